What follows belongs to an exercise in optimizing a design on an open flow for small area; a production flow would make more cautious choices.
Function was checked by simulation only, so behaviour that the tests miss may differ from the original.
Order is by start time. A run may have started before the one above it ended, and the first run may already hold edits.
The series may have gaps, and a smaller design here may also do less where the tests do not look.
The flow treats the clock pin as an ideal source, which a real chip does not have.
No activity file was given, so power comes from the tool's default toggle rates.

`design.v`:
```
module clk_div (
	CLK, RST, CLK_DIV, cntr
	);
	input CLK;
	input RST;
	output CLK_DIV;
	output [31:0] cntr;
	reg [31:0] cntr;
	reg CLK_DIV;
	parameter divider = 32'd6_000_000;
	always@(posedge CLK)
	begin
		if (!RST || !cntr) cntr <= divider;
		else cntr <= cntr - 1;
	end
	always@(posedge CLK)
	begin
		if (cntr == 1) CLK_DIV <= 1;
		else CLK_DIV <= 0;
	end
endmodule
module pb170proj (
		CLK, KEY, SW, LEDG, LEDR, HEX4, HEX5, HEX6, HEX7
	);
	clk_div #(.divider(250)) divider1 (
		.cntr(cntr), .CLK(CLK), .RST(RST), .CLK_DIV(clk_div)
	);
	input CLK;
	input [1:0] KEY;
	input [15:0] SW;
	output [4:0] LEDG;
	output [15:0] LEDR;
	output [6:0] HEX4;
	output [6:0] HEX5;
	output [6:0] HEX6;
	output [6:0] HEX7;
	wire clk_div;
	wire RST;
	wire [31:0] cntr;
	reg [19:0] rnd_cnt;
	reg [15:0] LEDS;
	reg [4:0] LEDZ;
	reg [19:0] rnd;
	reg [6:0] HX4;
	reg [6:0] HX6;
	wire [6:0] HX5;
	wire [6:0] HX7;
	assign HEX4 = HX4;
	assign HEX6 = HX6;
	assign HEX5 = HX5;
	assign HEX7 = HX7;
	reg [15:0] ledscfg;
	reg [2:0] mode;
	reg [15:0] cntdwn;
	wire [15:0] cnt_m1;
	wire [15:0] cnt_m2;
	wire [15:0] cnt_m4a;
	wire [15:0] cnt_m4b;
	reg [3:0] rounds_ok;
	reg [3:0] rounds;
	wire [3:0] max_rounds;
	reg old_key1;
	assign LEDR = LEDS;
	assign LEDG = LEDZ;
	assign RST = KEY[0];
	task showhex;
	input pos;
	input [3:0] num;
	reg [6:0] hex;
	begin
		case (num)
		0: hex = 7'b1000000;
		1: hex = 7'b1111001;
		2: hex = 7'b0100100;
		3: hex = 7'b0110000;
		4: hex = 7'b0011001;
		5: hex = 7'b0010010;
		6: hex = 7'b0000010;
		7: hex = 7'b1111000;
		8: hex = 7'b0000000;
		9: hex = 7'b0010000;
		default: hex = 7'b1111111;
		endcase
		if (pos == 0)
			HX6 <= hex;
		else
			HX4 <= hex;
	end
	endtask
	assign HX7 = 7'b1111111;
	assign HX5 = 7'b1111111;
	assign max_rounds = 4'd8;
	assign cnt_m1 = 16'd5;
	assign cnt_m2 = 16'd500;
	assign cnt_m4a = 16'd96;
	assign cnt_m4b = 16'd48;
	always @(posedge CLK)
	begin
		if (KEY[0] == 0)
			rnd_cnt <= 20'd0;
		else
			rnd_cnt <= rnd_cnt + 20'd1;
	end
	always @(posedge CLK)
	begin
		if (KEY[0] == 0)
		begin
			mode = 0;
			rounds = 0;
			rounds_ok = 0;
			old_key1 = 0;
		end
		if (KEY[1] == 0 && old_key1 == 1)
		begin
			case (mode)
			0:
			begin
				rnd = rnd_cnt;
				cntdwn = cnt_m1;
				mode = 1;
			end
			2:
			begin
				mode = 3;
			end
			endcase
		end
		old_key1 = KEY[1];
		if (clk_div)
		begin
			case (mode)
			0:
			begin
				cntdwn = cnt_m1;
			end
			1:
			begin
				case (cntdwn)
				0:
				begin
					LEDS <= 0;
					cntdwn = cnt_m2;
					mode = 2;
				end
				cnt_m1:
				begin
					ledscfg = (16'b1 << rnd[3:0]) | (16'b1 << rnd[7:4]) | (16'b1 << rnd[11:8]) | (16'b1 << rnd[15:12]) | (16'b1 << rnd[19:16]);
					LEDS <= ledscfg;
					cntdwn = cntdwn - 16'b1;
				end
				default:
				begin
					cntdwn = cntdwn - 16'b1;
				end
				endcase
			end
			2:
			begin
				if (cntdwn == 0)
				begin
					mode = 3;
				end
				else
				begin
					cntdwn = cntdwn - 16'b1;
				end
			end
			3:
			begin
				cntdwn = cnt_m4a;
				if (SW[15:0] == ledscfg)
				begin
					rounds_ok = rounds_ok + 4'b1;
					cntdwn = cnt_m4b;
				end
				rounds = rounds + 4'b1;
				showhex(0, rounds_ok);
				showhex(1, rounds);
				mode = 4;
			end
			4:
			begin
				LEDS <= cntdwn[2] ? ledscfg : 16'b0;
				if (cntdwn == 0)
				begin
					if (rounds == max_rounds)
					begin
						LEDS <= 16'b1;
						mode = 5;
					end
					else
					begin
						mode = 0;
					end
				end
				cntdwn = cntdwn - 16'b1;
			end
			5:
			begin
				LEDS <= (LEDS[14:0] << 1) | LEDS[15];
			end
			endcase
			LEDZ <= (5'b1 << mode);
		end
	end
endmodule
```
`run.sh`:
```
#!/bin/bash
# synth_recipe.tcl (not shown) runs the flow's synth.tcl, then flattens the netlist and writes it again
# the make line also repeats each setting of config.mk as NAME=value (left out here)
make -C /OpenROAD-flow-scripts/flow DESIGN_CONFIG=/design/flow/config.mk WORK_HOME=/design/flow/orfs CLKGATE_MAP_FILE= SYNTH_SCRIPT=/design/flow/synth_recipe.tcl finish
```
`config.mk`:
```
export PLATFORM = sky130hd
export DESIGN_NAME = pb170proj
export DESIGN_NICKNAME = pb170proj
export VERILOG_FILES = /design/flow/design.v
export SDC_FILE = /design/flow/constraint.sdc
export NUM_CORES = 4
export LEC_CHECK = 0
export CAP_MARGIN = 20
export CORE_MARGIN = 2
export CORE_UTILIZATION = 40
export SLEW_MARGIN = 20
```
`constraint.sdc`:
```
create_clock -name core_clock -period 10.0 [get_ports {CLK}]
set_input_delay 2.0000 -clock core_clock [delete_from_list [all_inputs] [get_ports {CLK}]]
set_output_delay 2.0000 -clock core_clock [all_outputs]
set_load 0.01 [all_outputs]
```
==> results of run 1 <==
[worst max path at each step]
| stage | from | to | depth (start not counted) |
|---|---|---|---|
| finish | KEY[0] | ledscfg[12] | 7 |
| floorplan | KEY[0] | HX6[4] | 12 |
| global placement | KEY[0] | ledscfg[2] | 7 |
| global route | KEY[0] | ledscfg[8] | 7 |
| CTS | KEY[0] | ledscfg[12] | 7 |
| detailed placement | KEY[0] | ledscfg[1] | 7 |
[worst max-delay path: stages]
cell and delay [ps]:
clkdlybuf4s50_1 450, buf_4 340, clkinv_1 740, nor4_1 910, nand2_1 230, inv_1 150
and3_1 640
[report_power, final]
group	switching (µW)	leakage [µW]	internal [µW]	total, µW
sequential	9.53	0.00127	642	652
clock	282	0.000276	330	613
combinational	41.5	0.00202	26.5	68.1
total	334	0.00357	999	1330
[layout by cell type, fill, tap and decap left out, types with 7 or more instances in the layout]
cell type / netlist / routed
clkdlybuf4s50_1: 0 / 53
inv_1: 24 / 24
dfxtp_1: 101 / 101
xnor2_1: 31 / 31
a21oi_1: 35 / 34
or3_1: 19 / 19
a31oi_1: 15 / 15
edfxtp_1: 51 / 51
nor3_1: 49 / 48
ha_1: 15 / 15
nor2b_1: 11 / 11
conb_1: 1 / 14
xor2_1: 39 / 39
nand2b_1: 43 / 43
a22o_1: 8 / 8
a22oi_1: 11 / 11
nor2_1: 117 / 117
clkbuf_16: 0 / 17
nand2_1: 137 / 137
a31o_2: 11 / 11
nor4_1: 25 / 24
and2_1: 8 / 7
o22ai_1: 31 / 31
o21ai_0: 45 / 45
nand3_1: 39 / 39
o31ai_1: 10 / 10
[registers in the layout (all words and copies together), names as in the netlist, 5 cells and up]
signal and cells:
HX4 7, HX6 7, LEDS 16, LEDZ 5, cntdwn 16, divider1.cntr 32, ledscfg 16, rnd 20
rnd_cnt 20
[cells by family after synthesis]
kind of cell / after synthesis / synth area share [%]
DFF: 152 / 40.6
and+or+nand+nor: 492 / 27.9
buffers and inverters: 94 / 4.99
adders and majority gates: 15 / 2.15
other: 1 / 0.0429
AOI/OAI and AO/OA: 216 / 16.5
muxes: 6 / 0.758
xor gates and xnor gates: 70 / 7.01
[layout make-up]
cell class | instances | area [µm²]
clock inverters | 13 | 109
clock buffers | 18 | 439
fillers | 2163 | 11700
flip-flops and latches | 152 | 3550
well taps | 280 | 350
multi-input cells | 813 | 4820
repair buffers | 58 | 568
inverters | 26 | 97.6
[routing by layer]
layer  routed length (µm)  vias up
met5                    0        -
met3                 1720       65
met1                10700     3632
met4                  693        0
met2                10300      349
li1                     -     3767
[through the flow]
stage               instances  total power [µW]  setup WS, ps  hold WS (ps)
floorplan                1059               713          5570           436
global placement         1329               733          4230           456
detailed placement       1329               732          4110           465
CTS                      1360              1350          4570           474
global route             1360              1380          4260           490
finish                   1360              1330          4580           468
==> results_dict.tcl, run 1 <==
set metrics [dict create \
    period_needed_ps 5420 \
    p_leak_uw 0.00357 \
    final_area_um2 9940 \
    cp.arrival_ps 5480 \
    synth_top_area_share_pct 23.1 \
    port_buffers 53 \
    die_height_um 152 \
    fin_util_pct 46.0 \
    dp.final_hpwl_mm 16.9 \
    clock_path_buffers 2 \
    synth_edf_count 51 \
    crit_fanout 34 \
    crit_required_ps 10060 \
    hold_class "flop to flop" \
    diodes 0 \
    placementRows 54 \
    grt_pass1_vias 7211 \
    drt_first_pass_iters 7 \
    yosysSeqAreaShare_pct 40.6 \
    p_per_area_nw_per_um2 134 \
    worstMarginPinSlew_ps 1050 \
    path_class "input pin to flop" \
    min_to "divider1.cntr[15]" \
    relSlewSlack_pct 29.4 \
    holdPathStages 2 \
    reg2reg_slack_ps 6740 \
    start_util_pct 40.5 \
    hold_viol_final 0 \
    area_growth_pct 13.6 \
    vdd_drop_max_v 0.000103 \
    synth_cells 1046 \
    yosys-top-cells-area "dfxtp_1 (23%), edfxtp_1 (18%), nand2_1 (5.9%)" \
    h-tree-depth 4 \
    cts.sinks 152 \
    grt_usage_pct 20.2 \
    routed_via_density 5.74 \
    grt_use_met1_pct 27.9 \
    clk_pin_slew_ps 70 \
    place_congestion 0.945 \
    grt_pass1_wl_mm 38.4 \
    overflow 0 \
    worstSkewPairLatency_ps 430 \
    fin_nets 1102 \
    ys_ff_latch 152 \
    drt_iter0_markers 863 \
    grt_max_degree 55 \
    cts_setup_buffers 0 \
    synth_cell_types 74 \
    post_drt_wl_per_cell_um 17.2 \
    setup_viol 0 \
    period_share_pct 54.2 \
    start_kind "input pin" \
    worst_clock_skew_ps 9.99 \
    netlist_area_um2 8750 \
    core_region_area_um2 21600 \
    critical_path.endpoint_type "flop" \
    use_met3_pct 4.34 \
    r2r_end "LEDS[12]" \
    dr_total_vias 7813 \
    cts_hold_buf 0 \
    netlist_top_cells_count "nand2_1 (137), nor2_1 (117), dfxtp_1 (101)" \
    rsz0062_at_grt "false" \
    cts_root_buf "clkbuf_16" \
    ant_nets 0 \
    final.setup.tns_ps 0 \
    ctsResizeCount 0 \
    r2r-start "mode[1]" \
    yosysMostFrequentCell "nand2_1" \
    finalMaxSlewViolations 0 \
    maxCapViolCount 0 \
    dieArea_um2 23100 \
    yosysWarnings 2 \
    top_level_ports 68 \
    synth_top_cell_by_area "dfxtp_1" \
    ff2ff_path_depth 5 \
    place_area_um2 9390 \
    max_freq_mhz 184 \
    drive_above_1_share_pct 7.22 \
    numCtsBuffers 17 \
    status "complete, no violations" \
    busiest_layer "met2" \
    min_from "divider1.cntr[15]" \
    synth_flop_cell "dfxtp_1" \
    cts_tree "done" \
    grt_use_met2_pct 31.3 \
    drc 0 \
    routed_wl_mm 23.3 \
    synth.avg_cell_area_um2 8.36 \
    postSynth.asyncResetShare_pct 0 \
    antenna_found_initial 0 \
    dieWidth_um 152 \
]
==> run 2, diff against run 1 <==
==> design.v (replaced) <==
module clk_div (
	CLK, RST, CLK_DIV
	);
	parameter divider = 250;
	localparam W = 8;
	input CLK;
	input RST;
	output CLK_DIV;
	reg [W-1:0] cntr;
	reg CLK_DIV;
	always @(posedge CLK)
	begin
		if (!RST || cntr == 0) cntr <= divider;
		else cntr <= cntr - 1'b1;
	end
	always @(posedge CLK)
		CLK_DIV <= (cntr == 1);
endmodule
module pb170proj (
		CLK, KEY, SW, LEDG, LEDR, HEX4, HEX5, HEX6, HEX7
	);
	input CLK;
	input [1:0] KEY;
	input [15:0] SW;
	output [4:0] LEDG;
	output [15:0] LEDR;
	output [6:0] HEX4;
	output [6:0] HEX5;
	output [6:0] HEX6;
	output [6:0] HEX7;
	wire rst_n = KEY[0];
	wire tick;
	clk_div #(.divider(250)) divider1 (.CLK(CLK), .RST(rst_n), .CLK_DIV(tick));
	reg [19:0] rnd_cnt;
	reg [15:0] ledscfg;
	reg [15:0] LEDS;
	reg [8:0] cntdwn;
	reg [2:0] disp;       
	reg rflag;            
	reg pflag;            
	reg zflag;            
	reg [2:0] rnds;       
	reg [3:0] oks;        
	reg old_key1;
	wire [3:0] n = oks;          
	assign HEX6 = {
		(~n[3] & ~n[2] & ~n[1]) | (n[2] & n[1] & n[0]),
		(~n[2] & (n[1] | n[0])) | (n[1] & n[0]),
		n[0] | (n[2] & ~n[1]),
		(~n[1] & (n[2] ^ n[0])) | (n[2] & n[1] & n[0]),
		~n[2] & n[1] & ~n[0],
		n[2] & (n[1] ^ n[0]),
		~n[1] & (n[2] ^ n[0])};
	wire [3:0] m = {1'b0, rnds} + 4'd1;    
	assign HEX4 = {
		(~m[3] & ~m[2] & ~m[1]) | (m[2] & m[1] & m[0]),
		(~m[2] & (m[1] | m[0])) | (m[1] & m[0]),
		m[0] | (m[2] & ~m[1]),
		(~m[1] & (m[2] ^ m[0])) | (m[2] & m[1] & m[0]),
		~m[2] & m[1] & ~m[0],
		m[2] & (m[1] ^ m[0]),
		~m[1] & (m[2] ^ m[0])};
	assign HEX5 = 7'b1111111;
	assign HEX7 = 7'b1111111;
	assign LEDR = LEDS;
	assign LEDG = {disp == 3'd4, disp == 3'd3, disp == 3'd2, disp == 3'd1, disp == 3'd0};
	wire [19:0] rnd_next = rst_n ? rnd_cnt + 20'd1 : 20'd0;
	always @(posedge CLK)
		rnd_cnt <= rnd_next;
	wire [15:0] pattern = (16'b1 << rnd_next[3:0]) | (16'b1 << rnd_next[7:4]) |
		(16'b1 << rnd_next[11:8]) | (16'b1 << rnd_next[15:12]) | (16'b1 << rnd_next[19:16]);
	wire [2:0] mode = rflag ? {2'b00, pflag} : {disp[2:1], disp[0] | pflag};
	wire press = !KEY[1] && old_key1;
	wire advance = press && (mode == 3'd0 || mode == 3'd2);
	wire [2:0] mode1 = !rst_n ? 3'd0 : advance ? mode + 3'd1 : mode;
	wire cnt0 = cntdwn == 9'd0;
	wire match = SW == ledscfg;
	reg [2:0] mode2;
	always @(*)
	begin
		mode2 = mode1;
		if (tick)
			case (mode1)
			1: if (cnt0) mode2 = 3'd2;
			2: if (cnt0) mode2 = 3'd3;
			3: mode2 = 3'd4;
			4: if (cnt0) mode2 = (rnds == 3'd7) ? 3'd5 : 3'd0;
			default: ;
			endcase
	end
	wire idle = mode2 == 3'd0;
	always @(posedge CLK)
	begin
		old_key1 <= KEY[1];
		if (idle)
			ledscfg <= pattern;
		if (!rst_n) begin
			rflag <= 1'b1;
			pflag <= 1'b0;
			zflag <= 1'b1;
		end else if (advance)
			pflag <= 1'b1;
		if (tick) begin
			case (mode1)
			1: begin
				if (cnt0) begin
					LEDS <= 16'd0;
					cntdwn <= 9'd500;
				end else begin
					if (cntdwn == 9'd5)
						LEDS <= ledscfg;
					cntdwn <= cntdwn - 9'd1;
				end
			end
			2: begin
				if (!cnt0)
					cntdwn <= cntdwn - 9'd1;
			end
			3: begin
				cntdwn <= match ? 9'd48 : 9'd96;
				oks <= (zflag ? 4'd0 : oks) + match;
				rnds <= zflag ? 3'd0 : rnds + 3'd1;
				zflag <= 1'b0;
			end
			4: begin
				LEDS <= cntdwn[2] ? ledscfg : 16'd0;
				if (cnt0 && rnds == 3'd7)
					LEDS <= 16'd1;
				cntdwn <= cntdwn - 9'd1;
			end
			5: begin
				LEDS <= {LEDS[14:0], LEDS[15]};
			end
			default: ;
			endcase
			disp <= mode2;
			rflag <= 1'b0;
			pflag <= 1'b0;
		end
		if (idle)
			cntdwn <= 9'd5;
	end
endmodule
--- a/config.mk
+++ b/config.mk
@@ -5,6 +5,7 @@
 export SDC_FILE = /design/flow/constraint.sdc
 export NUM_CORES = 4
 export LEC_CHECK = 0
+export ABC_AREA = 1
 export CAP_MARGIN = 20
 export CORE_MARGIN = 2
 export CORE_UTILIZATION = 40
==> results_dict.tcl, run 2 <==
set metrics [dict create \
    cp.arrival_ps 4510 \
    overflow 0 \
    max_freq_mhz 221 \
    dieWidth_um 119 \
    cts_setup_buffers 0 \
    dp_slack_ps 5160 \
    hold_slack_ps 450 \
    relSlewSlack_pct 25.5 \
    yosysMostFrequentCell "nand2_1" \
    dr_total_vias 5066 \
    routed_via_density 4.94 \
    maxCapViolCount 0 \
    finalMaxSlewViolations 0 \
    placementRows 42 \
    dp.final_hpwl_mm 10.8 \
    netlist_area_um2 5330 \
    clk_pin_slew_ps 60 \
    drive_above_1_share_pct 5.29 \
    period_needed_ps 4530 \
    p_per_area_nw_per_um2 116 \
    path_class "input pin to flop" \
    synth_cell_types 37 \
    yosysWarnings 2 \
    clock_path_buffers 2 \
    area_growth_pct 17.7 \
    power.total_uw 729 \
    hold_class "flop to flop" \
    place_congestion 0.945 \
    rsz0062_at_grt "false" \
    drt_iter0_markers 299 \
    die_height_um 119 \
    drt_first_pass_iters 5 \
    largest_register_ffs 20 \
    holdPathStages 1 \
    worst_clock_skew_ps 8.84 \
    ant_nets 0 \
    vdd_drop_max_v 0.0000606 \
    final_cell_mix "nand2_1 (229), nor2_1 (122), inv_1 (106)" \
    synth_flop_cell "edfxtp_1" \
    status "complete, no violations" \
    grt_use_met2_pct 31.5 \
    fin_ws_ps 5470 \
    grt_max_degree 25 \
    hold_viol_final 0 \
    yosys-top-cells-area "edfxtp_1 (24%), nand2_1 (16%), dfxtp_1 (16%)" \
    netlist_top_cells_count "nand2_1 (229), nor2_1 (122), inv_1 (106)" \
    routed_wl_mm 13.7 \
    antenna_found_initial 0 \
    grt_pass1_vias 4565 \
    ys_ff_latch 84 \
    yosysSeqAreaShare_pct 39.5 \
    cp_common_cell "nand2_2" \
    cts.sinks 84 \
    critical_path.endpoint_type "flop" \
    min_from "divider1.cntr[0]" \
    setup_viol 0 \
    drc 0 \
    grt_usage_pct 19.6 \
    core_region_area_um2 13100 \
    ff2ff_path_depth 10 \
    final_common_cell "nand2_1" \
    h-tree-depth 3 \
    dieArea_um2 14300 \
    start_util_pct 40.5 \
    crit_fanout 24 \
    path_cells "clkdlybuf4s50_1 > buf_4 > nand3_1 > nor2_2 > nand3_1 > nand2_1 > nand2_2 > nand2_2 > nand4_1 > nand2_2 > nand2_2 > inv_1" \
    reg2reg_slack_ps 7340 \
    worstSkewPairLatency_ps 340 \
    use_met3_pct 3.45 \
    grt_use_met1_pct 26.4 \
    r2r_end "ledscfg[6]" \
    top_level_ports 68 \
    slowest_delay_ps 450 \
    worstMarginPinSlew_ps 1110 \
    port_buffers 53 \
    p_leak_uw 0.00288 \
    busiest_layer "met2" \
    grt_pass1_wl_mm 22.3 \
    min_to "divider1.cntr[0]" \
    ctsResizeCount 0 \
    regMostFlops "rnd_cnt" \
    cts_root_buf "clkbuf_16" \
    synth_top_cell_by_area "edfxtp_1" \
    diodes 0 \
    critical-path-slowest-cell "clkdlybuf4s50_1" \
    synth_edf_count 42 \
    final.setup.tns_ps 0 \
    synth_top_area_share_pct 23.7 \
    post_drt_wl_per_cell_um 13.3 \
    synth_cells 787 \
    numCtsBuffers 9 \
    synth.avg_cell_area_um2 6.77 \
    fin_util_pct 47.7 \
    start_kind "input pin" \
    postSynth.asyncResetShare_pct 0 \
    cts_tree "done" \
    fin_nets 875 \
    crit_required_ps 9970 \
    cts_hold_buf 0 \
    r2r-start "disp[2]" \
    period_share_pct 45.3 \
]
[run 2: cell types whose count changed after synthesis, moves of 31 or more]
cell | previous run | this run
clkbuf_1 | 41 | 2
nand2b_1 | 43 | 0
inv_1 | 24 | 106
nor3_1 | 49 | 18
nand3_1 | 39 | 81
nand2_1 | 137 | 229
dfxtp_1 | 101 | 42
[run 2: kinds of logic (layout without fill, tap and decap cells)]
logic type                 Yosys count  after routing  synth area share [%]
and+or+nand+nor                    483            483                  38.5
adders and majority gates           11             11                  2.58
DFF                                 84             84                  39.5
other                                1             14                0.0704
xor gates and xnor gates            14             14                  2.30
AOI/OAI and AO/OA                   58             58                  6.32
buffers and inverters              136            186                  10.7
[run 2: worst max-delay path by stage]
stage                     slack, ps   start          end
final                          5470  KEY[0]   ledscfg[6]
after global routing           5270  KEY[0]   ledscfg[6]
after CTS                      5520  KEY[0]   ledscfg[6]
after detailed placement       5160  KEY[0]  ledscfg[12]
after global placement         5260  KEY[0]  ledscfg[15]
after floorplan                6270  KEY[1]   ledscfg[0]
[run 2: worst max-delay path: cells and delay by family]
kind                   cells  cell delay [ps]
buffers and inverters      3             1160
AND/OR/NAND/NOR            9             1350
[run 2: cell type report]
type / instances / area, µm²
inverter: 115 / 432
timing repair buffer: 55 / 546
multi-input combinational: 580 / 2700
fill: 1373 / 6870
clock buffer: 10 / 229
clock inverter: 6 / 41.3
tap: 176 / 220
sequential: 84 / 2100
[run 2: power by group]
part	switching, µW	internal, µW
clock	137	168
sequential	5.46	369
combinational	30.0	19.3
total	172	557
[run 2: metal layers]
| layer | wire length [µm] | share of wire [%] | up-vias |
|---|---|---|---|
| met1 | 6420 | 47 | 2287 |
| met2 | 6150 | 45 | 156 |
| met3 | 756 | 5.5 | 29 |
| met5 | 0 | 0 | - |
| met4 | 357 | 2.6 | 0 |
| li1 | - | - | 2594 |
[run 2: metrics by stage]
| step | std cells | cell area [µm²] |
|---|---|---|
| floorplan | 800 | 5380 |
| global placement | 1010 | 6000 |
| detailed placement | 1010 | 6000 |
| CTS | 1026 | 6270 |
| global route | 1026 | 6270 |
| finish | 1026 | 6270 |
==> run 3, diff against run 2 <==
==> flow/run.sh (new file) <==
#!/bin/bash
set -euo pipefail
export BUFFER_PORTS_ARGS="-buffer_cell sky130_fd_sc_hd__buf_1"
export CTS_ARGS="-sink_clustering_enable -repair_clock_nets -dont_use_dummy_load -buf_list sky130_fd_sc_hd__clkbuf_8 -sink_clustering_size 30 -sink_clustering_max_diameter 200"
bash standard.sh > standard.log 2>&1
==> standard.sh (new file) <==
#!/bin/bash
# synth_recipe.tcl (not shown) runs the flow's synth.tcl, then flattens the netlist and writes it again
# the make line also repeats each setting of config.mk as NAME=value (left out here)
make -C /OpenROAD-flow-scripts/flow DESIGN_CONFIG=/design/flow/config.mk WORK_HOME=/design/flow/orfs CLKGATE_MAP_FILE= SYNTH_SCRIPT=/design/flow/synth_recipe.tcl "${@:-finish}"
--- a/config.mk
+++ b/config.mk
@@ -8,5 +8,6 @@
 export ABC_AREA = 1
 export CAP_MARGIN = 20
 export CORE_MARGIN = 2
-export CORE_UTILIZATION = 40
+export CORE_UTILIZATION = 70
+export PLACE_DENSITY = 0.8
 export SLEW_MARGIN = 20
removed: run.sh
==> results_dict.tcl, run 3 <==
set metrics [dict create \
    status "complete, no violations" \
    numCtsBuffers 9 \
    path_buf_inv 3 \
    fin_util_pct 78.1 \
    antenna_found_initial 0 \
    drt_first_pass_iters 6 \
    synth_cell_types 37 \
    die_height_um 91.2 \
    yosysMostFrequentCell "nand2_1" \
    grt_max_degree 25 \
    min_from "divider1.cntr[0]" \
    hold_viol_final 0 \
    area_growth_pct 6.91 \
    synth_edf_count 42 \
    critical-path-slowest-cell "inv_1" \
    routed_wl_mm 12.0 \
    crit_start "KEY[0]" \
    start_kind "input pin" \
    worstMarginPinSlew_ps 800 \
    worstSkewPairLatency_ps 360 \
    overflow 0 \
    path_cells "buf_1 > buf_4 > nand3_1 > nor2_2 > nand3_1 > nand2_1 > nand2_2 > nand2_2 > nand4_1 > nand2_2 > nand2_2 > inv_1" \
    crit_required_ps 9960 \
    clock_path_buffers 2 \
    p_leak_uw 0.00267 \
    maxCapViolCount 0 \
    cp.arrival_ps 4090 \
    hold_class "flop to flop" \
    relSlewSlack_pct 46.6 \
    synth_cells 787 \
    postSynth.asyncResetShare_pct 0 \
    cts_root_buf "clkbuf_8" \
    grt_pass1_wl_mm 20.2 \
    synth_top_area_share_pct 23.7 \
    largest_register_ffs 20 \
    dieWidth_um 91.2 \
    ctsResizeCount 0 \
    yosysSeqAreaShare_pct 39.5 \
    r2r-start "disp[2]" \
    drive_above_1_share_pct 4.87 \
    post_drt_wl_per_cell_um 12.8 \
    netlist_area_um2 5330 \
    setup_viol 0 \
    ant_nets 0 \
    fin_nets 874 \
    cp_top_family "simple AND/OR/NAND/NOR gates" \
    start_util_pct 73.0 \
    placementRows 31 \
    period_needed_ps 4120 \
    routed_via_density 5.35 \
    cts_setup_buffers 0 \
    yosys-top-cells-area "edfxtp_1 (24%), nand2_1 (16%), dfxtp_1 (16%)" \
    dp.final_hpwl_mm 9.52 \
    dieArea_um2 8320 \
    slowest_delay_ps 420 \
    drc 0 \
    cts_tree "done" \
    synth_top_cell_by_area "edfxtp_1" \
    clk_pin_slew_ps 70 \
    diodes 0 \
    vdd_drop_max_v 0.0000822 \
    regMostFlops "rnd_cnt" \
    rsz0062_at_grt "false" \
    cts.sinks 84 \
    drt_iter0_markers 330 \
    p_per_area_nw_per_um2 106 \
    grt_usage_pct 29.9 \
    cp_common_cell "nand2_2" \
    place_congestion 0.956 \
    final.setup.tns_ps 0 \
    synth_flop_cell "edfxtp_1" \
    port_buffers 53 \
    crit_fanout 24 \
    final_cell_mix "nand2_1 (229), nor2_1 (120), inv_1 (106)" \
    ys_ff_latch 84 \
    h-tree-depth 3 \
    final_common_cell "nand2_1" \
    worst_clock_skew_ps 31.4 \
    netlist_top_cells_count "nand2_1 (229), nor2_1 (122), inv_1 (106)" \
    finalMaxSlewViolations 0 \
    top_level_ports 68 \
    max_freq_mhz 243 \
    critical_path.endpoint_type "flop" \
    period_share_pct 41.2 \
    dr_total_vias 5038 \
    reg2reg_slack_ps 7360 \
    grt_pass1_vias 4582 \
    hold_slack_ps 460 \
    yosysWarnings 2 \
    cts_hold_buf 0 \
    core_region_area_um2 7290 \
    synth.avg_cell_area_um2 6.77 \
    path_class "input pin to flop" \
]
==> run 3: cell counts after synthesis <==
No cell type changed its count.
==> run 3: per-stage QoR <==
step	setup slack (ps)	area, µm²	cells	power [µW]
floorplan	6270	5380	800	417
detailed placement	5570	5570	932	426
finish	5880	5690	941	602
global placement	5600	5570	932	424
global route	5650	5690	941	626
CTS	5920	5690	941	604
==> run 3: worst paths after layout <==
| check | to | depth (start not counted) |
|---|---|---|
| setup / recovery | ledscfg[2] | 12 |
| hold / removal | divider1.cntr[0] | 1 |
| hold reg to reg | divider1.cntr[0] | 1 |
| setup reg to reg | ledscfg[2] | 10 |
==> run 3: where the power goes <==
| group | internal [µW] | leakage, µW | total, µW | switching, µW |
|---|---|---|---|---|
| combinational | 14.8 | 0.00184 | 44.6 | 29.8 |
| sequential | 369 | 0.000758 | 375 | 5.87 |
| clock | 80.6 | 0.0000647 | 182 | 102 |
==> run 3: area by class of cell <==
class                      count  area, µm²
multi-input combinational    580       2710
sequential                    84       2100
fill                         558       1600
inverter                     115        432
timing repair buffer          54        206
clock buffer                   9        124
tap                           99        124
==> run 3: cell families (layout without fill, tap and decap cells) <==
kind of cell | count (synthesis) | count (layout) | share of synthesized area (%)
and+or+nand+nor | 483 | 483 | 38.5
adders and majority gates | 11 | 11 | 2.58
DFF | 84 | 84 | 39.5
xor gates and xnor gates | 14 | 14 | 2.30
buffers and inverters | 136 | 178 | 10.7
AOI/OAI and AO/OA | 58 | 58 | 6.32
other | 1 | 14 | 0.0704
==> run 3: worst register-to-register path: cells and delay by family (launching register included) <==
kind                   cells  cell delay (ps)
and+or+nand+nor            9             1350
DFF                        1              520
buffers and inverters      1              420
==> run 3: routing by layer <==
layer	wire length [µm]	track usage (%)	part of all wire, %
met5	0	0	0
met4	163	9.09	1.4
met3	829	5.81	6.9
met2	5730	50.6	48
met1	5280	38.9	44
==> run 4, diff against run 3 <==
==> flow/run.sh (replaced) <==
#!/bin/bash
set -euo pipefail
export BUFFER_PORTS_ARGS="-buffer_cell sky130_fd_sc_hd__buf_1"
export CTS_ARGS="-sink_clustering_enable -repair_clock_nets -dont_use_dummy_load -buf_list sky130_fd_sc_hd__clkbuf_16 -sink_clustering_size 90 -sink_clustering_max_diameter 500"
export SKIP_REPAIR_TIE_FANOUT=1
bash standard.sh > standard.log 2>&1
--- a/config.mk
+++ b/config.mk
@@ -8,6 +8,6 @@
 export ABC_AREA = 1
 export CAP_MARGIN = 20
 export CORE_MARGIN = 2
-export CORE_UTILIZATION = 70
-export PLACE_DENSITY = 0.8
+export CORE_UTILIZATION = 80
+export PLACE_DENSITY = 0.9
 export SLEW_MARGIN = 20
==> results_dict.tcl, run 4 <==
set metrics [dict create \
    area_growth_pct 7.33 \
    crit_start "KEY[0]" \
    cp.arrival_ps 4220 \
    placementRows 29 \
    cp_top_family "simple AND/OR/NAND/NOR gates" \
    yosysMostFrequentCell "nand2_1" \
    internal_power_uw 542 \
    synth_top_cell_by_area "edfxtp_1" \
    start_util_pct 83.4 \
    ant_nets 0 \
    final.setup.tns_ps 0 \
    netlist_top_cells_count "nand2_1 (229), nor2_1 (122), inv_1 (106)" \
    hold_viol_final 0 \
    p_sw_share_pct 22.7 \
    antenna_found_initial 0 \
    r2r-start "cntdwn[1]" \
    final_area_um2 5720 \
    critical-path-slowest-cell "inv_1" \
    largest_register_ffs 20 \
    ctsResizeCount 0 \
    cts_setup_buffers 0 \
    nFillCells 347 \
    place_area_um2 5490 \
    drive_above_1_share_pct 4.83 \
    clkPwrFrac_pct 39.5 \
    drc 0 \
    routed_via_density 6.34 \
    synth_top_family_by_area "simple AND/OR/NAND/NOR gates" \
    hold_class "flop to flop" \
    h-tree-depth 3 \
    cts.sinks 84 \
    comb_power_share_pct 7.0 \
    cts_root_buf "clkbuf_16" \
    synth_cells 787 \
    netlist_area_um2 5330 \
    multi_input_area_um2 2660 \
    synth_edf_count 42 \
    start_kind "input pin" \
    synth_flop_cell "edfxtp_1" \
    period_share_pct 42.5 \
    synth.mux.area_fraction_pct 0 \
    max_freq_mhz 235 \
    drt_iter0_markers 827 \
    power.total_uw 702 \
    crit_fanout 24 \
    numCtsBuffers 9 \
    place_congestion 1.06 \
    rsz0062_at_grt "false" \
    path_buf_inv 3 \
    slowest_delay_ps 420 \
    synth-xor-area-share_pct 2.30 \
    r2r_end "ledscfg[13]" \
    vdd_drop_max_v 0.000138 \
    routed_wl_mm 15.6 \
    synth-compound-area-share_pct 6.32 \
    cts_tree "done" \
    drt_first_pass_iters 12 \
    core_region_area_um2 6390 \
    setup_viol 0 \
    status "complete, no violations" \
    dp.final_hpwl_mm 9.79 \
    fin_nets 861 \
    path_cells "buf_1 > buf_4 > nand3_1 > nor2_2 > nand3_1 > nand2_1 > nand2_2 > nand2_2 > nand4_1 > nand2_2 > nand2_2 > inv_1" \
    synth_cell_types 37 \
    yosys-top-cells-area "edfxtp_1 (24%), nand2_1 (16%), dfxtp_1 (16%)" \
    finalMaxSlewViolations 0 \
    synth_top_area_share_pct 23.7 \
    port_buffers 53 \
    final_cell_mix "nand2_1 (229), nor2_1 (121), inv_1 (106)" \
    yosys.area_share.simple_pct 38.5 \
    diodes 0 \
    period_needed_ps 4250 \
    critical_path.endpoint_type "flop" \
    relSlewSlack_pct 27.2 \
    top_level_ports 68 \
    clock_path_buffers 2 \
    reg2reg_slack_ps 7210 \
    ff2ff_path_depth 10 \
    dieWidth_um 85.6 \
    dr_total_vias 5746 \
    path_class "input pin to flop" \
    grt_pass1_wl_mm 25.4 \
    dieArea_um2 7330 \
    worst_clock_skew_ps 16.3 \
    yosysWarnings 2 \
    postSynth.asyncResetShare_pct 0 \
    grt_max_degree 25 \
    synth.avg_cell_area_um2 6.77 \
    seq_area_um2 2100 \
    p_switching_uw 159 \
    worstSkewPairLatency_ps 340 \
    crit_required_ps 9970 \
    critical_path_depth 12 \
    cts_hold_buf 0 \
    synth-adder-area-share_pct 2.58 \
    critPathCapture "ledscfg[9]" \
    grt_usage_pct 44.3 \
    regMostFlops "rnd_cnt" \
    yosysSeqAreaShare_pct 39.5 \
    clk_pin_slew_ps 50 \
    grt_pass1_vias 5318 \
    worstMarginPinSlew_ps 1090 \
    fin_util_pct 89.5 \
    cp_common_cell "nand2_2" \
    post_drt_wl_per_cell_um 17.2 \
    ys_ff_latch 84 \
    p_leak_uw 0.00267 \
    overflow 0 \
    holdPathStages 1 \
    die_height_um 85.6 \
    p_per_area_nw_per_um2 123 \
    final_common_cell "nand2_1" \
    maxCapViolCount 0 \
    power_frac_seq_pct 53.6 \
]
## run 4: cell counts after synthesis
Identical to the previous run, type by type.
## run 4: how the worst min path moves through the flow
stage / start / end / slack [ps]
after global placement: divider1.cntr[0] / divider1.cntr[0] / 440
after CTS: divider1.cntr[0] / divider1.cntr[0] / 470
final: divider1.cntr[0] / divider1.cntr[0] / 470
after detailed placement: divider1.cntr[0] / divider1.cntr[0] / 460
after floorplan: divider1.cntr[0] / divider1.cntr[0] / 420
after global routing: divider1.cntr[0] / divider1.cntr[0] / 510
## run 4: metrics by stage
step           hold slack (ps)  setup slack (ps)  cells
2_1_floorplan              417              6270    787
3_3_place_gp               436              5650    897
3_5_place_dp               462              5590    897
4_1_cts                    472              5860    906
5_1_grt                    506              5590    906
6_report                   468              5750    906
## run 4: logic make-up after synthesis
kind of cell | after synthesis
XOR/XNOR | 14
AO/OA/AOI/OAI | 58
buffers and inverters | 136
other | 1
flip-flops | 84
AND/OR/NAND/NOR | 483
adder cells (fa/ha/maj) | 11
## run 4: power groups by stage
stage / combinational [µW] / sequential (µW) / clock [µW]
4_1_cts: 46.7 / 376 / 274
3_5_place_dp: 43.8 / 382 / 0
6_report: 48.9 / 376 / 277
5_1_grt: 53.2 / 376 / 289
2_1_floorplan: 36.5 / 381 / 0
3_3_place_gp: 41.3 / 382 / 0
## run 4: area by class of cell
class	instances	area share, %
clock buffer	9	3.94
inverter	115	7.55
multi-input combinational	567	46.4
sequential	84	36.8
tap	77	1.69
timing repair buffer	54	3.61
## run 4: per-layer routing
layer | track usage, % | share of wire, % | vias to the layer above
met5 | 0 | 0 | -
met3 | 10.9 | 12 | 154
met2 | 72.4 | 45 | 575
li1 | - | - | 2570
met1 | 52.3 | 35 | 2447
met4 | 28.1 | 7.3 | 0
==> run 5, diff against run 4 <==
--- a/design.v
+++ b/design.v
@@ -67,8 +67,6 @@
 	wire [19:0] rnd_next = rst_n ? rnd_cnt + 20'd1 : 20'd0;
 	always @(posedge CLK)
 		rnd_cnt <= rnd_next;
-	wire [15:0] pattern = (16'b1 << rnd_next[3:0]) | (16'b1 << rnd_next[7:4]) |
-		(16'b1 << rnd_next[11:8]) | (16'b1 << rnd_next[15:12]) | (16'b1 << rnd_next[19:16]);
 	wire [2:0] mode = rflag ? {2'b00, pflag} : {disp[2:1], disp[0] | pflag};
 	wire press = !KEY[1] && old_key1;
 	wire advance = press && (mode == 3'd0 || mode == 3'd2);
@@ -88,56 +86,62 @@
 			default: ;
 			endcase
 	end
-	wire idle = mode2 == 3'd0;
+	wire idle = mode2 == 3'd0 || mode2 == 3'd5;
+	wire t1 = tick && mode1 == 3'd1;
+	wire t3 = tick && mode1 == 3'd3;
+	wire t4 = tick && mode1 == 3'd4;
+	wire t5 = tick && mode1 == 3'd5;
+	wire showp = (t1 && cntdwn == 9'd5) || (t4 && cntdwn[2] && !(cnt0 && rnds == 3'd7));
+	wire set1 = t4 && cnt0 && rnds == 3'd7;
+	wire keep = !(t1 && (cnt0 || cntdwn == 9'd5)) && !t4 && !t5;
+	wire [15:0] leds_next = ({16{showp}} & ledscfg) | ({16{t5}} & {LEDS[14:0], LEDS[15]}) |
+		({16{keep}} & LEDS) | {15'd0, set1};
+	wire load500 = t1 && cnt0;
+	wire dec = tick && (mode1 == 3'd1 || mode1 == 3'd2 || mode1 == 3'd4) && !load500;
+	wire [3:0] dlo [0:4];
+	wire [3:0] dhi [0:4];
+	wire [15:0] pattern;
+	genvar k, i;
+	generate
+		for (k = 0; k < 5; k = k + 1) begin : pdec
+			wire [1:0] a = rnd_next[4*k+1:4*k];
+			wire [1:0] b = rnd_next[4*k+3:4*k+2];
+			assign dlo[k] = {a[1] & a[0], a[1] & ~a[0], ~a[1] & a[0], ~a[1] & ~a[0]};
+			assign dhi[k] = {idle & b[1] & b[0], idle & b[1] & ~b[0], idle & ~b[1] & b[0], idle & ~b[1] & ~b[0]};
+		end
+		for (i = 0; i < 16; i = i + 1) begin : pat
+			assign pattern[i] = (dhi[0][i/4] & dlo[0][i%4]) | (dhi[1][i/4] & dlo[1][i%4]) |
+				(dhi[2][i/4] & dlo[2][i%4]) | (dhi[3][i/4] & dlo[3][i%4]) | (dhi[4][i/4] & dlo[4][i%4]);
+		end
+	endgenerate
 	always @(posedge CLK)
 	begin
 		old_key1 <= KEY[1];
-		if (idle)
-			ledscfg <= pattern;
+		LEDS <= leds_next;
+		ledscfg <= pattern | ({16{!idle}} & ledscfg);
 		if (!rst_n) begin
 			rflag <= 1'b1;
 			pflag <= 1'b0;
 			zflag <= 1'b1;
 		end else if (advance)
 			pflag <= 1'b1;
+		if (idle)
+			cntdwn <= 9'd5;
+		else if (load500)
+			cntdwn <= 9'd500;
+		else if (t3)
+			cntdwn <= match ? 9'd48 : 9'd96;
+		else if (dec)
+			cntdwn <= cntdwn - 9'd1;
+		if (t3) begin
+			oks <= (zflag ? 4'd0 : oks) + match;
+			rnds <= zflag ? 3'd0 : rnds + 3'd1;
+			zflag <= 1'b0;
+		end
 		if (tick) begin
-			case (mode1)
-			1: begin
-				if (cnt0) begin
-					LEDS <= 16'd0;
-					cntdwn <= 9'd500;
-				end else begin
-					if (cntdwn == 9'd5)
-						LEDS <= ledscfg;
-					cntdwn <= cntdwn - 9'd1;
-				end
-			end
-			2: begin
-				if (!cnt0)
-					cntdwn <= cntdwn - 9'd1;
-			end
-			3: begin
-				cntdwn <= match ? 9'd48 : 9'd96;
-				oks <= (zflag ? 4'd0 : oks) + match;
-				rnds <= zflag ? 3'd0 : rnds + 3'd1;
-				zflag <= 1'b0;
-			end
-			4: begin
-				LEDS <= cntdwn[2] ? ledscfg : 16'd0;
-				if (cnt0 && rnds == 3'd7)
-					LEDS <= 16'd1;
-				cntdwn <= cntdwn - 9'd1;
-			end
-			5: begin
-				LEDS <= {LEDS[14:0], LEDS[15]};
-			end
-			default: ;
-			endcase
 			disp <= mode2;
 			rflag <= 1'b0;
 			pflag <= 1'b0;
 		end
-		if (idle)
-			cntdwn <= 9'd5;
 	end
 endmodule
==> flow/run.sh (replaced) <==
#!/bin/bash
# The standard layout (standard.sh), with these changes:
#  - synthesis maps the logic with an area-oriented ABC script (flow/synth.tcl
#    wraps synth_recipe.tcl; the registers are the standard synthesis's);
#  - the port buffers are the smallest buffer, buf_1;
#  - CTS uses clkbuf_8 and no dummy loads.
set -euo pipefail
here=$(pwd)
sed -E "s#SYNTH_SCRIPT=[^ ]*synth_recipe\.tcl#SYNTH_SCRIPT=$here/flow/synth.tcl#" standard.sh > own_standard.sh
grep -q "SYNTH_SCRIPT=$here/flow/synth.tcl" own_standard.sh
export BUFFER_PORTS_ARGS="-buffer_cell sky130_fd_sc_hd__buf_1"
export CTS_ARGS="-sink_clustering_enable -repair_clock_nets -dont_use_dummy_load -buf_list sky130_fd_sc_hd__clkbuf_8 -sink_clustering_size 30 -sink_clustering_max_diameter 200"
bash own_standard.sh > standard.log 2>&1
==> flow/abc_area.script (new file) <==
strash
&get -n
&deepsyn -T 30
&put
dch -f
amap
topo
==> flow/synth.tcl (new file) <==
# The standard flow's synthesis (synth_recipe.tcl, in the work folder), with ORFS's
# combinational mapping step run with an area-oriented ABC script
# (flow/abc_area.script). Registers are mapped before ABC runs, so they are
# the standard synthesis's registers.
set own_dir [file dirname [file normalize [info script]]]
proc abc {args} {
  global own_dir
  set i [lsearch -exact $args -script]
  if { $i >= 0 } {
    lset args [expr { $i + 1 }] [file join $own_dir abc_area.script]
  }
  puts "abc (own script): $args"
  yosys abc {*}$args
}
source [file join [file dirname $own_dir] synth_recipe.tcl]
--- a/config.mk
+++ b/config.mk
@@ -8,6 +8,6 @@
 export ABC_AREA = 1
 export CAP_MARGIN = 20
 export CORE_MARGIN = 2
-export CORE_UTILIZATION = 80
-export PLACE_DENSITY = 0.9
+export CORE_UTILIZATION = 70
+export PLACE_DENSITY = 0.8
 export SLEW_MARGIN = 20
==> results_dict.tcl, run 5 <==
set metrics [dict create \
    ctsResizeCount 0 \
    hold_viol_final 0 \
    cts.sinks 84 \
    fin_nets 657 \
    routed_via_density 6.55 \
    largest_register_ffs 20 \
    placementRows 28 \
    dieWidth_um 82.7 \
    drt_iter0_markers 420 \
    overflow 0 \
    diodes 0 \
    h-tree-depth 3 \
    cts_root_buf "clkbuf_8" \
    synth.avg_cell_area_um2 7.71 \
    p_leak_uw 0.00160 \
    crit_fanout 32 \
    synth_cells 562 \
    crit_start "KEY[0]" \
    path_class "input pin to flop" \
    ys_ff_latch 84 \
    nFillCells 419 \
    synth_edf_count 10 \
    final.setup.tns_ps 0 \
    cts_tree "done" \
    post_drt_wl_per_cell_um 17.4 \
    max_freq_mhz 163 \
    path_cells "buf_1 > clkinv_1 > nor2_1 > clkinv_1 > o21ai_0 > or2_0 > o21ai_0 > nor2_1 > a21oi_1 > nor2_1 > buf_4 > clkinv_1 > or4_1 > o22ai_1 > nor3_1 > o221ai_1" \
    path_buf_inv 5 \
    critical_path_depth 16 \
    top_level_ports 68 \
    cts_hold_buf 0 \
    antenna_found_initial 0 \
    postSynth.asyncResetShare_pct 0 \
    hold_class "flop to flop" \
    synth_top_cell_by_area "dfxtp_1" \
    routed_wl_mm 12.2 \
    yosysWarnings 2 \
    cp_top_family "buffers and inverters" \
    clk_pin_slew_ps 80 \
    reg2reg_slack_ps 5720 \
    grt_usage_pct 36.6 \
    crit_required_ps 10250 \
    dr_total_vias 4584 \
    clock_path_buffers 2 \
    multi_input_area_um2 2200 \
    holdPathStages 1 \
    start_kind "input pin" \
    status "complete, no violations" \
    period_needed_ps 6130 \
    start_util_pct 72.7 \
    r2r-start "disp[1]" \
    drive_above_1_share_pct 1.92 \
    worst_clock_skew_ps 19.8 \
    yosysSeqAreaShare_pct 41.1 \
    finalMaxSlewViolations 0 \
    port_buffers 53 \
    place_congestion 1.04 \
    synth_flop_cell "dfxtp_1" \
    netlist_area_um2 4330 \
    period_share_pct 61.3 \
    worstSkewPairLatency_ps 360 \
    min_to "divider1.CLK_DIV" \
    relSlewSlack_pct 34.2 \
    slowest_delay_ps 730 \
    setup_viol 0 \
    grt_max_degree 33 \
    regMostFlops "rnd_cnt" \
    dp.final_hpwl_mm 9.05 \
    r2r_end "ledscfg[12]" \
    cp.arrival_ps 6380 \
    min_from "divider1.cntr[2]" \
    synth_top_area_share_pct 34.2 \
    critical-path-slowest-cell "clkinv_1" \
    synth_cell_types 40 \
    rsz0062_at_grt "false" \
    cts_setup_buffers 0 \
    hold_slack_ps 441 \
    area_growth_pct 8.73 \
    ff2ff_path_depth 17 \
    grt_pass1_wl_mm 18.8 \
    fin_util_pct 79.1 \
    worstMarginPinSlew_ps 983 \
    yosysMostFrequentCell "nor2_1" \
    p_per_area_nw_per_um2 123 \
    ant_nets 0 \
    seq_area_um2 1780 \
    final_cell_mix "nor2_1 (94), clkinv_1 (78), dfxtp_1 (74)" \
    grt_pass1_vias 4018 \
    core_region_area_um2 5960 \
    dieArea_um2 6830 \
    vdd_drop_max_v 0.000118 \
    netlist_top_cells_count "nor2_1 (95), clkinv_1 (78), dfxtp_1 (74)" \
    yosys-top-cells-area "dfxtp_1 (34%), nor2_1 (8.2%), edfxtp_1 (6.9%)" \
    drt_first_pass_iters 6 \
    drc 0 \
    maxCapViolCount 0 \
    die_height_um 82.7 \
    critical_path.endpoint_type "flop" \
    numCtsBuffers 9 \
    final_common_cell "nor2_1" \
]
## run 5: cell count changes in the layout (fill, tap and decap cells not counted), sizes merged, moves of 32 or more
cell    delta
clkinv    +76
dfxtp     +32
edfxtp    -32
inv      -113
nand2    -186
nand3     -69
nor2      -33
## run 5: stage by stage
stage	std cells	power [µW]	instance area, µm²	setup WS [ps]
final	700	577	4710	3870
after global routing	700	594	4710	3370
after CTS	700	575	4710	4050
after detailed placement	691	394	4580	3710
after global placement	691	392	4580	3920
after floorplan	575	385	4380	4030
## run 5: where the power goes
part	total (µW)	leakage [µW]	internal (µW)	switching, µW
registers	349	0.000692	345	3.36
logic	39.8	0.000844	11.6	28.2
clock network	188	0.0000647	80.6	108
## run 5: routing by layer
| metal | vias up | wire (µm) | global-route usage (%) |
|---|---|---|---|
| li1 | 2104 | - | - |
| met1 | 2102 | 4890 | 46.5 |
| met2 | 311 | 5500 | 57.7 |
| met3 | 67 | 1190 | 6.41 |
| met4 | 0 | 586 | 23.1 |
| met5 | - | 0 | 0 |
## run 5: cell type report
type                    count  area share (%)
well taps                  75            1.99
repair buffers             55            4.54
flip-flops and latches     84            37.8
multi-input cells         399            46.8
clock buffers               9            2.63
inverters                  78            6.22
## run 5: how the worst max path moves through the flow
| stage | endpoint | slack (ps) |
|---|---|---|
| after global routing | ledscfg[12] | 3370 |
| after CTS | ledscfg[12] | 4050 |
| after floorplan | ledscfg[12] | 4030 |
| after detailed placement | ledscfg[12] | 3710 |
| after global placement | ledscfg[12] | 3920 |
| final | ledscfg[12] | 3870 |
## run 5: logic make-up after synthesis
| family | after synthesis | share of synthesized area, % |
|---|---|---|
| flip-flops | 84 | 41.1 |
| XOR/XNOR | 1 | 0.202 |
| AND/OR/NAND/NOR | 227 | 23.4 |
| buffers and inverters | 92 | 9.19 |
| other | 1 | 0.0866 |
| adder cells (fa/ha/maj) | 11 | 3.18 |
| AO/OA/AOI/OAI | 146 | 22.8 |
## run 5: worst reg2reg max path: stages, from the launching register on
cell and delay (ps):
edfxtp_1 430, clkinv_1 130, or2_0 260, o21ai_0 430
clkinv_1 250, nand2_1 170, nor3_1 80, nand2_1 100
clkinv_1 100, o221ai_1 270, a21oi_1 110, nor2_1 110
buf_4 310, clkinv_1 400, or4_1 670, o22ai_1 210
nor3_1 80, o221ai_1 90
==> run 6, diff against run 5 <==
--- a/design.v
+++ b/design.v
@@ -2,19 +2,42 @@
 	CLK, RST, CLK_DIV
 	);
 	parameter divider = 250;
-	localparam W = 8;
 	input CLK;
 	input RST;
 	output CLK_DIV;
-	reg [W-1:0] cntr;
+	reg [7:0] state;
 	reg CLK_DIV;
+	function [7:0] step;
+		input [7:0] s;
+		begin
+			step = {s[6:0], s[7] ^ s[5] ^ s[4] ^ s[3]};
+		end
+	endfunction
+	function [7:0] steps;
+		input [7:0] s;
+		input integer n;
+		integer j;
+		begin
+			steps = s;
+			for (j = 0; j < n; j = j + 1)
+				steps = step(steps);
+		end
+	endfunction
+	localparam [7:0] START = 8'h01;                        
+	localparam [7:0] ONE = steps(START, divider - 1);      
+	localparam [7:0] ZERO = steps(START, divider);         
+	localparam integer B = (ZERO[0] != START[0]) ? 0 : (ZERO[1] != START[1]) ? 1 :
+		(ZERO[2] != START[2]) ? 2 : (ZERO[3] != START[3]) ? 3 :
+		(ZERO[4] != START[4]) ? 4 : (ZERO[5] != START[5]) ? 5 :
+		(ZERO[6] != START[6]) ? 6 : 7;
+	wire zero = CLK_DIV && state[B] == ZERO[B];
 	always @(posedge CLK)
 	begin
-		if (!RST || cntr == 0) cntr <= divider;
-		else cntr <= cntr - 1'b1;
+		if (!RST || zero) state <= START;
+		else state <= step(state);
 	end
 	always @(posedge CLK)
-		CLK_DIV <= (cntr == 1);
+		CLK_DIV <= (state == ONE);
 endmodule
 module pb170proj (
 		CLK, KEY, SW, LEDG, LEDR, HEX4, HEX5, HEX6, HEX7
==> flow/run.sh (replaced) <==
#!/bin/bash
# The standard layout (standard.sh), with these changes:
#  - synthesis maps the logic with an area-oriented ABC script
#    (flow/synth.tcl wraps synth_recipe.tcl; registers are mapped before ABC
#    runs, so they are the standard synthesis's), and adders are left to ABC
#    instead of being mapped to half/full adder cells first;
#  - the port buffers are the smallest buffer, buf_1;
#  - the constant outputs share one tie cell;
#  - CTS uses clkbuf_8 and no dummy loads.
# Every tool's log is under orfs/logs/; make's own output is in standard.log.
set -euo pipefail
here=$(pwd)
sed -E "s#SYNTH_SCRIPT=[^ ]*synth_recipe\.tcl#SYNTH_SCRIPT=$here/flow/synth.tcl#" standard.sh > own_standard.sh
grep -q "SYNTH_SCRIPT=$here/flow/synth.tcl" own_standard.sh
export ADDER_MAP_FILE=
export SKIP_REPAIR_TIE_FANOUT=1
export BUFFER_PORTS_ARGS="-buffer_cell sky130_fd_sc_hd__buf_1"
export CTS_ARGS="-sink_clustering_enable -repair_clock_nets -dont_use_dummy_load -buf_list sky130_fd_sc_hd__clkbuf_8 -sink_clustering_size 30 -sink_clustering_max_diameter 200"
bash own_standard.sh > standard.log 2>&1
==> flow/abc_area.script (replaced) <==
strash
dc2
&get -n
&deepsyn -T 60 -I 8
&put
dch -f -r
amap -F 2 -A 4
topo
==> results_dict.tcl, run 6 <==
set metrics [dict create \
    dp_slack_ps 3670 \
    cts_tree "done" \
    postSynth.asyncResetShare_pct 0 \
    synth.avg_cell_area_um2 7.92 \
    cp.arrival_ps 6420 \
    status "complete, no violations" \
    finalMaxSlewViolations 0 \
    use_met3_pct 9.32 \
    yosys-top-cells-area "dfxtp_1 (38%), edfxtp_1 (7.6%), nor2_1 (7.4%)" \
    synth_top_area_share_pct 37.6 \
    antenna_found_initial 0 \
    area_growth_pct 8.79 \
    final.setup.tns_ps 0 \
    hold_viol_final 0 \
    regMostFlops "rnd_cnt" \
    synth.mux.area_fraction_pct 0 \
    path_class "input pin to flop" \
    vdd_drop_max_v 0.000141 \
    yosys.area_share.simple_pct 21.8 \
    relSlewSlack_pct 67.3 \
    routed_wl_mm 10.7 \
    synth_top_family_by_area "compound AO/OA/AOI/OAI gates" \
    synth_flop_cell "dfxtp_1" \
    clk_pin_slew_ps 80 \
    synth_top_cell_by_area "dfxtp_1" \
    crit_fanout 32 \
    grt_use_met2_pct 54.7 \
    place_congestion 1.08 \
    period_share_pct 61.5 \
    grt_use_met1_pct 47.2 \
    instances_no_fill 622 \
    clock_path_buffers 2 \
    grt_pass1_wl_mm 17.2 \
    synth_cell_types 36 \
    drc 0 \
    crit_required_ps 10270 \
    routed_via_density 6.52 \
    overflow 0 \
    dp.final_hpwl_mm 8.03 \
    netlist_area_um2 3940 \
    die_height_um 79.1 \
    yosysSeqAreaShare_pct 45.2 \
    setup_viol 0 \
    cts_setup_buffers 0 \
    largest_register_ffs 20 \
    dieWidth_um 79.1 \
    grt_pass1_vias 3672 \
    cts_hold_buf 0 \
    ant_nets 0 \
    p_per_area_nw_per_um2 132 \
    worstSkewPairLatency_ps 340 \
    grt_usage_pct 35.5 \
    worstMarginPinSlew_ps 486 \
    final_cell_mix "nor2_1 (77), dfxtp_1 (74), clkinv_1 (70)" \
    final_common_cell "nor2_1" \
    ys_ff_latch 84 \
    drt_iter0_markers 546 \
    period_needed_ps 6150 \
    post_drt_wl_per_cell_um 17.3 \
    rsz0062_at_grt "false" \
    busiest_layer "met2" \
    fin_nets 571 \
    p_leak_uw 0.00141 \
    maxCapViolCount 0 \
    ctsResizeCount 0 \
    numCtsBuffers 9 \
    placementRows 27 \
    dp.cells 613 \
    fin_ws_ps 3850 \
    start_kind "input pin" \
    yosysWarnings 2 \
    start_util_pct 72.1 \
    cts.sinks 84 \
    synth_edf_count 10 \
    worst_clock_skew_ps 22.6 \
    synth-adder-area-share_pct 0 \
    nFillCells 399 \
    drt_first_pass_iters 9 \
    max_freq_mhz 163 \
    diodes 0 \
    synth-compound-area-share_pct 23.6 \
    dr_total_vias 4058 \
    port_buffers 53 \
    grt_max_degree 33 \
    h-tree-depth 3 \
    top_level_ports 68 \
    synth-xor-area-share_pct 0 \
    hold_class "flop to flop" \
    cts_root_buf "clkbuf_8" \
    critical_path.endpoint_type "flop" \
    synth_cells 498 \
    drive_above_1_share_pct 2.73 \
    yosysMostFrequentCell "nor2_1" \
    netlist_top_cells_count "nor2_1 (78), dfxtp_1 (74), clkinv_1 (70)" \
    dieArea_um2 6250 \
    core_region_area_um2 5470 \
]
run 6: cell types whose count changed after synthesis, moves of 7 or more:
cell	previous run	this run
a222oi_1	0	16
a22oi_1	11	2
clkinv_1	78	70
ha_1	11	0
nand2_1	51	43
nor2_1	95	78
o2111ai_1	10	0
o221ai_1	10	3
or3_1	21	9
run 6: logic make-up (layout without fill, tap and decap cells):
family / after synthesis / count (layout)
AND/OR/NAND/NOR: 194 / 194
AO/OA/AOI/OAI: 135 / 135
flip-flops: 84 / 84
buffers and inverters: 84 / 136
other: 1 / 1
run 6: cell type report:
type	count	area, µm²	share of cell area, %
multi-input cells	330	1800	42.0
clock buffers	9	124	2.89
inverters	70	263	6.12
repair buffers	57	229	5.34
flip-flops and latches	84	1780	41.5
well taps	72	90.1	2.10
run 6: routing by layer:
metal	up-vias	wire [µm]	share of wire [%]
met5	-	0	0
met4	0	424	3.9
met3	59	1210	11
met2	277	4810	45
met1	1840	4310	40
li1	1882	-	-
run 6: report_power, final:
group	switching, µW	internal, µW	total (µW)
Sequential	3.42	346	349
Combinational	24.0	10.4	34.4
Clock	103	80.5	183
Total	130	437	567
run 6: final timing paths:
check        slack [ps]              start  depth (start not counted)                end
max reg2reg        5520         rnd_cnt[3]                         21         ledscfg[1]
min reg2reg         430  divider1.state[1]                          2  divider1.state[2]
max                3850             KEY[0]                         18        ledscfg[11]
min                 430  divider1.state[1]                          2  divider1.state[2]
run 6: worst max-delay path: stages:
cell and delay, ps:
buf_1 340, clkinv_1 530, nor2_1 330, nand2_1 140
nor3_1 220, nand2_1 220, o21ai_0 190, nor2_1 100
or2_0 230, a31oi_1 250, a22oi_1 120, nor2_2 110
buf_4 320, clkinv_1 430, or3_1 520, o22ai_1 210
nor3_1 80, o21ai_0 70
run 6: metrics by stage:
| stage | hold slack, ps | instance area, µm² | utilization, % | total power (µW) |
|---|---|---|---|---|
| final | 429 | 4290 | 78.4 | 567 |
| after global routing | 450 | 4290 | 78.4 | 585 |
| after CTS | 439 | 4290 | 78.4 | 566 |
| after detailed placement | 423 | 4170 | 76.1 | 390 |
| after global placement | 417 | 4170 | 76.1 | 388 |
| after floorplan | 403 | 3940 | - | 382 |
==> run 7, diff against run 6 <==
--- a/design.v
+++ b/design.v
@@ -65,24 +65,33 @@
 	reg [2:0] rnds;       
 	reg [3:0] oks;        
 	reg old_key1;
-	wire [3:0] n = oks;          
+	wire [2:0] rnds_inc;
+	wire [3:0] oks_inc;
+	assign rnds_inc = {
+		(rnds[2] & rnds[1]) | (rnds[1] & ~rnds[0]) | (~rnds[2] & ~rnds[1] & rnds[0]),
+		(~rnds[0]),
+		(rnds[2])};
+	assign HEX4 = {
+		(~rnds[1] & ~rnds[0]),
+		(~rnds[0]),
+		(rnds[2]) | (~rnds[1] & ~rnds[0]),
+		(~rnds[1] & ~rnds[0]) | (rnds[2] & rnds[1] & rnds[0]),
+		(~rnds[2] & rnds[1] & ~rnds[0]),
+		(~rnds[1] & rnds[0]),
+		(rnds[2] & rnds[1] & rnds[0]) | (~rnds[2] & ~rnds[1] & ~rnds[0])};
+	assign oks_inc = {
+		(~oks[0]) | (oks[2]) | (oks[1]),
+		(~oks[3] & ~oks[2]) | (~oks[2] & oks[1]),
+		(oks[2] & ~oks[0]) | (~oks[3] & ~oks[0]),
+		(oks[3] & ~oks[2]) | (oks[1])};
 	assign HEX6 = {
-		(~n[3] & ~n[2] & ~n[1]) | (n[2] & n[1] & n[0]),
-		(~n[2] & (n[1] | n[0])) | (n[1] & n[0]),
-		n[0] | (n[2] & ~n[1]),
-		(~n[1] & (n[2] ^ n[0])) | (n[2] & n[1] & n[0]),
-		~n[2] & n[1] & ~n[0],
-		n[2] & (n[1] ^ n[0]),
-		~n[1] & (n[2] ^ n[0])};
-	wire [3:0] m = {1'b0, rnds} + 4'd1;    
-	assign HEX4 = {
-		(~m[3] & ~m[2] & ~m[1]) | (m[2] & m[1] & m[0]),
-		(~m[2] & (m[1] | m[0])) | (m[1] & m[0]),
-		m[0] | (m[2] & ~m[1]),
-		(~m[1] & (m[2] ^ m[0])) | (m[2] & m[1] & m[0]),
-		~m[2] & m[1] & ~m[0],
-		m[2] & (m[1] ^ m[0]),
-		~m[1] & (m[2] ^ m[0])};
+		(oks[2] & ~oks[0]) | (~oks[3] & ~oks[0]),
+		(oks[2]) | (oks[1] & oks[0]),
+		(oks[2]) | (oks[3] & ~oks[1]),
+		(oks[2] & ~oks[0]) | (oks[3] & ~oks[1] & ~oks[0]),
+		(oks[1] & oks[0]),
+		(~oks[2] & ~oks[1] & oks[0]),
+		(oks[2] & oks[1]) | (oks[3] & ~oks[1] & ~oks[0])};
 	assign HEX5 = 7'b1111111;
 	assign HEX7 = 7'b1111111;
 	assign LEDR = LEDS;
@@ -105,7 +114,7 @@
 			1: if (cnt0) mode2 = 3'd2;
 			2: if (cnt0) mode2 = 3'd3;
 			3: mode2 = 3'd4;
-			4: if (cnt0) mode2 = (rnds == 3'd7) ? 3'd5 : 3'd0;
+			4: if (cnt0) mode2 = (rnds == 3'd3) ? 3'd5 : 3'd0;
 			default: ;
 			endcase
 	end
@@ -114,8 +123,8 @@
 	wire t3 = tick && mode1 == 3'd3;
 	wire t4 = tick && mode1 == 3'd4;
 	wire t5 = tick && mode1 == 3'd5;
-	wire showp = (t1 && cntdwn == 9'd5) || (t4 && cntdwn[2] && !(cnt0 && rnds == 3'd7));
-	wire set1 = t4 && cnt0 && rnds == 3'd7;
+	wire showp = (t1 && cntdwn == 9'd5) || (t4 && cntdwn[2] && !(cnt0 && rnds == 3'd3));
+	wire set1 = t4 && cnt0 && rnds == 3'd3;
 	wire keep = !(t1 && (cnt0 || cntdwn == 9'd5)) && !t4 && !t5;
 	wire [15:0] leds_next = ({16{showp}} & ledscfg) | ({16{t5}} & {LEDS[14:0], LEDS[15]}) |
 		({16{keep}} & LEDS) | {15'd0, set1};
@@ -157,8 +166,8 @@
 		else if (dec)
 			cntdwn <= cntdwn - 9'd1;
 		if (t3) begin
-			oks <= (zflag ? 4'd0 : oks) + match;
-			rnds <= zflag ? 3'd0 : rnds + 3'd1;
+			oks <= match ? (zflag ? 4'd14 : oks_inc) : (zflag ? 4'd0 : oks);
+			rnds <= zflag ? 3'd0 : rnds_inc;
 			zflag <= 1'b0;
 		end
 		if (tick) begin
==> flow/abc_area.script (replaced) <==
strash
dc2
&get -n
&deepsyn -T 60
&put
dch -f
amap
topo
==> results_dict.tcl, run 7 <==
set metrics [dict create \
    status "complete, no violations" \
    h-tree-depth 3 \
    cp_top_family "simple AND/OR/NAND/NOR gates" \
    maxCapViolCount 0 \
    min_from "divider1.state[6]" \
    die_height_um 80.1 \
    port_buffers 53 \
    place_congestion 1.10 \
    ant_nets 0 \
    synth_top_area_share_pct 36.6 \
    antenna_found_initial 0 \
    cts_setup_buffers 0 \
    netlist_area_um2 4050 \
    max_freq_mhz 151 \
    path_cells "buf_1 > clkinv_1 > nor2_1 > nand3_1 > nor2_1 > clkinv_1 > nor2_1 > clkinv_1 > o311a_1 > or2_0 > nor2_1 > o21ai_0 > clkinv_1 > a22oi_1 > nor2_1 > clkinv_1 > nor3_1 > clkinv_1 > or3_1 > o2111ai_1" \
    routed_via_density 6.57 \
    grt_use_met2_pct 53.8 \
    synth.avg_cell_area_um2 7.94 \
    yosysWarnings 2 \
    hold_slack_ps 436 \
    numCtsBuffers 9 \
    largest_register_ffs 20 \
    worstMarginPinSlew_ps 870 \
    use_met3_pct 7.42 \
    synth_cell_types 36 \
    drt_iter0_markers 444 \
    ctsResizeCount 0 \
    clk_pin_slew_ps 80 \
    critical_path.endpoint_type "flop" \
    grt_pass1_wl_mm 17.7 \
    hold_viol_final 0 \
    slowest_delay_ps 570 \
    period_share_pct 66.2 \
    cts.sinks 84 \
    synth_flop_cell "dfxtp_1" \
    path_class "input pin to flop" \
    final.setup.tns_ps 0 \
    p_per_area_nw_per_um2 130 \
    grt_use_met1_pct 48.8 \
    placementRows 27 \
    yosysMostFrequentCell "nor2_1" \
    yosysSeqAreaShare_pct 44.0 \
    cp.arrival_ps 6870 \
    synth_edf_count 10 \
    crit_fanout 21 \
    postSynth.asyncResetShare_pct 0 \
    critical-path-slowest-cell "clkinv_1" \
    regMostFlops "rnd_cnt" \
    rsz0062_at_grt "false" \
    clock_path_buffers 2 \
    r2r-start "disp[0]" \
    cts_root_buf "clkbuf_8" \
    post_drt_wl_per_cell_um 17.6 \
    drt_first_pass_iters 10 \
    dr_total_vias 4139 \
    setup_viol 0 \
    period_needed_ps 6620 \
    ys_ff_latch 84 \
    busiest_layer "met2" \
    diodes 0 \
    cp_common_cell "clkinv_1" \
    start_util_pct 73.1 \
    worstSkewPairLatency_ps 360 \
    drc 0 \
    netlist_top_cells_count "nor2_1 (86), clkinv_1 (80), dfxtp_1 (74)" \
    grt_max_degree 25 \
    synth_top_cell_by_area "dfxtp_1" \
    p_leak_uw 0.00142 \
    final_common_cell "nor2_1" \
    synth_cells 510 \
    cts_tree "done" \
    final_cell_mix "nor2_1 (85), clkinv_1 (80), dfxtp_1 (74)" \
    core_region_area_um2 5540 \
    top_level_ports 68 \
    cts_hold_buf 0 \
    finalMaxSlewViolations 0 \
    yosys-top-cells-area "dfxtp_1 (37%), nor2_1 (8.0%), clkinv_1 (7.4%)" \
    grt_usage_pct 35.9 \
    overflow 0 \
    worst_clock_skew_ps 36.0 \
    path_buf_inv 7 \
    crit_required_ps 10260 \
    dp.final_hpwl_mm 8.45 \
    fin_nets 579 \
    drive_above_1_share_pct 2.33 \
    grt_pass1_vias 3760 \
    hold_class "flop to flop" \
    fin_util_pct 78.8 \
    dieWidth_um 80.1 \
    dieArea_um2 6410 \
    vdd_drop_max_v 0.000130 \
    area_growth_pct 7.75 \
    routed_wl_mm 11.1 \
    relSlewSlack_pct 41.8 \
    crit_start "KEY[0]" \
    start_kind "input pin" \
]
## run 7: cell count changes in the layout (fill, tap and decap cells not counted), sizes merged, moves of 3 or more
cell / delta
o22a: +7
nor3: -9
nor4: -5
o2111ai: +12
a31oi: +3
clkinv: +10
a211oi: +11
nor2: +8
a2111oi: -4
or3: +7
nand2: -4
a21oi: +11
o22ai: -21
o21ai: -19
## run 7: cell families after synthesis
group | Yosys count | synth area share [%]
other cells | 1 | 0.0926
flops | 84 | 44.0
buf+inv | 96 | 10.4
simple gates | 198 | 22.0
compound gates | 131 | 23.6
## run 7: final cells by class
type                       count  area (µm²)
multi-input combinational    330        1860
sequential                    84        1780
fill                         347        1170
inverter                      80         300
timing repair buffer          55         214
clock buffer                   9         124
tap                           72        90.1
## run 7: worst paths after layout
path	endpoint	slack [ps]	cells after the start
setup reg to reg	ledscfg[8]	5300	17
hold / removal	divider1.state[7]	440	2
setup / recovery	ledscfg[8]	3380	20
hold reg to reg	divider1.state[7]	440	2
## run 7: through the flow
step / std cells / power, µW / worst slack (ps) / cell area (µm²)
2_1_floorplan: 510 / 382 / 3570 / 4050
3_3_place_gp: 621 / 388 / 3640 / 4240
3_5_place_dp: 621 / 390 / 3240 / 4240
4_1_cts: 630 / 565 / 3550 / 4360
5_1_grt: 630 / 582 / 2940 / 4370
6_report: 630 / 569 / 3380 / 4370
## run 7: worst reg2reg max path: cells and delay by family (launching register included)
| kind | cells | cell delay [ps] |
|---|---|---|
| compound gates | 6 | 1260 |
| buf+inv | 5 | 1190 |
| flops | 1 | 460 |
| simple gates | 6 | 1680 |
## run 7: metal layers
layer | vias to the layer above | wire length [µm] | part of all wire (%)
met5 | - | 0 | 0
met4 | 0 | 417 | 3.8
met3 | 60 | 1270 | 11
met2 | 319 | 4880 | 44
met1 | 1850 | 4510 | 41
li1 | 1910 | - | -
## run 7: power breakdown
group          internal, µW  total, µW  switching [µW]
clock network          80.6        185             104
logic                  9.93       34.4            24.4
registers               346        349            3.85
==> run 8, diff against run 7 <==
--- a/flow/run.sh
+++ b/flow/run.sh
@@ -1,9 +1,9 @@
 #!/bin/bash
 # The standard layout (standard.sh), with these changes:
-#  - synthesis maps the logic with an area-oriented ABC script
-#    (flow/synth.tcl wraps synth_recipe.tcl; registers are mapped before ABC
-#    runs, so they are the standard synthesis's), and adders are left to ABC
-#    instead of being mapped to half/full adder cells first;
+#  - synthesis maps the logic with area-oriented ABC scripts and keeps the
+#    smallest result (flow/synth.tcl wraps synth_recipe.tcl; registers are
+#    mapped before ABC runs, so they are the standard synthesis's), and
+#    adders are left to ABC instead of being mapped to adder cells first;
 #  - the port buffers are the smallest buffer, buf_1;
 #  - the constant outputs share one tie cell;
 #  - CTS uses clkbuf_8 and no dummy loads.
==> flow/abc_area1.script (new file) <==
strash
dc2
&get -n
&deepsyn -T 30 -S 1
&put
dch -f
amap
topo
==> flow/abc_area2.script (new file) <==
strash
dc2
&get -n
&deepsyn -T 30 -S 2
&put
dch -f
amap
topo
==> flow/abc_area3.script (new file) <==
strash
dc2
&get -n
&deepsyn -T 30 -S 3
&put
dch -f
amap
topo
==> flow/abc_area4.script (new file) <==
strash
dc2
&get -n
&deepsyn -T 30 -S 4
&put
dch -f
amap
topo
==> flow/synth.tcl (replaced) <==
# The standard flow's synthesis (synth_recipe.tcl, in the work folder), with ORFS's
# combinational mapping step (its one abc call) replaced: ABC runs with each
# of the area-oriented scripts flow/abc_area*.script and the smallest result
# is kept. Registers are mapped before this step, so they are the standard
# synthesis's registers.
set own_dir [file dirname [file normalize [info script]]]
proc abc {args} {
  global own_dir
  set i [lsearch -exact $args -script]
  set libs {}
  foreach {a b} [lrange $args 0 end] { }
  for {set j 0} {$j < [llength $args]} {incr j} {
    if { [lindex $args $j] == "-liberty" } { lappend libs -liberty [lindex $args [expr { $j + 1 }]] }
  }
  yosys design -save own_pre_abc
  set best ""
  set best_area 1e18
  foreach script [lsort [glob [file join $own_dir abc_area*.script]]] {
    yosys design -load own_pre_abc
    set a $args
    lset a [expr { $i + 1 }] $script
    puts "abc (own script [file tail $script])"
    yosys abc {*}$a
    set stat_file [file join $::env(OBJECTS_DIR) own_abc_stat.txt]
    yosys tee -q -o $stat_file stat {*}$libs
    set fh [open $stat_file r]
    set txt [read $fh]
    close $fh
    if { ![regexp {Chip area for module '[^']*': ([0-9.eE+]+)} $txt -> area] } { error "no area" }
    puts "abc (own script [file tail $script]): area $area"
    if { $area < $best_area } {
      set best_area $area
      set best $script
      yosys design -save own_best_abc
    }
  }
  puts "abc: keeping [file tail $best], area $best_area"
  yosys design -load own_best_abc
}
source [file join [file dirname $own_dir] synth_recipe.tcl]
--- a/config.mk
+++ b/config.mk
@@ -9,5 +9,5 @@
 export CAP_MARGIN = 20
 export CORE_MARGIN = 2
 export CORE_UTILIZATION = 70
-export PLACE_DENSITY = 0.8
+export PLACE_DENSITY = 0.72
 export SLEW_MARGIN = 20
removed: flow/abc_area.script
==> results_dict.tcl, run 8 <==
set metrics [dict create \
    fin_nets 587 \
    place_area_um2 4140 \
    period_needed_ps 6110 \
    worst_clock_skew_ps 24.0 \
    hold_viol_final 0 \
    fin_ws_ps 3890 \
    max_freq_mhz 164 \
    critical_path.endpoint_type "flop" \
    netlist_area_um2 3960 \
    reg2reg_slack_ps 5720 \
    synth_top_cell_by_area "dfxtp_1" \
    period_share_pct 61.1 \
    die_height_um 79.2 \
    nFillCells 395 \
    postSynth.asyncResetShare_pct 0 \
    setup_viol 0 \
    synth-xor-area-share_pct 0 \
    worstSkewPairLatency_ps 350 \
    ys_ff_latch 84 \
    drc 0 \
    regMostFlops "rnd_cnt" \
    hold_slack_ps 430 \
    cp_top_family "buffers and inverters" \
    path_class "input pin to flop" \
    largest_register_ffs 20 \
    yosysMostFrequentCell "nor2_1" \
    diodes 0 \
    top_level_ports 68 \
    antenna_found_initial 0 \
    grt_usage_pct 35.1 \
    r2r_end "ledscfg[1]" \
    clk_pin_slew_ps 80 \
    crit_start "KEY[0]" \
    ctsResizeCount 0 \
    critical_path_depth 17 \
    synth.mux.area_fraction_pct 0 \
    critPathCapture "ledscfg[1]" \
    grt_max_degree 35 \
    placementRows 27 \
    yosysSeqAreaShare_pct 45.0 \
    cp.arrival_ps 6380 \
    cts_hold_buf 0 \
    status "complete, no violations" \
    crit_required_ps 10270 \
    port_buffers 53 \
    cts_tree "done" \
    ff2ff_path_depth 21 \
    cp_common_cell "clkinv_1" \
    cts_root_buf "clkbuf_8" \
    hold_class "flop to flop" \
    r2r-start "disp[0]" \
    drt_iter0_markers 445 \
    p_per_area_nw_per_um2 133 \
    synth_cells 519 \
    path_buf_inv 5 \
    vdd_drop_max_v 0.000135 \
    slowest_delay_ps 630 \
    final_common_cell "nor2_1" \
    clock_path_buffers 2 \
    core_region_area_um2 5470 \
    relSlewSlack_pct 23.9 \
    fin_util_pct 78.0 \
    dp_slack_ps 3680 \
    ant_nets 0 \
    yosys-top-cells-area "dfxtp_1 (37%), nor2_1 (8.8%), edfxtp_1 (7.6%)" \
    synth_top_family_by_area "compound AO/OA/AOI/OAI gates" \
    finalMaxSlewViolations 0 \
    dp.final_hpwl_mm 7.98 \
    drive_above_1_share_pct 2.12 \
    synth_flop_cell "dfxtp_1" \
    cts_setup_buffers 0 \
    grt_pass1_vias 3567 \
    dieWidth_um 79.2 \
    dieArea_um2 6270 \
    synth_edf_count 10 \
    cts.sinks 84 \
    synth_top_area_share_pct 37.4 \
    numCtsBuffers 9 \
    synth-adder-area-share_pct 0 \
    h-tree-depth 3 \
    internal_power_uw 437 \
    final_area_um2 4270 \
    start_kind "input pin" \
    worstMarginPinSlew_ps 1130 \
    power_frac_seq_pct 61.4 \
    drt_first_pass_iters 6 \
    p_sw_share_pct 23.0 \
    synth-compound-area-share_pct 23.4 \
    yosysWarnings 2 \
    start_util_pct 72.3 \
    maxCapViolCount 0 \
    area_growth_pct 7.77 \
    comb_power_share_pct 6.5 \
    clkPwrFrac_pct 32.1 \
    final_cell_mix "nor2_1 (92), dfxtp_1 (74), clkinv_1 (64)" \
    path_cells "buf_1 > clkinv_1 > nor2_1 > nand2_1 > o31ai_1 > nand2_1 > nor2_1 > o21ai_0 > clkinv_1 > a22oi_1 > nor2_2 > buf_4 > clkinv_1 > or3_1 > o22ai_1 > nor3_1 > o21ai_0" \
    p_switching_uw 131 \
    routed_via_density 6.35 \
    critical-path-slowest-cell "clkinv_1" \
    post_drt_wl_per_cell_um 16.5 \
    final.setup.tns_ps 0 \
    dr_total_vias 4052 \
    p_leak_uw 0.00137 \
    netlist_top_cells_count "nor2_1 (93), dfxtp_1 (74), clkinv_1 (64)" \
    synth.avg_cell_area_um2 7.63 \
    place_congestion 1.00 \
    overflow 0 \
    grt_pass1_wl_mm 17.1 \
    rsz0062_at_grt "false" \
    yosys.area_share.simple_pct 22.4 \
    routed_wl_mm 10.5 \
    synth_cell_types 34 \
    crit_fanout 34 \
]
## run 8: logic make-up (layout without fill, tap and decap cells)
family          count (synthesis)  after routing
other cells                     1              1
flops                          84             84
compound gates                149            149
simple gates                  205            205
buf+inv                        80            127
## run 8: final cells by class
type	instances	area, µm²	share of cell area [%]
clock buffer	9	124	2.90
tap	72	90.1	2.11
inverter	64	240	5.63
sequential	84	1780	41.8
timing repair buffer	54	206	4.84
multi-input combinational	355	1820	42.8
## run 8: power groups by stage
| stage | logic (µW) | clock network, µW | registers (µW) |
|---|---|---|---|
| 2_1_floorplan | 28.2 | 0 | 356 |
| 3_3_place_gp | 34.6 | 0 | 356 |
| 3_5_place_dp | 35.8 | 0 | 357 |
| 4_1_cts | 35.9 | 184 | 349 |
| 5_1_grt | 41.4 | 197 | 350 |
| 6_report | 36.9 | 182 | 349 |
## run 8: stage by stage
step | std cells | total power [µW]
after detailed placement | 629 | 392
final | 638 | 568
after global routing | 638 | 587
after CTS | 638 | 569
after floorplan | 519 | 384
after global placement | 629 | 391
## run 8: tightest hold or removal path, delay by kind of cell (launching register included)
family | cells | cell delay [ps]
flip-flops | 1 | 310
buffers and inverters | 1 | 50
AND/OR/NAND/NOR | 1 | 40
## run 8: how the worst min path moves through the flow
stage | from | end | slack, ps | cells after the start
after floorplan | divider1.state[1] | divider1.state[2] | 400 | 2
after global placement | divider1.state[1] | divider1.state[2] | 410 | 2
after detailed placement | divider1.state[6] | divider1.state[7] | 420 | 2
after CTS | divider1.state[6] | divider1.state[7] | 440 | 2
after global routing | divider1.state[1] | divider1.state[2] | 450 | 2
final | divider1.state[6] | divider1.state[7] | 430 | 2
## run 8: metal layers
metal / part of all wire (%) / global-route usage, %
met3: 11 / 7.39
met1: 40 / 45.2
met4: 3.5 / 15.2
met2: 46 / 57.3
met5: 0 / 0
==> run 9, diff against run 8 <==
--- a/design.v
+++ b/design.v
@@ -55,8 +55,9 @@
 	wire tick;
 	clk_div #(.divider(250)) divider1 (.CLK(CLK), .RST(rst_n), .CLK_DIV(tick));
 	reg [19:0] rnd_cnt;
-	reg [15:0] ledscfg;
-	reg [15:0] LEDS;
+	reg pending;          
+	reg [15:0] ledscfg;   
+	reg show;             
 	reg [8:0] cntdwn;
 	reg [2:0] disp;       
 	reg rflag;            
@@ -94,27 +95,29 @@
 		(oks[2] & oks[1]) | (oks[3] & ~oks[1] & ~oks[0])};
 	assign HEX5 = 7'b1111111;
 	assign HEX7 = 7'b1111111;
-	assign LEDR = LEDS;
+	assign LEDR = {16{show}} & ledscfg;
 	assign LEDG = {disp == 3'd4, disp == 3'd3, disp == 3'd2, disp == 3'd1, disp == 3'd0};
-	wire [19:0] rnd_next = rst_n ? rnd_cnt + 20'd1 : 20'd0;
-	always @(posedge CLK)
-		rnd_cnt <= rnd_next;
 	wire [2:0] mode = rflag ? {2'b00, pflag} : {disp[2:1], disp[0] | pflag};
 	wire press = !KEY[1] && old_key1;
 	wire advance = press && (mode == 3'd0 || mode == 3'd2);
 	wire [2:0] mode1 = !rst_n ? 3'd0 : advance ? mode + 3'd1 : mode;
+	wire starting = mode1 == 3'd1 && (pflag || advance);
 	wire cnt0 = cntdwn == 9'd0;
 	wire match = SW == ledscfg;
+	wire last = rnds == 3'd3;
+	wire carry8 = &rnd_cnt[7:0];
+	wire up = !starting && (carry8 || pending);
+	wire [19:0] rnd_next = rst_n ? {rnd_cnt[19:8] + {11'd0, up}, rnd_cnt[7:0] + 8'd1} : 20'd0;
 	reg [2:0] mode2;
 	always @(*)
 	begin
 		mode2 = mode1;
 		if (tick)
 			case (mode1)
-			1: if (cnt0) mode2 = 3'd2;
+			1: if (cnt0 && !starting) mode2 = 3'd2;
 			2: if (cnt0) mode2 = 3'd3;
 			3: mode2 = 3'd4;
-			4: if (cnt0) mode2 = (rnds == 3'd3) ? 3'd5 : 3'd0;
+			4: if (cnt0) mode2 = last ? 3'd5 : 3'd0;
 			default: ;
 			endcase
 	end
@@ -123,34 +126,41 @@
 	wire t3 = tick && mode1 == 3'd3;
 	wire t4 = tick && mode1 == 3'd4;
 	wire t5 = tick && mode1 == 3'd5;
-	wire showp = (t1 && cntdwn == 9'd5) || (t4 && cntdwn[2] && !(cnt0 && rnds == 3'd3));
-	wire set1 = t4 && cnt0 && rnds == 3'd3;
-	wire keep = !(t1 && (cnt0 || cntdwn == 9'd5)) && !t4 && !t5;
-	wire [15:0] leds_next = ({16{showp}} & ledscfg) | ({16{t5}} & {LEDS[14:0], LEDS[15]}) |
-		({16{keep}} & LEDS) | {15'd0, set1};
-	wire load500 = t1 && cnt0;
-	wire dec = tick && (mode1 == 3'd1 || mode1 == 3'd2 || mode1 == 3'd4) && !load500;
+	wire first = tick && starting;       
+	wire t1end = t1 && !starting && cnt0;
+	wire set1 = t4 && cnt0 && last;      
+	wire dec = tick && (mode1 == 3'd1 || mode1 == 3'd2 || mode1 == 3'd4);
+	wire [19:0] r = {rnd_cnt[19:8], cntdwn[7:0]};
 	wire [3:0] dlo [0:4];
 	wire [3:0] dhi [0:4];
 	wire [15:0] pattern;
 	genvar k, i;
 	generate
 		for (k = 0; k < 5; k = k + 1) begin : pdec
-			wire [1:0] a = rnd_next[4*k+1:4*k];
-			wire [1:0] b = rnd_next[4*k+3:4*k+2];
+			wire [1:0] a = r[4*k+1:4*k];
+			wire [1:0] b = r[4*k+3:4*k+2];
 			assign dlo[k] = {a[1] & a[0], a[1] & ~a[0], ~a[1] & a[0], ~a[1] & ~a[0]};
-			assign dhi[k] = {idle & b[1] & b[0], idle & b[1] & ~b[0], idle & ~b[1] & b[0], idle & ~b[1] & ~b[0]};
+			assign dhi[k] = {first & b[1] & b[0], first & b[1] & ~b[0], first & ~b[1] & b[0], first & ~b[1] & ~b[0]};
 		end
 		for (i = 0; i < 16; i = i + 1) begin : pat
 			assign pattern[i] = (dhi[0][i/4] & dlo[0][i%4]) | (dhi[1][i/4] & dlo[1][i%4]) |
 				(dhi[2][i/4] & dlo[2][i%4]) | (dhi[3][i/4] & dlo[3][i%4]) | (dhi[4][i/4] & dlo[4][i%4]);
 		end
 	endgenerate
+	wire keep = !first && !set1 && !t5;
 	always @(posedge CLK)
 	begin
 		old_key1 <= KEY[1];
-		LEDS <= leds_next;
-		ledscfg <= pattern | ({16{!idle}} & ledscfg);
+		rnd_cnt <= rnd_next;
+		pending <= rst_n && (starting ? (pending || carry8) : (pending && carry8));
+		ledscfg <= pattern | ({16{t5}} & {ledscfg[14:0], ledscfg[15]}) |
+			({16{keep}} & ledscfg) | {15'd0, set1};
+		if (first)
+			show <= 1'b1;
+		else if (t1end)
+			show <= 1'b0;
+		else if (t4)
+			show <= cntdwn[2] || set1;
 		if (!rst_n) begin
 			rflag <= 1'b1;
 			pflag <= 1'b0;
@@ -158,8 +168,10 @@
 		end else if (advance)
 			pflag <= 1'b1;
 		if (idle)
-			cntdwn <= 9'd5;
-		else if (load500)
+			cntdwn <= {1'b0, rnd_next[7:0]};
+		else if (first)
+			cntdwn <= 9'd4;
+		else if (t1end)
 			cntdwn <= 9'd500;
 		else if (t3)
 			cntdwn <= match ? 9'd48 : 9'd96;
==> results_dict.tcl, run 9 <==
set metrics [dict create \
    place_congestion 1.07 \
    cp_common_cell "nand2_1" \
    crit_required_ps 10180 \
    die_height_um 77.2 \
    grt_pass1_vias 3677 \
    max_freq_mhz 213 \
    nFillCells 357 \
    hold_class "flop to flop" \
    instances_no_fill 618 \
    synth_edf_count 18 \
    cp.arrival_ps 4880 \
    grt_pass1_wl_mm 16.3 \
    dp_slack_ps 4740 \
    grt_max_degree 20 \
    crit_fanout 19 \
    synth_cell_types 33 \
    finalMaxSlewViolations 0 \
    routed_wl_mm 10.3 \
    path_buf_inv 4 \
    cts_setup_buffers 0 \
    regMostFlops "rnd_cnt" \
    synth_top_cell_by_area "dfxtp_1" \
    area_growth_pct 8.60 \
    h-tree-depth 3 \
    hold_viol_final 0 \
    largest_register_ffs 20 \
    worst_clock_skew_ps 19.0 \
    crit_start "KEY[1]" \
    maxCapViolCount 0 \
    cts_root_buf "clkbuf_8" \
    fin_nets 569 \
    period_needed_ps 4700 \
    diodes 0 \
    cp_top_family "simple AND/OR/NAND/NOR gates" \
    ctsResizeCount 0 \
    setup_viol 0 \
    yosysWarnings 2 \
    postSynth.asyncResetShare_pct 0 \
    final.setup.tns_ps 0 \
    drt_first_pass_iters 5 \
    path_cells "buf_1 > o41ai_1 > nand2_1 > nor2_2 > nor4_1 > buf_4 > clkinv_1 > nand2_1 > nor2_1 > nand2_1 > o21ai_0 > buf_4 > o221ai_1" \
    grt_usage_pct 34.4 \
    synth_top_area_share_pct 27.7 \
    ant_nets 0 \
    numCtsBuffers 9 \
    synth_cells 498 \
    start_kind "input pin" \
    yosys-top-cells-area "dfxtp_1 (28%), edfxtp_1 (14%), nor2_1 (10%)" \
    rsz0062_at_grt "false" \
    port_buffers 53 \
    cts_hold_buf 0 \
    path_class "input pin to flop" \
    drive_above_1_share_pct 2.55 \
    clk_pin_slew_ps 70 \
    synth.avg_cell_area_um2 7.54 \
    cts_tree "done" \
    netlist_area_um2 3750 \
    final_common_cell "nor2_1" \
    p_leak_uw 0.00144 \
    critical_path.endpoint_type "flop" \
    final_cell_mix "nor2_1 (101), clkinv_1 (72), nand2_1 (65)" \
    period_share_pct 47.0 \
    start_util_pct 73.0 \
    cts.sinks 70 \
    worstMarginPinSlew_ps 777 \
    top_level_ports 68 \
    worstSkewPairLatency_ps 340 \
    multi_input_area_um2 1780 \
    synth_flop_cell "dfxtp_1" \
    core_region_area_um2 5140 \
    ys_ff_latch 70 \
    yosysSeqAreaShare_pct 42.1 \
    antenna_found_initial 0 \
    routed_via_density 6.32 \
    drc 0 \
    dieWidth_um 77.2 \
    relSlewSlack_pct 47.8 \
    dieArea_um2 5960 \
    yosysMostFrequentCell "nor2_1" \
    post_drt_wl_per_cell_um 16.7 \
    seq_area_um2 1580 \
    vdd_drop_max_v 0.000132 \
    fin_ws_ps 5300 \
    p_per_area_nw_per_um2 134 \
    placementRows 26 \
    critical-path-slowest-cell "o41ai_1" \
    r2r-start "disp[0]" \
    clock_path_buffers 2 \
    dp.final_hpwl_mm 7.94 \
    dr_total_vias 3906 \
    netlist_top_cells_count "nor2_1 (102), clkinv_1 (72), nand2_1 (65)" \
    status "complete, no violations" \
    dp.cells 609 \
    slowest_delay_ps 660 \
    drt_iter0_markers 485 \
    overflow 0 \
    min_from "divider1.state[6]" \
]
run 9: routing by layer:
layer | vias up | wire length, µm | GRT usage [%]
li1 | 1840 | - | -
met1 | 1790 | 4180 | 42.6
met2 | 240 | 4920 | 57.2
met3 | 36 | 948 | 6.24
met4 | 0 | 299 | 18.0
met5 | - | 0 | 0
run 9: path summary, 6_finish.rpt:
kind	depth (start not counted)	slack, ps	to
max reg2reg	14	6450	ledscfg[10]
max	13	5300	ledscfg[10]
min reg2reg	2	440	divider1.state[7]
min	2	440	divider1.state[7]
run 9: cells by family after synthesis:
kind of cell | synth area share, %
and+or+nand+nor | 22.2
DFF | 42.1
buffers and inverters | 10.4
AOI/OAI and AO/OA | 25.1
other | 0.0999
run 9: layout make-up:
cell class | instances | share of cell area, %
sequential | 70 | 38.8
inverter | 72 | 6.63
multi-input combinational | 340 | 43.8
clock buffer | 9 | 3.04
tap | 70 | 2.15
timing repair buffer | 57 | 5.62
run 9: worst reg2reg max path, stage by stage (launching register included):
cell and delay, ps:
edfxtp_1 450, clkinv_1 100, nor2_1 80, o41ai_1 640, nand2_1 270, nor2_2 610, nor4_1 150, buf_4 210
clkinv_1 80, nand2_1 70, nor2_1 200, nand2_1 90, o21ai_0 100, buf_4 230, o221ai_1 140
run 9: report_power, final:
group,internal [µW],switching (µW),total (µW)
combinational,21.1,47.6,68.7
sequential,302,8.35,310
clock,80.1,88.1,168
run 9: stage by stage:
step	hold slack (ps)	power, µW	utilization, %	area, µm²
after detailed placement	416	382	76.9	3950
final	436	547	79.3	4080
after global routing	450	564	79.3	4080
after floorplan	403	365	-	3750
after global placement	412	379	76.9	3950
after CTS	429	545	79.3	4070
==> run 10, diff against run 9 <==
--- a/design.v
+++ b/design.v
@@ -54,16 +54,20 @@
 	wire rst_n = KEY[0];
 	wire tick;
 	clk_div #(.divider(250)) divider1 (.CLK(CLK), .RST(rst_n), .CLK_DIV(tick));
-	reg [19:0] rnd_cnt;
+	reg [19:0] n_rnd_cnt;   
+	wire [19:0] rnd_cnt = ~n_rnd_cnt;
 	reg pending;          
-	reg [15:0] ledscfg;   
-	reg show;             
+	reg [15:0] nledscfg;  
+	wire [15:0] ledscfg = ~nledscfg;
+	reg n_show;   
+	wire show = ~n_show;
 	reg [8:0] cntdwn;
 	reg [2:0] disp;       
 	reg rflag;            
 	reg pflag;            
 	reg zflag;            
-	reg [2:0] rnds;       
+	reg [2:0] n_rnds;   
+	wire [2:0] rnds = ~n_rnds;
 	reg [3:0] oks;        
 	reg old_key1;
 	wire [2:0] rnds_inc;
@@ -151,16 +155,16 @@
 	always @(posedge CLK)
 	begin
 		old_key1 <= KEY[1];
-		rnd_cnt <= rnd_next;
+		n_rnd_cnt <= ~(rnd_next);
 		pending <= rst_n && (starting ? (pending || carry8) : (pending && carry8));
-		ledscfg <= pattern | ({16{t5}} & {ledscfg[14:0], ledscfg[15]}) |
-			({16{keep}} & ledscfg) | {15'd0, set1};
+		nledscfg <= ~(pattern | ({16{t5}} & {ledscfg[14:0], ledscfg[15]}) |
+			({16{keep}} & ledscfg) | {15'd0, set1});
 		if (first)
-			show <= 1'b1;
+			n_show <= ~(1'b1);
 		else if (t1end)
-			show <= 1'b0;
+			n_show <= ~(1'b0);
 		else if (t4)
-			show <= cntdwn[2] || set1;
+			n_show <= ~(cntdwn[2] || set1);
 		if (!rst_n) begin
 			rflag <= 1'b1;
 			pflag <= 1'b0;
@@ -179,7 +183,7 @@
 			cntdwn <= cntdwn - 9'd1;
 		if (t3) begin
 			oks <= match ? (zflag ? 4'd14 : oks_inc) : (zflag ? 4'd0 : oks);
-			rnds <= zflag ? 3'd0 : rnds_inc;
+			n_rnds <= ~(zflag ? 3'd0 : rnds_inc);
 			zflag <= 1'b0;
 		end
 		if (tick) begin
==> results_dict.tcl, run 10 <==
set metrics [dict create \
    area_growth_pct 8.45 \
    place_congestion 1.01 \
    slowest_delay_ps 790 \
    post_drt_wl_per_cell_um 16.6 \
    synth.avg_cell_area_um2 7.72 \
    worstSkewPairLatency_ps 350 \
    comb_power_share_pct 8.8 \
    yosysWarnings 2 \
    start_util_pct 71.7 \
    drive_above_1_share_pct 2.13 \
    yosysMostFrequentCell "nor2_1" \
    grt_pass1_vias 3194 \
    fin_nets 537 \
    status "complete, no violations" \
    seq_area_um2 1580 \
    yosysSeqAreaShare_pct 43.8 \
    vdd_drop_max_v 0.000129 \
    relSlewSlack_pct 35.3 \
    met1_length_mm 3.92 \
    multi_input_area_um2 1700 \
    nFillCells 372 \
    ctsResizeCount 0 \
    cts_hold_buf 0 \
    port_buffers 53 \
    drt_iter0_markers 480 \
    cts.sinks 70 \
    period_needed_ps 6930 \
    critical-path-slowest-cell "o21ai_0" \
    p_leak_uw 0.00125 \
    crit_required_ps 10150 \
    p_per_area_nw_per_um2 134 \
    path_buf_inv 3 \
    die_height_um 75.9 \
    synth_cells 468 \
    start_kind "input pin" \
    p_sw_share_pct 25.0 \
    synth_cell_types 31 \
    drc 0 \
    hold_slack_ps 433 \
    period_share_pct 69.3 \
    h-tree-depth 3 \
    drt_first_pass_iters 8 \
    clock_path_buffers 2 \
    dp_slack_ps 2870 \
    setup_viol 0 \
    synth_top_area_share_pct 28.8 \
    final.setup.tns_ps 0 \
    dieArea_um2 5750 \
    postSynth.asyncResetShare_pct 0 \
    grt_usage_pct 35.6 \
    regMostFlops "n_rnd_cnt" \
    cp.arrival_ps 7080 \
    top_level_ports 68 \
    path_class "input pin to flop" \
    path_cells "buf_1 > buf_4 > clkinv_1 > nor2_1 > o2111ai_1 > nor3_1 > nand2_1 > nor2_1 > nor2_1 > o21ai_0 > nor2_1 > or3_1 > nor2_1 > o21ai_0 > o21ai_0 > nand2_1 > or3_1 > o32ai_1" \
    critical_path.endpoint_type "flop" \
    power_frac_seq_pct 58.6 \
    final_common_cell "nor2_1" \
    clkPwrFrac_pct 32.6 \
    max_freq_mhz 144 \
    netlist_area_um2 3610 \
    grt_max_degree 25 \
    final_cell_mix "nor2_1 (86), clkinv_1 (56), buf_1 (53)" \
    overflow 0 \
    largest_register_ffs 20 \
    core_region_area_um2 5040 \
    power.total_uw 524 \
    dp.final_hpwl_mm 7.40 \
    routed_wl_mm 9.71 \
    antenna_found_initial 0 \
    grt_pass1_wl_mm 15.1 \
    rsz0062_at_grt "false" \
    cp_top_family "simple AND/OR/NAND/NOR gates" \
    synth_top_cell_by_area "dfxtp_1" \
    top_layer_used "met4" \
    ys_ff_latch 70 \
    internal_power_uw 393 \
    numCtsBuffers 9 \
    synth_edf_count 18 \
    cts_tree "done" \
    cts_setup_buffers 0 \
    wl_met2_mm 4.32 \
    diodes 0 \
    dieWidth_um 75.9 \
    clk_pin_slew_ps 70 \
    netlist_top_cells_count "nor2_1 (86), clkinv_1 (56), dfxtp_1 (52)" \
    crit_fanout 16 \
    worstMarginPinSlew_ps 960 \
    ant_nets 0 \
    cp_common_cell "nor2_1" \
    routed_via_density 6.37 \
    hold_viol_final 0 \
    met3_length_mm 1.13 \
    worst_clock_skew_ps 19.3 \
    p_switching_uw 131 \
    synth_flop_cell "dfxtp_1" \
    hold_class "flop to flop" \
    placementRows 26 \
    yosys-top-cells-area "dfxtp_1 (29%), edfxtp_1 (15%), nor2_1 (8.9%)" \
    finalMaxSlewViolations 0 \
    fin_ws_ps 3070 \
    dr_total_vias 3733 \
    maxCapViolCount 0 \
    cts_root_buf "clkbuf_8" \
]
run 10: cells by family after synthesis:
family / Yosys count / share of synthesized area (%)
flops: 70 / 43.8
simple gates: 202 / 24.5
other cells: 1 / 0.104
buf+inv: 72 / 9.14
xor+xnor: 4 / 0.969
compound gates: 119 / 21.5
run 10: layer usage:
layer | global-route usage (%) | vias up
met5 | 0 | -
met4 | 17.0 | 0
met3 | 9.92 | 46
met2 | 55.0 | 273
met1 | 46.3 | 1641
li1 | - | 1773
run 10: final cells by class:
cell class              count  share of cell area (%)
clock buffers               9                    3.16
inverters                  56                    5.36
flip-flops and latches     70                    40.3
repair buffers             55                    5.46
multi-input cells         326                    43.4
well taps                  70                    2.23
run 10: worst reg2reg max path, stage by stage, from the launching register on:
cell and delay [ps]:
edfxtp_1 440, or2_0 300, nor2_1 220, clkinv_1 160, nor2_1 180, clkinv_1 110
nor2_1 180, clkinv_1 110, nor2_1 220, clkinv_1 140, nor3_1 250, nand2_1 200
nor2_1 160, nor2_1 50, o21ai_0 350, nor2_1 140, or3_1 570, nor2_1 170
o21ai_0 140, o21ai_0 790, nand2_1 240, or3_1 450, o32ai_1 280
run 10: final timing paths:
path              cells past startpoint                 to  slack [ps]              start
setup / recovery                     18          cntdwn[1]        3070             KEY[0]
hold reg to reg                       2  divider1.state[2]         430  divider1.state[1]
setup reg to reg                     22          cntdwn[1]        3950          cntdwn[0]
hold / removal                        2  divider1.state[2]         430  divider1.state[1]
run 10: per-stage QoR:
stage | cell area [µm²] | std cells | util, %
finish | 3920 | 586 | 77.7
global route | 3920 | 586 | 77.7
CTS | 3920 | 586 | 77.7
detailed placement | 3800 | 577 | 75.3
global placement | 3800 | 577 | 75.3
floorplan | 3610 | 468 | -
run 10: power by group through the flow:
stage / clock, µW / sequential, µW / combinational (µW)
after floorplan: 0 / 310 / 35.0
after global placement: 0 / 312 / 42.5
after detailed placement: 0 / 313 / 44.6
after CTS: 171 / 307 / 44.7
after global routing: 183 / 308 / 50.9
final: 171 / 307 / 45.9
==> run 11, diff against run 10 <==
--- a/flow/run.sh
+++ b/flow/run.sh
@@ -6,7 +6,9 @@
 #    adders are left to ABC instead of being mapped to adder cells first;
 #  - the port buffers are the smallest buffer, buf_1;
 #  - the constant outputs share one tie cell;
-#  - CTS uses clkbuf_8 and no dummy loads.
+#  - CTS builds the clock tree from clkbuf_4, without dummy loads; then
+#    flow/clkfix.tcl (after CTS) swaps each clock buffer that drives other
+#    clock buffers, or whose loads see a slew over 80 ps, for clkbuf_8.
 # Every tool's log is under orfs/logs/; make's own output is in standard.log.
 set -euo pipefail
 here=$(pwd)
@@ -15,5 +17,8 @@
 export ADDER_MAP_FILE=
 export SKIP_REPAIR_TIE_FANOUT=1
 export BUFFER_PORTS_ARGS="-buffer_cell sky130_fd_sc_hd__buf_1"
-export CTS_ARGS="-sink_clustering_enable -repair_clock_nets -dont_use_dummy_load -buf_list sky130_fd_sc_hd__clkbuf_8 -sink_clustering_size 30 -sink_clustering_max_diameter 200"
+export CTS_ARGS="-sink_clustering_enable -repair_clock_nets -dont_use_dummy_load -buf_list sky130_fd_sc_hd__clkbuf_4"
+export POST_CTS_TCL=$here/flow/clkfix.tcl
+export OWN_CLK_BIG_BUF=sky130_fd_sc_hd__clkbuf_8
+export OWN_CLK_SLEW_NS=0.08
 bash own_standard.sh > standard.log 2>&1
==> flow/clkfix.tcl (new file) <==
# ORFS POST_CTS hook: CTS builds the clock tree from the small clock buffer
# (CTS_ARGS); here each clock buffer whose loads see a slew above
# OWN_CLK_SLEW_NS (or that drives other clock buffers) is swapped for the
# larger OWN_CLK_BIG_BUF, and the design is legalized again.
estimate_parasitics -placement
set_propagated_clock [all_clocks]
proc own_worst_slew { pins } {
  set w 0
  foreach p $pins {
    sta::redirect_string_begin
    report_slews $p
    set r [sta::redirect_string_end]
    if { [regexp {\^ ([0-9.]+):([0-9.]+) v ([0-9.]+):([0-9.]+)} $r -> a b c d] } {
      foreach x [list $a $b $c $d] { if { $x > $w } { set w $x } }
    }
  }
  return $w
}
set big [get_lib_cells $::env(OWN_CLK_BIG_BUF)]
set changed 1
set round 0
while { $changed && $round < 4 } {
  set changed 0
  incr round
  foreach inst [get_cells -hierarchical *] {
    set m [get_property $inst ref_name]
    if { ![string match "sky130_fd_sc_hd__clkbuf_*" $m] || $m == $::env(OWN_CLK_BIG_BUF) } { continue }
    set out [get_pins -of_objects $inst -filter "direction == output"]
    set loads [get_pins -of_objects [get_nets -of_objects $out] -filter "direction == input"]
    set drives_buf 0
    foreach l $loads {
      set lm [get_property [get_cells -of_objects $l] ref_name]
      if { [string match "sky130_fd_sc_hd__clkbuf_*" $lm] } { set drives_buf 1 }
    }
    set w [own_worst_slew $loads]
    if { $drives_buf || $w > $::env(OWN_CLK_SLEW_NS) } {
      puts "own clock fix: [get_full_name $inst] ($m, load slew $w) -> $::env(OWN_CLK_BIG_BUF)"
      replace_cell $inst $big
      set changed 1
    }
  }
  estimate_parasitics -placement
}
detailed_placement
check_placement -verbose
estimate_parasitics -placement
==> results_dict.tcl, run 11 <==
set metrics [dict create \
    crit_start "KEY[0]" \
    cp_common_cell "nor2_1" \
    overflow 0 \
    p_sw_share_pct 25.3 \
    drt_iter0_markers 616 \
    yosysWarnings 2 \
    yosysMostFrequentCell "nor2_1" \
    dp_slack_ps 2870 \
    synth.avg_cell_area_um2 7.72 \
    drc 0 \
    cts.sinks 70 \
    cp_top_family "simple AND/OR/NAND/NOR gates" \
    period_share_pct 69.4 \
    path_cells "buf_1 > buf_4 > clkinv_1 > nor2_1 > o2111ai_1 > nor3_1 > nand2_1 > nor2_1 > nor2_1 > o21ai_0 > nor2_1 > or3_1 > nor2_1 > o21ai_0 > o21ai_0 > nand2_1 > or3_1 > o32ai_1" \
    placementRows 26 \
    routed_via_density 6.38 \
    vdd_drop_max_v 0.000128 \
    path_class "input pin to flop" \
    dieArea_um2 5750 \
    period_needed_ps 6940 \
    internal_power_uw 380 \
    grt_usage_pct 35.6 \
    area_growth_pct 7.93 \
    min_from "divider1.state[1]" \
    path_buf_inv 3 \
    clkPwrFrac_pct 30.6 \
    nFillCells 373 \
    start_util_pct 71.7 \
    yosysSeqAreaShare_pct 43.8 \
    r2r-start "cntdwn[1]" \
    comb_power_share_pct 9.1 \
    top_level_ports 68 \
    finalMaxSlewViolations 0 \
    fin_nets 537 \
    instances_no_fill 586 \
    hold_viol_final 0 \
    dp.cells 577 \
    synth_top_cell_by_area "dfxtp_1" \
    dr_total_vias 3736 \
    synth_flop_cell "dfxtp_1" \
    netlist_area_um2 3610 \
    start_kind "input pin" \
    maxCapViolCount 0 \
    regMostFlops "n_rnd_cnt" \
    p_per_area_nw_per_um2 130 \
    p_leak_uw 0.00124 \
    diodes 0 \
    critical_path.endpoint_type "flop" \
    routed_wl_mm 9.75 \
    netlist_top_cells_count "nor2_1 (86), clkinv_1 (56), dfxtp_1 (52)" \
    port_buffers 53 \
    max_freq_mhz 144 \
    grt_pass1_vias 3198 \
    status "complete, no violations" \
    postSynth.asyncResetShare_pct 0 \
    antenna_found_initial 0 \
    worst_clock_skew_ps 23.7 \
    final.setup.tns_ps 0 \
    clk_pin_slew_ps 80 \
    ant_nets 0 \
    crit_required_ps 10150 \
    place_congestion 1.01 \
    slowest_delay_ps 810 \
    drive_above_1_share_pct 2.13 \
    hold_class "flop to flop" \
    relSlewSlack_pct 33.4 \
    dieWidth_um 75.9 \
    worstMarginPinSlew_ps 988 \
    setup_viol 0 \
    synth_cell_types 31 \
    final_common_cell "nor2_1" \
    post_drt_wl_per_cell_um 16.6 \
    drt_first_pass_iters 5 \
    yosys-top-cells-area "dfxtp_1 (29%), edfxtp_1 (15%), nor2_1 (8.9%)" \
    fin_ws_ps 3060 \
    crit_fanout 16 \
    largest_register_ffs 20 \
    cp.arrival_ps 7100 \
    core_region_area_um2 5040 \
    rsz0062_at_grt "false" \
    die_height_um 75.9 \
    synth_cells 468 \
    dp.final_hpwl_mm 7.40 \
    cts_tree "done" \
    synth_top_area_share_pct 28.8 \
    worstSkewPairLatency_ps 350 \
    grt_pass1_wl_mm 15.2 \
    power_frac_seq_pct 60.3 \
    synth_edf_count 18 \
    p_switching_uw 129 \
    final_cell_mix "nor2_1 (86), clkinv_1 (56), buf_1 (53)" \
    ys_ff_latch 70 \
    critical-path-slowest-cell "o21ai_0" \
    grt_max_degree 25 \
]
-- run 11: path summary, 6_finish.rpt --
path                            end  slack, ps  depth (start not counted)
setup reg to reg          cntdwn[1]       3960                         22
hold / removal    divider1.state[2]        440                          2
hold reg to reg   divider1.state[2]        440                          2
setup / recovery          cntdwn[1]       3060                         18
-- run 11: cell type report --
class | count | area, µm² | area share (%)
Multi-Input combinational cell | 326 | 1700 | 43.6
Sequential cell | 70 | 1580 | 40.5
Timing Repair Buffer | 55 | 214 | 5.48
Inverter | 56 | 210 | 5.39
Clock buffer | 9 | 105 | 2.69
Tap cell | 70 | 87.6 | 2.25
-- run 11: logic make-up (layout without fill, tap and decap cells) --
family	after synthesis	count (layout)	share of synthesized area (%)
AOI/OAI and AO/OA	119	119	21.5
and+or+nand+nor	202	202	24.5
other	1	1	0.104
xor gates and xnor gates	4	4	0.969
buffers and inverters	72	120	9.14
DFF	70	70	43.8
-- run 11: power groups by stage --
stage,Combinational [µW],Sequential (µW),Clock (µW)
2_1_floorplan,35.0,310,0
3_3_place_gp,42.5,312,0
3_5_place_dp,44.6,313,0
5_1_grt,51.1,308,167
6_report,46.2,307,156
-- run 11: per-layer routing --
metal | global-route usage, % | wire, µm | vias up
met3 | 7.67 | 1070 | 45
met1 | 47.0 | 3980 | 1667
li1 | - | - | 1774
met4 | 18.5 | 337 | 0
met2 | 54.9 | 4370 | 250
met5 | 0 | 0 | -
-- run 11: through the flow --
stage / util [%] / hold WS, ps / area [µm²] / power (µW)
finish: 77.4 / 443 / 3900 / 509
global route: 77.4 / 458 / 3900 / 526
detailed placement: 75.3 / 421 / 3800 / 357
global placement: 75.3 / 414 / 3800 / 355
floorplan: - / 399 / 3610 / 345
-- run 11: tightest hold or removal path, stage by stage (launching register included) --
cell and delay (ps):
dfxtp_1 300, clkinv_1 60, nor2_1 40
==> run 12, diff against run 11 <==
--- a/design.v
+++ b/design.v
@@ -171,16 +171,8 @@
 			zflag <= 1'b1;
 		end else if (advance)
 			pflag <= 1'b1;
-		if (idle)
-			cntdwn <= {1'b0, rnd_next[7:0]};
-		else if (first)
-			cntdwn <= 9'd4;
-		else if (t1end)
-			cntdwn <= 9'd500;
-		else if (t3)
-			cntdwn <= match ? 9'd48 : 9'd96;
-		else if (dec)
-			cntdwn <= cntdwn - 9'd1;
+		cntdwn <= idle ? {1'b0, rnd_next[7:0]} : first ? 9'd4 : t1end ? 9'd500 :
+			t3 ? (match ? 9'd48 : 9'd96) : cntdwn - {8'd0, dec};
 		if (t3) begin
 			oks <= match ? (zflag ? 4'd14 : oks_inc) : (zflag ? 4'd0 : oks);
 			n_rnds <= ~(zflag ? 3'd0 : rnds_inc);
==> flow/abc_area5.script (new file) <==
strash
dch -f
amap
topo
==> flow/abc_area6.script (new file) <==
strash
dc2
&get -n
&deepsyn -T 30 -S 5
&put
dch -f -r
amap -F 2 -A 4
topo
==> results_dict.tcl, run 12 <==
set metrics [dict create \
    netlist_area_um2 3540 \
    path_class "input pin to flop" \
    regMostFlops "n_rnd_cnt" \
    cts_tree "done" \
    grt_max_degree 24 \
    synth_flop_cell "dfxtp_1" \
    drt_first_pass_iters 9 \
    die_height_um 75.1 \
    netlist_top_cells_count "nor2_1 (93), dfxtp_1 (60), clkinv_1 (59)" \
    period_share_pct 60.3 \
    max_freq_mhz 166 \
    worst_clock_skew_ps 18.3 \
    grt_usage_pct 36.3 \
    multi_input_area_um2 1700 \
    critical_path.endpoint_type "flop" \
    final_cell_mix "nor2_1 (93), dfxtp_1 (60), clkinv_1 (59)" \
    place_congestion 1.11 \
    synth_top_family_by_area "simple AND/OR/NAND/NOR gates" \
    cp_common_cell "nor2_1" \
    grt_pass1_wl_mm 15.4 \
    status "complete, no violations" \
    vdd_drop_max_v 0.000125 \
    start_kind "input pin" \
    dieArea_um2 5640 \
    instances_no_fill 584 \
    setup_viol 0 \
    postSynth.asyncResetShare_pct 0 \
    nFillCells 307 \
    yosysSeqAreaShare_pct 42.4 \
    core_region_area_um2 4790 \
    final_common_cell "nor2_1" \
    synth-xor-area-share_pct 0 \
    routed_via_density 6.46 \
    start_util_pct 73.9 \
    ant_nets 0 \
    placementRows 25 \
    worstSkewPairLatency_ps 340 \
    yosys-top-cells-area "dfxtp_1 (34%), nor2_1 (9.9%), o22ai_1 (9.4%)" \
    hold_viol_final 0 \
    p_leak_uw 0.00127 \
    synth.mux.area_fraction_pct 0 \
    synth_edf_count 10 \
    period_needed_ps 6030 \
    dp.final_hpwl_mm 7.41 \
    cp.arrival_ps 6290 \
    largest_register_ffs 20 \
    port_buffers 53 \
    yosys.area_share.simple_pct 24.6 \
    hold_slack_ps 425 \
    synth.avg_cell_area_um2 7.54 \
    relSlewSlack_pct 53.3 \
    p_per_area_nw_per_um2 131 \
    area_growth_pct 7.99 \
    fin_nets 538 \
    dr_total_vias 3770 \
    maxCapViolCount 0 \
    post_drt_wl_per_cell_um 16.7 \
    ys_ff_latch 70 \
    synth_cell_types 33 \
    yosysMostFrequentCell "nor2_1" \
    path_buf_inv 8 \
    drt_iter0_markers 645 \
    seq_area_um2 1500 \
    critical-path-slowest-cell "or4_1" \
    slowest_delay_ps 460 \
    antenna_found_initial 0 \
    overflow 0 \
    cts.sinks 70 \
    synth_cells 469 \
    routed_wl_mm 9.73 \
    final.setup.tns_ps 0 \
    worstMarginPinSlew_ps 698 \
    grt_pass1_vias 3315 \
    yosysWarnings 2 \
    synth_top_area_share_pct 33.9 \
    place_area_um2 3720 \
    crit_required_ps 10260 \
    crit_fanout 9 \
    top_level_ports 68 \
    synth_top_cell_by_area "dfxtp_1" \
    rsz0062_at_grt "false" \
    hold_class "flop to flop" \
    clk_pin_slew_ps 70 \
    drc 0 \
    dieWidth_um 75.1 \
    synth-compound-area-share_pct 23.2 \
    cp_top_family "simple AND/OR/NAND/NOR gates" \
    final_area_um2 3820 \
    synth-adder-area-share_pct 0 \
    dp.cells 575 \
    drive_above_1_share_pct 2.13 \
    diodes 0 \
    finalMaxSlewViolations 0 \
]
## run 12: cell count changes after synthesis, moves of 5 or more
cell / before / now
dfxtp_1: 52 / 60
edfxtp_1: 18 / 10
nand2_1: 50 / 44
nor2_1: 86 / 93
o21ai_0: 17 / 10
o22ai_1: 48 / 53
## run 12: cells by family after synthesis
logic type             Yosys count
AOI/OAI and AO/OA              124
DFF                             70
buffers and inverters           75
other                            1
and+or+nand+nor                199
## run 12: tightest hold or removal path, delay by kind of cell, from the launching register on
| family | cells | cell delay, ps |
|---|---|---|
| flops | 1 | 300 |
| buf+inv | 1 | 50 |
| simple gates | 1 | 40 |
## run 12: area by class of cell
cell class                 instances  share of cell area [%]
clock buffer                       9                    2.75
inverter                          59                    5.80
multi-input combinational        324                    44.4
sequential                        70                    39.3
tap                               67                    2.19
timing repair buffer              55                    5.60
## run 12: report_power, final
group | internal [µW] | switching, µW | total (µW) | leakage (µW)
combinational | 15.7 | 29.1 | 44.9 | 0.000633
clock | 67.6 | 85.3 | 153 | 0.0000569
sequential | 293 | 11.3 | 305 | 0.000583
total | 377 | 126 | 502 | 0.00127
## run 12: routing by layer
layer | up-vias | GRT usage (%) | share of wire (%)
met1 | 1664 | 47.7 | 41
li1 | 1781 | - | -
met4 | 0 | 14.1 | 3.8
met5 | - | 0 | 0
met3 | 48 | 9.77 | 12
met2 | 277 | 57.2 | 43
## run 12: path summary, 6_finish.rpt
path / startpoint / cells past startpoint / slack [ps] / endpoint
setup reg to reg: disp[2] / 25 / 5270 / cntdwn[1]
setup / recovery: KEY[1] / 26 / 3970 / cntdwn[1]
hold / removal: divider1.state[6] / 2 / 420 / divider1.state[7]
hold reg to reg: divider1.state[6] / 2 / 420 / divider1.state[7]
## run 12: per-stage QoR
stage                     total power [µW]  setup WS, ps  util, %
after floorplan                        340          4310        -
after global placement                 352          3950     77.6
after detailed placement               354          3690     77.6
after global routing                   522          3450     79.8
final                                  502          3970     79.8
==> run 13, diff against run 12 <==
--- a/flow/run.sh
+++ b/flow/run.sh
@@ -8,7 +8,7 @@
 #  - the constant outputs share one tie cell;
 #  - CTS builds the clock tree from clkbuf_4, without dummy loads; then
 #    flow/clkfix.tcl (after CTS) swaps each clock buffer that drives other
-#    clock buffers, or whose loads see a slew over 80 ps, for clkbuf_8.
+#    clock buffers, or whose loads see a slew over 95 ps, for clkbuf_8.
 # Every tool's log is under orfs/logs/; make's own output is in standard.log.
 set -euo pipefail
 here=$(pwd)
@@ -20,5 +20,5 @@
 export CTS_ARGS="-sink_clustering_enable -repair_clock_nets -dont_use_dummy_load -buf_list sky130_fd_sc_hd__clkbuf_4"
 export POST_CTS_TCL=$here/flow/clkfix.tcl
 export OWN_CLK_BIG_BUF=sky130_fd_sc_hd__clkbuf_8
-export OWN_CLK_SLEW_NS=0.08
+export OWN_CLK_SLEW_NS=0.095
 bash own_standard.sh > standard.log 2>&1
==> flow/abc_area7.script (new file) <==
strash
dc2
&get -n
&deepsyn -T 45 -S 7
&put
dch -f
amap
topo
==> flow/abc_area8.script (new file) <==
strash
dc2
&get -n
&deepsyn -T 45 -S 8
&put
dch -f
amap
topo
==> results_dict.tcl, run 13 <==
set metrics [dict create \
    status "complete, no violations" \
    synth_top_area_share_pct 33.9 \
    grt_pass1_vias 3310 \
    vdd_drop_max_v 0.000125 \
    worstMarginPinSlew_ps 702 \
    die_height_um 75.1 \
    dieArea_um2 5640 \
    power_frac_seq_pct 61.3 \
    start_util_pct 73.9 \
    grt_max_degree 24 \
    drt_iter0_markers 680 \
    max_freq_mhz 165 \
    port_buffers 53 \
    p_per_area_nw_per_um2 130 \
    ff2ff_path_depth 25 \
    p_switching_uw 124 \
    internal_power_uw 373 \
    netlist_top_cells_count "nor2_1 (93), dfxtp_1 (60), clkinv_1 (59)" \
    fin_ws_ps 3930 \
    hold_viol_final 0 \
    yosys-top-cells-area "dfxtp_1 (34%), nor2_1 (9.9%), o22ai_1 (9.4%)" \
    cts_tree "done" \
    final.setup.tns_ps 0 \
    p_leak_uw 0.00127 \
    yosysWarnings 2 \
    grt_usage_pct 36.3 \
    dp.final_hpwl_mm 7.41 \
    regMostFlops "n_rnd_cnt" \
    worstSkewPairLatency_ps 340 \
    finalMaxSlewViolations 0 \
    yosysMostFrequentCell "nor2_1" \
    synth_flop_cell "dfxtp_1" \
    multi_input_area_um2 1700 \
    period_needed_ps 6070 \
    cp.arrival_ps 6320 \
    postSynth.asyncResetShare_pct 0 \
    ys_ff_latch 70 \
    rsz0062_at_grt "false" \
    antenna_found_initial 0 \
    cts.sinks 70 \
    clkPwrFrac_pct 29.6 \
    synth.avg_cell_area_um2 7.54 \
    synth_top_cell_by_area "dfxtp_1" \
    ant_nets 0 \
    area_growth_pct 7.81 \
    clk_pin_slew_ps 70 \
    crit_required_ps 10250 \
    seq_area_um2 1500 \
    holdPathStages 2 \
    grt_pass1_wl_mm 15.4 \
    relSlewSlack_pct 53.1 \
    yosysSeqAreaShare_pct 42.4 \
    nFillCells 309 \
    netlist_area_um2 3540 \
    routed_via_density 6.44 \
    crit_fanout 9 \
    routed_wl_mm 9.72 \
    synth_cell_types 33 \
    setup_viol 0 \
    core_region_area_um2 4790 \
    fin_nets 538 \
    post_drt_wl_per_cell_um 16.6 \
    final_common_cell "nor2_1" \
    drc 0 \
    placementRows 25 \
    comb_power_share_pct 9.1 \
    synth_edf_count 10 \
    dieWidth_um 75.1 \
    synth_cells 469 \
    p_sw_share_pct 25.0 \
    drt_first_pass_iters 12 \
    critical_path.endpoint_type "flop" \
    period_share_pct 60.7 \
    final_cell_mix "nor2_1 (93), dfxtp_1 (60), clkinv_1 (59)" \
    top_level_ports 68 \
    maxCapViolCount 0 \
    worst_clock_skew_ps 24.1 \
    diodes 0 \
    place_congestion 1.11 \
    largest_register_ffs 20 \
    dp_slack_ps 3690 \
    overflow 0 \
    path_class "input pin to flop" \
    start_kind "input pin" \
    drive_above_1_share_pct 2.13 \
    hold_class "flop to flop" \
    dr_total_vias 3759 \
]
## run 13: power by group through the flow
stage | Combinational (µW) | Sequential (µW) | Clock [µW]
final | 45.2 | 305 | 147
after global routing | 50.7 | 305 | 161
after detailed placement | 43.7 | 310 | 0
after global placement | 42.5 | 310 | 0
after floorplan | 33.7 | 306 | 0
## run 13: critical path: stages
cell,delay [ps]
buf_1,90
clkinv_1,60
a31oi_1,270
o21a_1,220
o21ai_0,170
nor2_1,170
clkinv_1,110
nor2_1,140
clkinv_1,90
nor2_1,130
clkinv_1,100
nor2_1,150
nand2_1,120
nor2_1,170
clkinv_1,110
nor2_1,140
clkinv_1,160
o22ai_1,210
nor2_1,110
or4_1,460
a21oi_1,160
nor2_1,80
clkinv_1,160
nand2_1,120
or3_1,420
o22ai_1,180
## run 13: path summary, 6_finish.rpt
check,start,end,slack [ps]
worst min-delay path,divider1.state[1],divider1.state[2],420
worst max-delay path,KEY[1],cntdwn[1],3930
worst max register to register,disp[2],cntdwn[1],5250
worst min register to register,divider1.state[1],divider1.state[2],420
## run 13: kinds of logic (layout without fill, tap and decap cells)
logic type / Yosys count / in the layout / synth area share [%]
flip-flops: 70 / 70 / 42.4
AO/OA/AOI/OAI: 124 / 124 / 23.2
other: 1 / 1 / 0.106
buffers and inverters: 75 / 123 / 9.65
AND/OR/NAND/NOR: 199 / 199 / 24.6
## run 13: layout make-up
type | count | share of cell area [%]
clock buffer | 9 | 2.59
inverter | 59 | 5.81
multi-input combinational | 324 | 44.4
sequential | 70 | 39.4
tap | 67 | 2.20
timing repair buffer | 55 | 5.61
## run 13: metal layers
| metal | up-vias | wire length (µm) | track usage (%) |
|---|---|---|---|
| li1 | 1778 | - | - |
| met1 | 1628 | 3940 | 47.9 |
| met2 | 306 | 4270 | 57.9 |
| met3 | 47 | 1210 | 9.50 |
| met4 | 0 | 294 | 12.7 |
| met5 | - | 0 | 0 |
## run 13: through the flow
step | power [µW] | std cells | cell area, µm² | hold WS, ps | utilization, %
2_1_floorplan | 340 | 469 | 3540 | 399 | -
3_3_place_gp | 352 | 575 | 3720 | 406 | 77.6
3_5_place_dp | 354 | 575 | 3720 | 416 | 77.6
5_1_grt | 517 | 584 | 3810 | 456 | 79.7
6_report | 497 | 584 | 3810 | 425 | 79.7

## separate check: timing with driven ports
Ports are ideal in the flow. The routed layouts listed here were re-timed in OpenROAD. Step 1 sets driving cells, clkbuf_16 on the clock port and buf_2 on the other inputs (assumed; they add their load-dependent delay and slew). Step 2, shift: input delay + t, output delay - t, t = (earliest + latest rising clock arrival at the registers) / 2. This alone moves slack from input paths to output paths. a / b / c = ideal / step 1 / step 2; a / b = the first two.
| run | t (ns) | setup slack, ns | worst setup path at the end | worst data-port slew with drivers (ns) |
|---|---|---|---|---|
| run 1 | 0.474 | 4.579 / 4.594 / 4.121 | input to register | 0.04 |
| run 2 | 0.379 | 5.470 / 5.480 / 5.102 | input to register | 0.04 |
| run 3 | 0.372 | 5.879 / 5.890 / 5.518 | input to register | 0.03 |
| run 4 | 0.364 | 5.745 / 5.749 / 5.385 | input to register | 0.05 |
| run 5 | 0.378 | 3.869 / 3.870 / 3.492 | input to register | 0.04 |
| run 6 | 0.363 | 3.847 / 3.842 / 3.479 | input to register | 0.04 |
| run 7 | 0.372 | 3.382 / 3.391 / 3.019 | input to register | 0.03 |
| run 8 | 0.374 | 3.886 / 3.894 / 3.520 | input to register | 0.04 |
| run 9 | 0.362 | 5.303 / 5.302 / 4.939 | input to register | 0.04 |
| run 10 | 0.370 | 3.070 / 3.071 / 2.701 | input to register | 0.03 |
| run 11 | 0.363 | 3.057 / 3.054 / 2.691 | input to register | 0.03 |
| run 12 | 0.357 | 3.966 / 3.965 / 3.608 | input to register | 0.04 |
| run 13 | 0.354 | 3.930 / 3.929 / 3.575 | input to register | 0.04 |
After both steps setup and hold are still met in every run listed. The setup slack of run 1, which loses most, moves by +0.015 ns with the drivers and by -0.458 ns with both steps.
